Context: an optimization exercise on an open-source flow, tuned for small area. The choices shown serve that exercise and are no tape-out recipe.
At most, simulation tests tie the RTL to the original design; equivalence was not proved.
The runs stand in the order in which they began. Some may have run side by side, so a run need not build on the results above it, and the first need not be the original design.
Not every run is shown, and edits may drop behaviour that the tests do not exercise.
No functional check of the RTL was part of runs 4 and 8.
The clock port is modelled as an ideal driver; clocking choices that lean on that would not hold on a real chip.
Power and IR drop assume default switching activity.

File: flow/design.v
`timescale 1ns/1ns
module lock_by_sequence_detector_pro(clk, rst, BTN, code_8bit, digit_seg, digit_cath, R_N5_T5, G_R3_T6);
parameter code2=8'b11111111;
parameter code1=8'b00000000;
parameter code0=8'b11111111;
input clk;
input rst;
input BTN;
input [7:0] code_8bit;
output [7:0] digit_seg;
output [1:0] digit_cath;
output[1:0] R_N5_T5;
output[1:0] G_R3_T6;
wire BTN_pulse;
reg [1:0] choose;
reg [1:0] cnt;
reg [23:0] code_temp;
reg self_lock;
reg correct;
reg false;
reg [1:0] R_N5_T5_temp;
reg [1:0] G_R3_T6_temp;
reg [27:0] flag_G;
reg [27:0] flag_R;
wire digit_seg_temp;
assign R_N5_T5[0] = self_lock==1?0:R_N5_T5_temp[0];
assign R_N5_T5[1] = self_lock==1?0:R_N5_T5_temp[1];
assign G_R3_T6[0] = self_lock==1?1:G_R3_T6_temp[0];
assign G_R3_T6[1] = self_lock==1?1:G_R3_T6_temp[1];
always @(posedge clk or posedge rst) begin
	if (rst) begin
		G_R3_T6_temp<=2'b11;
	end
	else if(flag_G==25000000) begin
		G_R3_T6_temp<=2'b11;
	end
	else if (correct) begin
		G_R3_T6_temp<=0;
	end
	else begin
		G_R3_T6_temp<=G_R3_T6_temp;
	end
end
always @(posedge clk or posedge rst) begin
	if (rst) begin
		flag_G<=0;
	end
	else if (G_R3_T6_temp==0) begin
		flag_G<=flag_G+1;
	end
	else begin
		flag_G<=0;
	end
end
always @(posedge clk or posedge rst) begin
	if (rst) begin
		R_N5_T5_temp<=2'b11;
	end
	else if (flag_R==25000000) begin
		R_N5_T5_temp<=2'b11;
	end
	else if (false) begin
		R_N5_T5_temp<=0;
	end
	else begin
		R_N5_T5_temp<=R_N5_T5_temp;
	end
end
always @(posedge clk or posedge rst) begin
	if (rst) begin
		flag_R<=0;
	end
	else if (R_N5_T5_temp==0) begin
		flag_R<=flag_R+1;
	end
	else begin
		flag_R<=0;
	end
end
always @(posedge clk or posedge rst) begin
	if (rst) begin
		cnt<=0;
	end
	else if (cnt==3) begin
		cnt<=0;
	end
	else if (BTN_pulse)begin
		cnt<=cnt+1;
	end
end
always @(posedge clk or posedge rst) begin
	if (rst) begin
		code_temp<=0;
	end
	else if(BTN_pulse) begin
		if (cnt==0) begin
			code_temp[7:0]<=code_8bit;
		end
		else if (cnt==1) begin
			code_temp[15:8]<=code_8bit;
		end
		else begin
			code_temp[23:16]<=code_8bit;
		end
	end
	else begin
		code_temp<=code_temp;
	end
end
always @(posedge clk or posedge rst) begin
	if (rst) begin
		choose<=0;
		self_lock<=0;
		correct<=0;
		false<=0;
	end
	else if (correct==1) begin
		correct<=0;
	end
	else if (false==1) begin
		false<=0;
	end
	else if (choose==3) begin
		self_lock<=1;
	end
	else if (cnt == 3) begin
		if (code_temp!={code2, code1, code0}) begin
			choose<=choose+1;
			false<=1;
		end
		else begin
			choose<=0;
			correct<=1;
		end
	end
end
debounce u_debounce(.clk(clk),.rst(rst),.key(~BTN),.key_pulse(BTN_pulse));
seg_scan u_decode(.clk_50M(clk),.rst_button(rst), .switch(code_8bit), .digit_seg(digit_seg), .digit_cath(digit_cath));
endmodule
 module debounce (clk,rst,key,key_pulse);
        parameter       N  =  1;                       
	input             clk;
        input             rst;
        input 	[N-1:0]   key;                         
	output  [N-1:0]   key_pulse;                   
        reg     [N-1:0]   key_rst_pre;                 
        reg     [N-1:0]   key_rst;                     
        wire    [N-1:0]   key_edge;                    
        always @(posedge clk  or  posedge rst)
          begin
             if (rst) begin
                 key_rst <= {N{1'b1}};                 
                 key_rst_pre <= {N{1'b1}};
             end
             else begin
                 key_rst <= key;                      
                 key_rst_pre <= key_rst;              
             end    
           end
        assign  key_edge = key_rst_pre & (~key_rst); 
        reg	[17:0]	  cnt;                        
        always @(posedge clk or posedge rst)
           begin
             if(rst)
                cnt <= 18'h0;
             else if(key_edge)
                cnt <= 18'h0;
             else
                cnt <= cnt + 1'h1;
             end  
        reg     [N-1:0]   key_sec_pre;                 
        reg     [N-1:0]   key_sec;                    
        always @(posedge clk  or  posedge rst)
          begin
             if (rst) 
                 key_sec <= {N{1'b1}};                
             else if (cnt==18'h3ffff)
                 key_sec <= key;  
          end
       always @(posedge clk  or  posedge rst)
          begin
             if (rst)
                 key_sec_pre <= {N{1'b1}};
             else                   
                 key_sec_pre <= key_sec;             
         end      
       assign  key_pulse = key_sec_pre & (~key_sec);     
endmodule
module seg_scan(clk_50M,rst_button, switch, digit_seg, digit_cath);
input clk_50M;  
input rst_button;
input [7:0] switch;
output reg [7:0] digit_seg;  
output [1:0] digit_cath;  
wire reset;  
assign reset = rst_button;
reg [31:0] div_count;
always @(posedge clk_50M,posedge reset)
begin
    if(reset)
        div_count <= 0;    
    else
        div_count <= div_count + 1;
end
wire [7:0] digit_display;
assign digit_display = switch;
wire [3:0] digit;
always @(*)       
begin
    case (digit)
        4'h0:  digit_seg <= 8'b11111100;  
        4'h1:  digit_seg <= 8'b01100000;   
        4'h2:  digit_seg <= 8'b11011010;
        4'h3:  digit_seg <= 8'b11110010;
        4'h4:  digit_seg <= 8'b01100110;
        4'h5:  digit_seg <= 8'b10110110;
        4'h6:  digit_seg <= 8'b10111110;
        4'h7:  digit_seg <= 8'b11100000;
        4'h8:  digit_seg <= 8'b11111110;
        4'h9:  digit_seg <= 8'b11110110;
        4'hA:  digit_seg <= 8'b11101110;
        4'hB:  digit_seg <= 8'b00111110;
        4'hC:  digit_seg <= 8'b10011100;
        4'hD:  digit_seg <= 8'b01111010;
        4'hE:  digit_seg <= 8'b10011110;
        4'hF:  digit_seg <= 8'b10001110;
    endcase
end
reg segcath_holdtime;
always @(posedge clk_50M, posedge reset)
begin
if(reset)
     segcath_holdtime <= 0;
else if (div_count[10:0] == 11'h3ff)
     segcath_holdtime <= ~segcath_holdtime;
end
assign digit_cath ={segcath_holdtime, ~segcath_holdtime};
assign digit =segcath_holdtime ? digit_display[7:4] : digit_display[3:0];
endmodule
File: flow/run.sh
#!/bin/bash
# synth_recipe.tcl (not shown) runs the flow's synth.tcl, then flattens the netlist and writes it again
# the make line also repeats each setting of config.mk as NAME=value (left out here)
make -C /OpenROAD-flow-scripts/flow DESIGN_CONFIG=/design/flow/config.mk WORK_HOME=/design/flow/orfs CLKGATE_MAP_FILE= SYNTH_SCRIPT=/design/flow/synth_recipe.tcl finish
File: flow/config.mk
export PLATFORM = sky130hd
export DESIGN_NAME = lock_by_sequence_detector_pro
export DESIGN_NICKNAME = lock_by_sequence_detector_pro
export VERILOG_FILES = /design/flow/design.v
export SDC_FILE = /design/flow/constraint.sdc
export NUM_CORES = 4
export LEC_CHECK = 0
export CAP_MARGIN = 20
export CORE_MARGIN = 2
export CORE_UTILIZATION = 40
export SLEW_MARGIN = 20
File: flow/constraint.sdc
create_clock -name core_clock -period 10.0 [get_ports {clk}]
set_input_delay 2.0000 -clock core_clock [delete_from_list [all_inputs] [get_ports {clk}]]
set_output_delay 2.0000 -clock core_clock [all_outputs]
set_load 0.01 [all_outputs]
==> results.json, run 1 <==
{
  "status": "timing/DRC/antenna clean",
  "gp_congestion": 0.7903,
  "cp.arrival_ns": 4.31,
  "cts_hold_buf": 0,
  "cts.path.max_buffers": 2,
  "synth_nets": 625,
  "period_needed_ns": 6.310,
  "cap_viol_max_count": 0,
  "die_area_um2": 16330,
  "yosys_warnings": 3,
  "worstSetupPathType": "in -> out",
  "rsz0062_at_grt": "false",
  "pre_cts_slack_ns": 3.691,
  "synth_cells": 596,
  "cts_setup_buffers": 0,
  "critPathMaxFanout": 6,
  "synth_flop_cell": "dfrtp_1",
  "finalClockSkew_ns": 0.007943,
  "vdd_drop_max_v": 0.0001146,
  "finalSetupViolCount": 0,
  "required_ns": 8.00,
  "cts_tree": "yes",
  "drc_errors": 0,
  "hpwlAfterDp_mm": 7.813,
  "drt-vias-per-instance": 5.412,
  "area_growth_pct": 15.61,
  "cts_sinks": 123,
  "crit_chain": "clkdlybuf4s50_1 -> mux2i_1 -> inv_1 -> ha_1 -> nand2b_1 -> a21oi_1 -> a21oi_1 -> clkdlybuf4s50_1",
  "seq_area_frac_synth": 0.5033,
  "max_freq_mhz": 158.5,
  "antenna_found_initial": 0,
  "cts_htree_levels": 4,
  "drt-initial-drc-count": 198,
  "nNetsFinal": 643,
  "p_leak_nw": 2.890,
  "maxSlewViolCount": 0,
  "n_antenna_cell": 0,
  "grt_first_pass_wirelength_mm": 20.09,
  "grt_max_degree": 70,
  "netlist_area_um2": 6131,
  "clk_pin_slew_ns": 0.06,
  "async_flop_share": 1.000,
  "postRouteAntennaNets": 0,
  "grt_use_total": 0.1536,
  "port_buffers": 23,
  "slew_headroom": 0.4287,
  "synth_cell_types": 46,
  "grt_pass1_vias": 4289,
  "hp-class": "reg -> reg",
  "dr_total_vias": 4411,
  "syn_area_per_cell_um2": 10.29,
  "powerDensity_nw_per_um2": 192.0,
  "timing.hold.ws_ns": 0.3704,
  "numCtsBuffers": 17,
  "finalSetupTns_ns": 0,
  "drt-wirelength-per-cell_um": 14.11,
  "drt_wl_total_mm": 11.50,
  "start_kind": "input pin",
  "critPathMaxStageDelay_ns": 0.55,
  "setup_ws_ns": 3.690,
  "drt-pass1-iter-count": 4,
  "crit_path_end_kind": "primary output",
  "drive_above_1_share": 0.1228,
  "hold_violations": 0,
  "ioPinCount": 25,
  "cts_root_buffer": "clkbuf_16",
  "tightest_slew_ns": 0.8569,
  "crit_path_top_delay_cell": "clkdlybuf4s50_1",
  "fp-row-count": 45,
  "die_h_um": 127.8,
  "synth-seq-cells": 123,
  "clk_latency_ns": 0.41,
  "coreArea_um2": 15090,
  "initial_utilization": 0.4063,
  "fp.dieW_um": 127.8,
  "finalCritPeriodShare": 0.6310,
  "synth_edf_count": 0,
  "cts.repair.resized": 0,
  "grt-ovfl-total": 0,
  "finalPower_mw": 1.361
}
[registers in the layout (all words and copies together) (netlist names)]
register and cells:
G_R3_T6_temp 1, R_N5_T5_temp 1, choose 2, cnt 2, code_temp 24, correct 1, false 1, flag_G 28
flag_R 28, self_lock 1, u_debounce.cnt 18, u_debounce.key_rst 1, u_debounce.key_rst_pre 1, u_debounce.key_sec 1, u_debounce.key_sec_pre 1, u_decode.div_count 11
u_decode.segcath_holdtime 1
[Yosys cell counts, drive strengths merged (16+ instances only)]
cell,n,area [um^2]
nand4,25,156.4
or3,16,100.1
nand3,30,167.7
xnor2,20,175.2
or4,18,138.9
inv,17,63.81
o31ai,16,120.1
xor2,29,254.0
nor2,51,191.4
ha,18,225.2
o21ai,19,95.09
dfrtp,117,2928
mux2,27,304.0
nand2,47,176.4
clkbuf,17,63.81
a21oi,33,165.2
[critical path: cells and delay by family]
kind,cells,cell delay (ns)
buf+inv,3,1.19
mux,1,0.49
fa+ha+maj,1,0.26
compound gates,2,0.22
simple gates,1,0.15
[where the power goes]
part	internal (mW)	switching [mW]	total [mW]
Clock	0.371	0.233	0.604
Combinational	0.0838	0.0661	0.150
Sequential	0.566	0.0415	0.607
Total	1.02	0.340	1.36
[per-layer routing]
| metal | vias up | part of all wire | track usage | wire length (um) |
|---|---|---|---|---|
| met3 | 13 | 0.037 | 0.04424 | 429 |
| met2 | 65 | 0.46 | 0.2413 | 5336 |
| li1 | 2182 | - | - | - |
| met5 | - | 0 | 0 | 0 |
| met4 | 0 | 0.012 | 0.05882 | 143 |
| met1 | 2151 | 0.49 | 0.2020 | 5592 |
[cell families (layout without fill, tap and decap cells)]
family | after synthesis | in the layout | share of synthesized area
adders and majority gates | 18 | 18 | 0.03674
other | 1 | 1 | 0.0006117
AOI/OAI and AO/OA | 76 | 76 | 0.07102
xor gates and xnor gates | 49 | 49 | 0.07000
muxes | 31 | 31 | 0.05612
DFF | 123 | 123 | 0.5033
buffers and inverters | 42 | 73 | 0.02898
and+or+nand+nor | 256 | 256 | 0.2333
[final timing paths]
path | start | end | slack [ns] | cells after the start
setup / recovery | code_8bit[5] | digit_seg[1] | 3.69 | 8
hold / removal | u_debounce.key_rst | u_debounce.key_rst_pre | 0.37 | 0
setup reg to reg | flag_G[3] | flag_G[27] | 7.58 | 4
hold reg to reg | u_debounce.key_rst | u_debounce.key_rst_pre | 0.37 | 0
max in group asynchronous | rst | flag_R[17] | 6.65 | 3
min in group asynchronous | rst | u_decode.div_count[3] | 2.04 | 2
[stage by stage]
step / cell area (um^2) / std cells / utilization
after floorplan: 6131 / 596 / -
after global placement: 6492 / 783 / 0.4303
after detailed placement: 6495 / 783 / 0.4304
after CTS: 7084 / 815 / 0.4695
after global routing: 7088 / 815 / 0.4697
final: 7088 / 815 / 0.4697
[cell type report]
class	count	area (um^2)
clock buffers	17	425.4
inverters	17	66.31
clock inverters	15	163.9
well taps	188	235.2
flip-flops and latches	123	3085
repair buffers	24	237.7
fillers	1417	8001
multi-input cells	431	2874
[placed cells by master (no fill, tap or decap), drive strengths merged, types with 20 or more instances in the layout]
cell type,Yosys,layout
nand2,47,47
nand4,25,25
xor2,29,29
xnor2,20,20
nand3,30,30
dfrtp,117,117
nor2,51,51
a21oi,33,33
mux2,27,27
inv,17,23
clkdlybuf4s50,0,23
==> inputs of run 2 (changes only) <==
==> flow/design.v (replaced) <==
`timescale 1ns/1ns
module lock_by_sequence_detector_pro(clk, rst, BTN, code_8bit, digit_seg, digit_cath, R_N5_T5, G_R3_T6);
input clk;
input rst;
input BTN;
input [7:0] code_8bit;
output [7:0] digit_seg;
output [1:0] digit_cath;
output [1:0] R_N5_T5;
output [1:0] G_R3_T6;
reg b1, b2;
always @(posedge clk or posedge rst)
	if (rst) begin b1 <= 1'b0; b2 <= 1'b0; end
	else begin b1 <= BTN; b2 <= b1; end
wire key_edge = b1 & ~b2;
localparam [17:0] DP = 18'h2aaaa;
reg [17:0] d;
wire dclr = rst | key_edge;
wire dm = (d[16:0] == DP[16:0]);
wire dev = dm & ~d[17];
always @(posedge clk)
	if (dclr) d <= DP;
	else d <= {~d[16:0], ~(d[17] ^ d[10]) ^ dm};
reg ks, pls;
always @(posedge clk or posedge rst)
	if (rst) begin ks <= 1'b0; pls <= 1'b0; end
	else begin
		if (dev) ks <= BTN;
		pls <= dev & BTN & ~ks;
	end
reg [1:0] cnt;
wire cnt3 = cnt[1] & ~cnt[0];
always @(posedge clk or posedge rst)
	if (rst) cnt <= 2'b00;
	else if (cnt3 | pls) cnt <= {cnt[0], ~cnt[1]};
wire cnt0 = ~cnt[1] & ~cnt[0];
wire cnt1 = ~cnt[1] & cnt[0];
wire byte_ok = cnt1 ? (code_8bit == 8'h00) : (code_8bit == 8'hff);
reg ok;
always @(posedge clk)
	if (pls) ok <= (ok | cnt0) & byte_ok;
reg pend;
always @(posedge clk)
	pend <= cnt3;
wire correct = pend & ok;
wire wrong = pend & ~ok;
reg [1:0] choose;
reg self_lock;
always @(posedge clk or posedge rst)
	if (rst) begin choose <= 2'b00; self_lock <= 1'b0; end
	else begin
		if (pend) choose <= ok ? 2'b00 : {choose[0], ~choose[1]};
		if (choose[1] & ~choose[0]) self_lock <= 1'b1;
	end
localparam [24:0] TT = 25'h14fd512;
reg goff, roff;
reg [24:0] tg, tr;
wire g_end = (tg == TT);
wire r_end = (tr == TT);
always @(posedge clk or posedge rst)
	if (rst) begin goff <= 1'b1; roff <= 1'b1; end
	else begin
		goff <= goff ? ~correct : g_end;
		roff <= roff ? ~wrong : r_end;
	end
always @(posedge clk) begin
	tg <= goff ? 25'd0 : {~tg[23:0], ~(tg[24] ^ tg[21])};
	tr <= roff ? 25'd0 : {~tr[23:0], ~(tr[24] ^ tr[21])};
end
assign R_N5_T5 = {2{~(self_lock | ~roff)}};
assign G_R3_T6 = {2{self_lock | goff}};
localparam [10:0] QP = 11'h2aa;
localparam [10:0] QR = 11'h54a;
reg [10:0] q;
wire qm = (q[9:0] == QP[9:0]);
always @(posedge clk)
	if (rst) q <= QR;
	else q <= {~q[9:0], q[10] ^ q[8] ^ qm};
reg sel;
always @(posedge clk or posedge rst)
	if (rst) sel <= 1'b0;
	else if (q[10] & qm) sel <= ~sel;
assign digit_cath = {sel, ~sel};
wire [3:0] digit = sel ? code_8bit[7:4] : code_8bit[3:0];
wire [3:0] dn = ~digit;
wire [15:0] mt;
assign mt[0] = dn[3] & dn[2] & dn[1] & dn[0];
assign mt[1] = dn[3] & dn[2] & dn[1] & digit[0];
assign mt[2] = dn[3] & dn[2] & digit[1] & dn[0];
assign mt[3] = dn[3] & dn[2] & digit[1] & digit[0];
assign mt[4] = dn[3] & digit[2] & dn[1] & dn[0];
assign mt[5] = dn[3] & digit[2] & dn[1] & digit[0];
assign mt[6] = dn[3] & digit[2] & digit[1] & dn[0];
assign mt[7] = dn[3] & digit[2] & digit[1] & digit[0];
assign mt[8] = digit[3] & dn[2] & dn[1] & dn[0];
assign mt[9] = digit[3] & dn[2] & dn[1] & digit[0];
assign mt[10] = digit[3] & dn[2] & digit[1] & dn[0];
assign mt[11] = digit[3] & dn[2] & digit[1] & digit[0];
assign mt[12] = digit[3] & digit[2] & dn[1] & dn[0];
assign mt[13] = digit[3] & digit[2] & dn[1] & digit[0];
assign mt[14] = digit[3] & digit[2] & digit[1] & dn[0];
assign mt[15] = digit[3] & digit[2] & digit[1] & digit[0];
wire seg_a = mt[0] | mt[2] | mt[3] | mt[5] | mt[6] | mt[7] | mt[8] | mt[9] | mt[10] | mt[12] | mt[14] | mt[15];
wire seg_b = mt[0] | mt[1] | mt[2] | mt[3] | mt[4] | mt[7] | mt[8] | mt[9] | mt[10] | mt[13];
wire seg_c = mt[0] | mt[1] | mt[3] | mt[4] | mt[5] | mt[6] | mt[7] | mt[8] | mt[9] | mt[10] | mt[11] | mt[13];
wire seg_d = mt[0] | mt[2] | mt[3] | mt[5] | mt[6] | mt[8] | mt[9] | mt[11] | mt[12] | mt[13] | mt[14];
wire seg_e = mt[0] | mt[2] | mt[6] | mt[8] | mt[10] | mt[11] | mt[12] | mt[13] | mt[14] | mt[15];
wire seg_f = mt[0] | mt[4] | mt[5] | mt[6] | mt[8] | mt[9] | mt[10] | mt[11] | mt[12] | mt[14] | mt[15];
wire seg_g = mt[2] | mt[3] | mt[4] | mt[5] | mt[6] | mt[8] | mt[9] | mt[10] | mt[11] | mt[13] | mt[14] | mt[15];
assign digit_seg = {seg_a, seg_b, seg_c, seg_d, seg_e, seg_f, seg_g, 1'b0};
endmodule
--- a/flow/config.mk
+++ b/flow/config.mk
@@ -8,4 +8,5 @@
 export CAP_MARGIN = 20
 export CORE_MARGIN = 2
-export CORE_UTILIZATION = 40
+export CORE_UTILIZATION = 70
+export CTS_BUF_LIST = sky130_fd_sc_hd__clkbuf_8
 export SLEW_MARGIN = 20
==> run 2 against run 1 <==
Against the previous run:
- still clean
- combinational power decreased by 82%
- via count decreased by 54%
- sequential power decreased by 38%
- critical endpoint is now digit_seg[6]
- critical path depth decreased by 2
- setup slack improved by 0.33 ns
- clock skew about the same
==> results.json, run 2 <==
{
  "drt_wl_total_mm": 4.753,
  "fp-row-count": 24,
  "die_h_um": 70.26,
  "yosysTopAreaCellShare": 0.5212,
  "synth_cells": 301,
  "cts.repair.resized": 0,
  "finalSetupTns_ns": 0,
  "fp.dieW_um": 70.26,
  "drt-pass1-iter-count": 4,
  "synth_edf_count": 1,
  "postRouteAntennaNets": 0,
  "yosys.area_share.adder": 0,
  "synth-simple-area-share": 0.2227,
  "grt_first_pass_wirelength_mm": 8.694,
  "cap_viol_max_count": 0,
  "finalCritPeriodShare": 0.5979,
  "hold_violations": 0,
  "powerDensity_nw_per_um2": 189.0,
  "n_antenna_cell": 0,
  "drt-vias-per-instance": 5.443,
  "vdd_drop_max_v": 0.0001507,
  "die_area_um2": 4936,
  "yosysMostFrequentCell": "dfxtp_1",
  "finalClockSkew_ns": 0.008033,
  "power.clock.fraction": 0.384,
  "p_leak_nw": 1.361,
  "synth-seq-cells": 93,
  "final_cell_mix": "dfxtp_1, nor2_1, nand2_1",
  "antenna_found_initial": 0,
  "tightest_slew_ns": 0.5827,
  "critPathMaxFanout": 6,
  "synth_cell_types": 44,
  "met2_usage": 0.3574,
  "netlist_area_um2": 3073,
  "grt_max_degree": 28,
  "cp.arrival_ns": 3.98,
  "port_buffers": 23,
  "maxSlewViolCount": 0,
  "synth_nets": 312,
  "comb_power_share": 0.041,
  "synth_flop_cell": "dfxtp_1",
  "cts.path.max_buffers": 2,
  "cts_root_buffer": "clkbuf_8",
  "syn_area_per_cell_um2": 10.21,
  "drive_above_1_share": 0.07862,
  "ioPinCount": 25,
  "async_flop_share": 0.1290,
  "worstSetupPathType": "in -> out",
  "drt-wirelength-per-cell_um": 12.85,
  "grt.busiest_layer": "met2",
  "hp-class": "reg -> reg",
  "synthTopCellsByCount": "dfxtp_1, nor2_1, nand2_1",
  "drt-initial-drc-count": 88,
  "layout_commonest_cell": "dfxtp_1",
  "synth_mux_area_frac": 0.03257,
  "crit_path_end_kind": "primary output",
  "drc_errors": 0,
  "start_kind": "input pin",
  "status": "timing/DRC/antenna clean",
  "cts_setup_buffers": 0,
  "seqPwrFrac": 0.576,
  "synth_top_family_by_area": "simple AND/OR/NAND/NOR gates",
  "gr-usage-met3": 0.06782,
  "initial_utilization": 0.7156,
  "grt.met1_usage": 0.2762,
  "required_ns": 8.00,
  "hpwlAfterDp_mm": 3.233,
  "yosys-top-cells-area": "dfxtp_1, nor2_1, dfrtp_1, nand2_1, buf_4",
  "synthXorXnorAreaFrac": 0.01710,
  "finalPower_mw": 0.6526,
  "top_regs": "tg (25), tr (25), d (18)",
  "area_growth_pct": 12.38,
  "cts_hold_buf": 0,
  "p_int_mw": 0.5221,
  "power.switching_mw": 0.1305,
  "nNetsFinal": 324,
  "cts_sinks": 93,
  "yosys_warnings": 1,
  "seq_area_frac_synth": 0.6295,
  "slew_headroom": 0.6101,
  "yosysTopAreaCell": "dfxtp_1",
  "period_needed_ns": 5.979,
  "grt_pass1_vias": 2059,
  "cts_tree": "yes",
  "finalSetupViolCount": 0,
  "cts_htree_levels": 3,
  "rsz0062_at_grt": "false",
  "gp_congestion": 0.7556,
  "netSwitchingFraction": 0.2000,
  "grt-ovfl-total": 0,
  "clk_pin_slew_ns": 0.08,
  "dr_total_vias": 2014,
  "grt_use_total": 0.2232,
  "coreArea_um2": 4294,
  "max_freq_mhz": 167.3,
  "synth_compound_gate_area_share": 0.04886,
  "clk_latency_ns": 0.34,
  "numCtsBuffers": 9
}
-- run 2: changes by cell type in the layout (fill, tap and decap cells not counted), moves of 19 or more --
cell     change
nand3_1     -25
nand2_1     -22
nor2_1      +20
nand4_1     -19
dfxtp_1     +80
xor2_1      -25
dfrtp_1    -107
a21oi_1     -28
mux2_2      -23
-- run 2: path summary, 6_finish.rpt --
path	start	end	slack (ns)	depth (start not counted)
max in group asynchronous	rst	cnt[0]	7.38	2
max reg2reg	d[12]	ks	8.27	4
min reg2reg	d[8]	d[9]	0.37	1
max	code_8bit[5]	digit_seg[6]	4.02	6
min	d[8]	d[9]	0.37	1
min in group asynchronous	rst	choose[1]	2.24	2
-- run 2: cell type report --
type | count | area (um^2)
fillers | 273 | 840.8
well taps | 52 | 65.06
repair buffers | 23 | 230.2
clock inverters | 4 | 45.04
flip-flops and latches | 93 | 1934
inverters | 6 | 22.52
clock buffers | 12 | 165.2
multi-input cells | 180 | 991.0
-- run 2: routing by layer --
layer | vias up | wire, um
met5 | - | 0
met4 | 0 | 103
li1 | 1020 | -
met3 | 11 | 136
met1 | 958 | 2273
met2 | 25 | 2240
-- run 2: stage by stage --
| stage | cell area, um^2 | worst slack [ns] | util | instances | hold slack [ns] |
|---|---|---|---|---|---|
| after global routing | 3453 | 3.861 | 0.8042 | 370 | 0.3935 |
| after global placement | 3243 | 4.124 | 0.7552 | 354 | 0.3583 |
| after floorplan | 3073 | 5.094 | - | 301 | 0.3465 |
| after CTS | 3453 | 4.043 | 0.8042 | 370 | 0.3716 |
| after detailed placement | 3243 | 4.049 | 0.7552 | 354 | 0.3623 |
| final | 3453 | 4.021 | 0.8042 | 370 | 0.3709 |
-- run 2: logic make-up after synthesis --
kind of cell / after synthesis
AO/OA/AOI/OAI: 24
AND/OR/NAND/NOR: 140
other: 1
XOR/XNOR: 6
flip-flops: 93
buffers and inverters: 28
multiplexers: 9
-- run 2: critical path, cell delays in order --
cell and delay, ns:
clkdlybuf4s50_1 0.46, mux2i_1 0.41, nand2_1 0.20, xor2_1 0.18
a21oi_1 0.16, clkdlybuf4s50_1 0.55
-- run 2: power by group through the flow --
stage	Clock (mW)	Combinational, mW	Sequential (mW)
6_report	0.250	0.0265	0.376
2_1_floorplan	0	0.0182	0.384
3_3_place_gp	0	0.0262	0.384
4_1_cts	0.257	0.0266	0.376
3_5_place_dp	0	0.0264	0.384
5_1_grt	0.272	0.0294	0.376
==> inputs of run 3 (changes only) <==
==> flow/flow/run.sh (new file) <==
#!/bin/bash
# The standard ORFS layout (standard.sh), changed in two places:
# the port buffers use the smallest buffer, and clock tree synthesis
# inserts no dummy loads and uses smaller sink clusters.
set -o pipefail
export BUFFER_PORTS_ARGS="-buffer_cell sky130_fd_sc_hd__buf_1"
export CTS_ARGS="-sink_clustering_enable -repair_clock_nets -buf_list {sky130_fd_sc_hd__clkbuf_4 sky130_fd_sc_hd__clkbuf_8} -sink_clustering_size 10 -dont_use_dummy_load"
bash standard.sh > standard.log 2>&1
==> flow/standard.sh (new file) <==
#!/bin/bash
# synth_recipe.tcl (not shown) runs the flow's synth.tcl, then flattens the netlist and writes it again
# the make line also repeats each setting of config.mk as NAME=value (left out here)
make -C /OpenROAD-flow-scripts/flow DESIGN_CONFIG=/design/flow/config.mk WORK_HOME=/design/flow/orfs CLKGATE_MAP_FILE= SYNTH_SCRIPT=/design/flow/synth_recipe.tcl "${@:-finish}"
--- a/flow/config.mk
+++ b/flow/config.mk
@@ -9,4 +9,4 @@
 export CORE_MARGIN = 2
 export CORE_UTILIZATION = 70
-export CTS_BUF_LIST = sky130_fd_sc_hd__clkbuf_8
+export CTS_BUF_LIST = sky130_fd_sc_hd__clkbuf_4
 export SLEW_MARGIN = 20
removed: flow/run.sh
==> run 3 against run 2 <==
Against the previous run:
- sequential power barely moved
- flip-flop and latch count unchanged
- synthesized area did not move
- setup slack gained 0.81 ns
- first-iteration DRC count down 3.4%
- cell area is 6.7% lower
- critical path depth unchanged
==> results.json, run 3 <==
{
  "initial_utilization": 0.7156,
  "worstHoldPathCells": 0,
  "gp_congestion": 0.8085,
  "antenna_found_initial": 0,
  "layout_commonest_cell": "dfxtp_1",
  "synth_compound_gate_area_share": 0.04886,
  "area_growth_pct": 4.886,
  "maxUsedRoutingLayer": "met4",
  "cts_setup_buffers": 0,
  "yosys-top-cells-area": "dfxtp_1, nor2_1, dfrtp_1, nand2_1, buf_4",
  "synth_edf_count": 1,
  "drt_wl_total_mm": 4.453,
  "seq_area_frac_synth": 0.6295,
  "cts_hold_buf": 0,
  "drt-vias-per-instance": 5.474,
  "ioPinCount": 25,
  "fp.dieW_um": 70.26,
  "synthTopCellsByCount": "dfxtp_1, nor2_1, nand2_1",
  "async_flop_share": 0.1290,
  "grt_max_degree": 28,
  "vdd_drop_max_v": 0.0001474,
  "p_leak_nw": 1.250,
  "yosysTopAreaCell": "dfxtp_1",
  "synth-simple-area-share": 0.2227,
  "drive_above_1_share": 0.06109,
  "final_util": 0.7506,
  "cts.path.max_buffers": 2,
  "period_needed_ns": 5.171,
  "wl_met1_mm": 2.141,
  "grt_use_total": 0.2038,
  "synth_top_family_by_area": "simple AND/OR/NAND/NOR gates",
  "grt_first_pass_wirelength_mm": 7.838,
  "place_area_um2": 3099,
  "r2r_start": "d[8]",
  "clk_latency_ns": 0.34,
  "grt-ovfl-total": 0,
  "max_freq_mhz": 193.4,
  "hold_violations": 0,
  "maxSlewViolCount": 0,
  "fp-row-count": 24,
  "regToRegSetupSlack_ns": 8.25,
  "synthXorXnorAreaFrac": 0.01710,
  "die_area_um2": 4936,
  "top_regs": "tg (25), tr (25), d (18)",
  "finalCritPeriodShare": 0.5171,
  "timing.hold.ws_ns": 0.3696,
  "fin_cells": 363,
  "stdcell_area_um2": 3223,
  "synth_nets": 312,
  "cts_tree": "yes",
  "setup_ws_ns": 4.829,
  "synth-seq-cells": 93,
  "grt_pass1_vias": 1851,
  "cap_viol_max_count": 0,
  "worstSetupPathType": "in -> out",
  "cts.repair.resized": 0,
  "hold_start": "b1",
  "final_cell_mix": "dfxtp_1, nor2_1, nand2_1",
  "netlist_area_um2": 3073,
  "drc_errors": 0,
  "status": "timing/DRC/antenna clean",
  "syn_area_per_cell_um2": 10.21,
  "whs_endpoint": "b2",
  "finalClockSkew_ns": 0.02172,
  "die_h_um": 70.26,
  "start_kind": "input pin",
  "r2r_cells": 4,
  "yosysTopAreaCellShare": 0.5212,
  "yosys.area_share.adder": 0,
  "powerDensity_nw_per_um2": 179.3,
  "synth_cells": 301,
  "crit_path_end_kind": "primary output",
  "met3_length_um": 163,
  "yosysMostFrequentCell": "dfxtp_1",
  "hpwlAfterDp_mm": 3.161,
  "drt-pass1-iter-count": 4,
  "hp-class": "reg -> reg",
  "yosys_warnings": 1,
  "nNetsFinal": 324,
  "port_buffers": 23,
  "rsz0062_at_grt": "false",
  "critPathMaxFanout": 6,
  "cts_root_buffer": "clkbuf_8",
  "clk_pin_slew_ns": 0.06,
  "placed_cells": 354,
  "synth_cell_types": 44,
  "drt-wirelength-per-cell_um": 12.27,
  "numCtsBuffers": 9,
  "cts_htree_levels": 3,
  "cts_sinks": 93,
  "wl_met2_mm": 2.089,
  "finalSetupTns_ns": 0,
  "drt-initial-drc-count": 85,
  "synth_mux_area_frac": 0.03257,
  "finalPower_mw": 0.5779,
  "slew_headroom": 0.6069,
  "tightest_slew_ns": 0.5890,
  "finalSetupViolCount": 0,
  "cp.arrival_ns": 3.17,
  "synth_flop_cell": "dfxtp_1",
  "postRouteAntennaNets": 0,
  "reg2reg_to": "ks",
  "dr_total_vias": 1987,
  "n_antenna_cell": 0,
  "coreArea_um2": 4294,
  "pre_cts_slack_ns": 4.844,
  "required_ns": 8.00
}
[run 3: changes by cell type in the layout (fill, tap and decap cells not counted)]
cell             previous run  this run
buf_1                       0        23
clkbuf_8                   12         9
clkdlybuf4s50_1            23         0
bufinv_16                   1         0
clkinv_2                    1         0
inv_1                       7         6
inv_4                       1         0
[run 3: worst max path at each step]
stage	start	end	slack [ns]	cells after the start
final	code_8bit[5]	digit_seg[6]	4.83	6
after global routing	code_8bit[5]	digit_seg[4]	4.69	6
after CTS	code_8bit[5]	digit_seg[6]	4.83	6
after detailed placement	code_8bit[5]	digit_seg[6]	4.84	6
after global placement	code_8bit[5]	digit_seg[6]	4.87	6
after floorplan	code_8bit[6]	digit_seg[5]	5.09	5
[run 3: cell families after synthesis]
family,count (synthesis)
multiplexers,9
other,1
flip-flops,93
AND/OR/NAND/NOR,140
AO/OA/AOI/OAI,24
XOR/XNOR,6
buffers and inverters,28
[run 3: where the power goes]
| part | internal [mW] | leakage, nW | total [mW] | switching, mW |
|---|---|---|---|---|
| clock network | 0.0805 | 0.0647 | 0.181 | 0.101 |
| logic | 0.00751 | 0.364 | 0.0208 | 0.0133 |
| registers | 0.374 | 0.821 | 0.376 | 0.00152 |
| total | 0.462 | 1.25 | 0.578 | 0.115 |
[run 3: area by class of cell]
class / instances / area, um^2
Timing Repair Buffer: 23 / 86.33
Tap cell: 52 / 65.06
Fill cell: 322 / 1071
Inverter: 6 / 22.52
Multi-Input combinational cell: 180 / 991.0
Sequential cell: 93 / 1934
Clock buffer: 9 / 123.9
[run 3: metal layers]
layer | global-route usage | vias to the layer above
met4 | 0.1026 | 0
met1 | 0.2634 | 931
met5 | 0 | -
met3 | 0.05195 | 6
met2 | 0.3187 | 32
li1 | - | 1018
[run 3: critical path, stage by stage]
cell,delay [ns]
buf_1,0.11
mux2i_1,0.38
nand2_1,0.20
xor2_1,0.18
a21oi_1,0.14
buf_1,0.17
==> inputs of run 4 (changes only) <==
--- a/flow/design.v
+++ b/flow/design.v
@@ -53,5 +53,8 @@
 		if (choose[1] & ~choose[0]) self_lock <= 1'b1;
 	end
-localparam [24:0] TT = 25'h14fd512;
+localparam [24:0] TGATE = 25'h0242205;
+localparam [24:0] TOFF  = 25'h0202205;
+localparam [24:0] TINV  = TGATE & ~25'd1;
+localparam [24:0] TT    = 25'h06ae67d;
 reg goff, roff;
 reg [24:0] tg, tr;
@@ -64,7 +67,9 @@
 		roff <= roff ? ~wrong : r_end;
 	end
+wire [24:0] tg_on = {tg[23:0], tg[24] ^ tg[21]} ^ TINV;
+wire [24:0] tr_on = {tr[23:0], tr[24] ^ tr[21]} ^ TINV;
 always @(posedge clk) begin
-	tg <= goff ? 25'd0 : {~tg[23:0], ~(tg[24] ^ tg[21])};
-	tr <= roff ? 25'd0 : {~tr[23:0], ~(tr[24] ^ tr[21])};
+	tg <= goff ? ((tg_on & ~TGATE) | TOFF) : tg_on;
+	tr <= roff ? ((tr_on & ~TGATE) | TOFF) : tr_on;
 end
 assign R_N5_T5 = {2{~(self_lock | ~roff)}};
==> flow/flow/run.sh (replaced) <==
#!/bin/bash
# The standard ORFS layout (standard.sh), changed in two places:
# the port buffers use the smallest buffer, and clock tree synthesis
# inserts no dummy loads and uses smaller sink clusters.
set -o pipefail
export BUFFER_PORTS_ARGS="-buffer_cell sky130_fd_sc_hd__buf_1"
export CTS_ARGS="-sink_clustering_enable -repair_clock_nets -root_buf sky130_fd_sc_hd__clkbuf_8 -buf_list sky130_fd_sc_hd__clkbuf_4 -sink_clustering_size 8 -dont_use_dummy_load"
bash standard.sh > standard.log 2>&1
==> run 4 against run 3 <==
Against the previous run:
- die area fell by 3.9%
- largest cell class unchanged
- still clean on timing, DRC and antenna
- cell area fell by 3.4%
- clock skew fell by 0.0062 ns
- maximum frequency fell by 5.8%
- flip-flop and latch count did not move
- critical endpoint is now digit_seg[7]
- register-to-register slack got worse by 0.02 ns
==> results.json, run 4 <==
{
  "syn_area_per_cell_um2": 11.28,
  "antenna_found_initial": 0,
  "seq_area_frac_synth": 0.6568,
  "grt.busiest_layer": "met2",
  "grt_first_pass_wirelength_mm": 7.003,
  "port_buffers": 23,
  "die_area_um2": 4742,
  "gp_congestion": 0.7584,
  "fp-row-count": 23,
  "crit_path_end_kind": "primary output",
  "initial_utilization": 0.7311,
  "cp.arrival_ns": 3.49,
  "area_growth_pct": 5.735,
  "gr-usage-met3": 0.09253,
  "crit_path_top_delay_cell": "mux2i_1",
  "top_regs": "tg (25), tr (25), d (18)",
  "finalSetupTns_ns": 0,
  "async_flop_share": 0.1290,
  "period_needed_ns": 5.488,
  "postRouteAntennaNets": 0,
  "fp.dieW_um": 68.87,
  "placed_cells": 318,
  "cts_sinks": 93,
  "cts_hold_buf": 0,
  "hold_violations": 0,
  "synth_edf_count": 1,
  "start_kind": "input pin",
  "finalPower_mw": 0.5814,
  "final_util": 0.7730,
  "cap_viol_max_count": 0,
  "cts_tree": "yes",
  "coreArea_um2": 4029,
  "drt-initial-drc-count": 52,
  "drc_errors": 0,
  "slew_headroom": 0.3702,
  "rsz0062_at_grt": "false",
  "grt_pass1_vias": 1649,
  "synth_nets": 272,
  "cts_root_buffer": "clkbuf_8",
  "tightest_slew_ns": 0.9184,
  "yosysMostFrequentCell": "dfxtp_1",
  "yosysTopAreaCell": "dfxtp_1",
  "grt_use_total": 0.2086,
  "yosys_warnings": 1,
  "p_leak_nw": 1.219,
  "multiInputGateArea_um2": 869.6,
  "numCtsBuffers": 9,
  "final_cell_mix": "dfxtp_1, nor2_1, nand2_1, buf_1, nand2b_1",
  "synthTopCellsByCount": "dfxtp_1, nor2_1, nand2_1",
  "cts.path.max_buffers": 2,
  "power.clock.fraction": 0.317,
  "cts_setup_buffers": 0,
  "drt-wirelength-per-cell_um": 13.24,
  "yosysTopAreaCellShare": 0.5438,
  "grt-ovfl-total": 0,
  "finalClockSkew_ns": 0.01550,
  "cts_htree_levels": 3,
  "drt-vias-per-instance": 5.413,
  "clk_pin_slew_ns": 0.08,
  "comb_power_share": 0.036,
  "synth_cells": 261,
  "critPathMaxStageDelay_ns": 0.73,
  "dr_total_vias": 1770,
  "yosys-top-cells-area": "dfxtp_1, dfrtp_1, nor2_1, nand2_1, buf_4",
  "finalCritPeriodShare": 0.5488,
  "num-fill-cells": 268,
  "power.switching_mw": 0.1190,
  "worstSetupPathType": "in -> out",
  "layout_commonest_cell": "dfxtp_1",
  "crit_chain": "buf_1 -> mux2i_1 -> nor4_1 -> a311oi_1 -> buf_1",
  "netlist_area_um2": 2945,
  "clk_latency_ns": 0.34,
  "powerDensity_nw_per_um2": 186.7,
  "status": "timing/DRC/antenna clean",
  "hp-class": "reg -> reg",
  "timing.hold.ws_ns": 0.3411,
  "finalSetupViolCount": 0,
  "seqPwrFrac": 0.647,
  "synth_cell_types": 46,
  "synth_flop_cell": "dfxtp_1",
  "critPathMaxFanout": 13,
  "grt.met1_usage": 0.2706,
  "max_freq_mhz": 182.2,
  "regArea_um2": 1934,
  "vdd_drop_max_v": 0.0001397,
  "drive_above_1_share": 0.07942,
  "die_h_um": 68.87,
  "drt_wl_total_mm": 4.331,
  "synth-seq-cells": 93,
  "fin_cells": 327,
  "cpMostUsedCell": "buf_1",
  "drt-pass1-iter-count": 5,
  "n_antenna_cell": 0,
  "required_ns": 8.00,
  "hpwlAfterDp_mm": 2.896,
  "ioPinCount": 25,
  "met2_usage": 0.3065,
  "grt_max_degree": 18,
  "maxSlewViolCount": 0,
  "p_int_mw": 0.4624,
  "nNetsFinal": 290,
  "cts.repair.resized": 0,
  "netSwitchingFraction": 0.2047
}
## run 4: cell count changes after synthesis, moves of 4 or more
cell,delta
xnor2_1,+4
inv_1,+4
nor2_1,-47
xor2_1,-4
nand2b_1,+10
clkbuf_1,-7
## run 4: cell type report
| cell class | count | share of cell area |
|---|---|---|
| Clock buffer | 9 | 0.03978 |
| Inverter | 10 | 0.01205 |
| Multi-Input combinational cell | 142 | 0.2792 |
| Sequential cell | 93 | 0.6211 |
| Tap cell | 50 | 0.02009 |
| Timing Repair Buffer | 23 | 0.02772 |
## run 4: metrics by stage
stage / area (um^2) / setup WS, ns
after detailed placement: 2990 / 4.526
after global routing: 3114 / 4.336
after CTS: 3114 / 4.539
final: 3114 / 4.512
after floorplan: 2945 / 5.019
after global placement: 2990 / 4.602
## run 4: power groups by stage
stage                     Clock, mW  Sequential, mW  Combinational (mW)
after global placement            0           0.384              0.0208
after CTS                     0.191           0.376              0.0212
final                         0.184           0.376              0.0211
after detailed placement          0           0.384              0.0211
after floorplan                   0           0.384              0.0184
after global routing          0.202           0.376              0.0240
## run 4: routing by layer
metal  share of wire  vias to the layer above  wire (um)
li1                -                      916          -
met5               0                        -          0
met3           0.041                        6        176
met2            0.46                       23       1987
met4           0.014                        0         62
met1            0.49                      825       2105
## run 4: cells by family after synthesis
group | share of synthesized area
other cells | 0.001273
compound gates | 0.05523
xor+xnor | 0.01784
flops | 0.6568
buf+inv | 0.04800
mux | 0.02974
simple gates | 0.1912
## run 4: worst max-delay path, delay by kind of cell
kind / cells / cell delay, ns
muxes: 1 / 0.73
AOI/OAI and AO/OA: 1 / 0.30
buffers and inverters: 2 / 0.29
and+or+nand+nor: 1 / 0.18
## run 4: final timing paths
kind / from / to / slack, ns / depth (start not counted)
worst min-delay path: tr[23] / tr[24] / 0.34 / 0
worst min register to register: tr[23] / tr[24] / 0.34 / 0
min in group asynchronous: rst / b1 / 1.86 / 2
worst max-delay path: code_8bit[7] / digit_seg[7] / 4.51 / 5
max in group asynchronous: rst / ks / 7.74 / 2
worst max register to register: d[10] / ks / 8.23 / 4
==> inputs of run 5 (changes only) <==
--- a/flow/design.v
+++ b/flow/design.v
@@ -57,8 +57,9 @@
 localparam [24:0] TINV  = TGATE & ~25'd1;
 localparam [24:0] TT    = 25'h06ae67d;
+localparam [24:0] TB    = 25'h1ffffd7;
 reg goff, roff;
 reg [24:0] tg, tr;
-wire g_end = (tg == TT);
-wire r_end = (tr == TT);
+wire g_end = ((tg & TB) == (TT & TB));
+wire r_end = ((tr & TB) == (TT & TB));
 always @(posedge clk or posedge rst)
 	if (rst) begin goff <= 1'b1; roff <= 1'b1; end
==> flow/flow/run.sh (replaced) <==
#!/bin/bash
# The standard ORFS layout (standard.sh), changed in three places:
# the port buffers use the smallest buffer, clock tree synthesis uses
# clkbuf_4 and inserts no dummy loads, and after it the clock buffers with
# a large fanout are upsized (flow/post_cts.tcl).
set -o pipefail
export BUFFER_PORTS_ARGS="-buffer_cell sky130_fd_sc_hd__buf_1"
export CTS_ARGS="-sink_clustering_enable -repair_clock_nets -buf_list sky130_fd_sc_hd__clkbuf_4 -dont_use_dummy_load"
export POST_CTS_TCL="$PWD/flow/post_cts.tcl"
bash standard.sh > standard.log 2>&1
==> flow/flow/post_cts.tcl (new file) <==
# After clock tree synthesis: a clkbuf_4 that drives many flip-flops gives
# them a slow clock edge, so each clock buffer driving 12 or more pins is
# upsized to clkbuf_8, and the placement is legalised again.
set upsized 0
foreach inst [get_cells *] {
  if { [get_property $inst ref_name] ne "sky130_fd_sc_hd__clkbuf_4" } { continue }
  set name [get_full_name $inst]
  set net [get_nets -of_objects [get_pins $name/X]]
  set fanout [llength [get_pins -of_objects $net -filter "direction==input"]]
  if { $fanout >= 12 } {
    replace_cell $name sky130_fd_sc_hd__clkbuf_8
    incr upsized
    puts "post_cts: upsized $name (fanout $fanout)"
  }
}
puts "post_cts: upsized $upsized clock buffers"
if { $upsized > 0 } {
  detailed_placement
  check_placement -verbose
}
--- a/flow/config.mk
+++ b/flow/config.mk
@@ -8,5 +8,6 @@
 export CAP_MARGIN = 20
 export CORE_MARGIN = 2
-export CORE_UTILIZATION = 70
+export CORE_UTILIZATION = 85
 export CTS_BUF_LIST = sky130_fd_sc_hd__clkbuf_4
+export PLACE_DENSITY = 0.9
 export SLEW_MARGIN = 20
==> run 5 against run 4 <==
Against the previous run:
- still clean on timing, DRC and antenna
- total power shrank 3.0%
- setup slack got worse by 0.036 ns
- critical path depth did not move
- sequential power is essentially flat
- wire length increased by 33%
- cell count down 1.5%
- non-clock buffer count unchanged
- sequential share of layout area up 0.94 points
- clock skew rose by 0.0065 ns
- critical endpoint is now digit_seg[3]
==> results.json, run 5 <==
{
  "regToRegSetupSlack_ns": 8.24,
  "cts_tree": "yes",
  "cts_sinks": 93,
  "layout_commonest_cell": "dfxtp_1",
  "grt_pass1_vias": 2010,
  "area_growth_pct": 4.741,
  "yosysMostFrequentCell": "dfxtp_1",
  "r2r_cells": 4,
  "vdd_drop_max_v": 0.0001510,
  "synthTopCellsByCount": "dfxtp_1, nand2_1, nor2_1",
  "final_cell_mix": "dfxtp_1, nand2_1, nor2_1",
  "max_freq_mhz": 181.0,
  "async_flop_share": 0.1290,
  "synth-seq-cells": 93,
  "synth_cells": 260,
  "grt_first_pass_wirelength_mm": 9.729,
  "reg2reg_to": "ks",
  "antenna_found_initial": 0,
  "drt-pass1-iter-count": 4,
  "drt-wirelength-per-cell_um": 17.89,
  "grt-ovfl-total": 0,
  "yosys_warnings": 1,
  "finalCritPeriodShare": 0.5524,
  "cap_viol_max_count": 0,
  "top_regs": "tg (25), tr (25), d (18)",
  "netlist_area_um2": 2929,
  "initial_utilization": 0.8847,
  "status": "timing/DRC/antenna clean",
  "grt_use_total": 0.3341,
  "synth_edf_count": 1,
  "period_needed_ns": 5.524,
  "slew_headroom": 0.3429,
  "dr_total_vias": 1952,
  "required_ns": 8.00,
  "fp.dieW_um": 62.70,
  "synth_nets": 271,
  "clk_pin_slew_ns": 0.10,
  "drc_errors": 0,
  "ioPinCount": 25,
  "drive_above_1_share": 0.07246,
  "port_buffers": 23,
  "postRouteAntennaNets": 0,
  "crit_path_end_kind": "primary output",
  "fp-row-count": 21,
  "n_antenna_cell": 0,
  "grt_max_degree": 18,
  "drt_wl_total_mm": 5.760,
  "stdcell_area_um2": 3068,
  "worstSetupPathType": "in -> out",
  "hold_violations": 0,
  "rsz0062_at_grt": "false",
  "r2r_start": "d[14]",
  "finalClockSkew_ns": 0.02199,
  "worstHoldPathCells": 0,
  "finalSetupViolCount": 0,
  "yosysTopAreaCell": "dfxtp_1",
  "cp-startpoint": "code_8bit[6]",
  "drt-initial-drc-count": 150,
  "hp-class": "reg -> reg",
  "seq_area_frac_synth": 0.6604,
  "yosysTopAreaCellShare": 0.5468,
  "nNetsFinal": 289,
  "yosys-top-cells-area": "dfxtp_1, dfrtp_1, nand2_1, nor2_1, buf_4",
  "synth_flop_cell": "dfxtp_1",
  "whs_endpoint": "tr[8]",
  "tightest_slew_ns": 0.9582,
  "drt-vias-per-instance": 6.062,
  "gp_congestion": 0.7969,
  "syn_area_per_cell_um2": 11.27,
  "start_kind": "input pin",
  "synth_cell_types": 44,
  "finalSetupTns_ns": 0,
  "hpwlAfterDp_mm": 3.603,
  "place_area_um2": 2969,
  "die_area_um2": 3931,
  "p_leak_nw": 1.201,
  "hold_start": "tr[7]",
  "powerDensity_nw_per_um2": 183.9,
  "maxSlewViolCount": 0,
  "critPathMaxFanout": 14,
  "clk_latency_ns": 0.41,
  "die_h_um": 62.70,
  "setup_ws_ns": 4.476,
  "coreArea_um2": 3311,
  "cp.arrival_ns": 3.52,
  "timing.hold.ws_ns": 0.3360,
  "pre_cts_slack_ns": 4.522
}
run 5: critical path, cell delays in order:
cell and delay [ns]:
buf_1 0.11, mux2i_1 0.74, o21ai_0 0.24, a22oi_1 0.24
buf_1 0.19
run 5: logic make-up after synthesis:
family,Yosys count,share of synthesized area
and+or+nand+nor,102,0.1922
DFF,93,0.6604
AOI/OAI and AO/OA,26,0.05254
buffers and inverters,24,0.04571
muxes,8,0.02990
xor gates and xnor gates,6,0.01794
other,1,0.001280
run 5: layout make-up:
type,instances,area (um^2)
Multi-Input combinational cell,143,860.8
Sequential cell,93,1934
Clock buffer,9,98.84
Fill cell,107,242.7
Tap cell,46,57.56
Inverter,8,30.03
Timing Repair Buffer,23,86.33
run 5: routing by layer:
layer  vias to the layer above  wire length [um]  track usage
li1                        904                 -            -
met1                       951              2276       0.3872
met2                        76              2992       0.5726
met3                        21               318       0.1135
met4                         0               174       0.1306
met5                         -                 0            0
run 5: through the flow:
stage                       util  instances  total power, mW
after floorplan                -        260           0.4020
after global placement    0.8968        313           0.4043
after detailed placement  0.8968        313           0.4053
after global routing      0.9267        322           0.5837
final                     0.9267        322           0.5641
run 5: worst max path at each step:
stage	endpoint	slack, ns
final	digit_seg[3]	4.48
after global routing	digit_seg[1]	4.28
after detailed placement	digit_seg[7]	4.52
after global placement	digit_seg[7]	4.62
after floorplan	digit_seg[1]	5.02
run 5: power by group:
group          total, mW  internal [mW]  switching [mW]
clock network      0.166         0.0631           0.103
logic             0.0218        0.00741          0.0144
registers          0.376          0.374         0.00196
==> inputs of run 6 (changes only) <==
--- a/flow/config.mk
+++ b/flow/config.mk
@@ -8,6 +8,5 @@
 export CAP_MARGIN = 20
 export CORE_MARGIN = 2
-export CORE_UTILIZATION = 85
+export CORE_UTILIZATION = 70
 export CTS_BUF_LIST = sky130_fd_sc_hd__clkbuf_4
-export PLACE_DENSITY = 0.9
 export SLEW_MARGIN = 20
==> run 6 against run 5 <==
Against the previous run:
- still clean on timing, DRC and antenna
- total power is 2.7% lower
- critical path depth is 1 higher
- critical path type unchanged
- synthesized cell count stayed put
- hold slack worse by 0.0043 ns
- synthesized area stayed put
- combinational power is 2% lower
- global-route usage is 13 points lower
- cell area is 0.24% lower
==> results.json, run 6 <==
{
  "status": "timing/DRC/antenna clean",
  "drc_errors": 0,
  "yosysMostFrequentCell": "dfxtp_1",
  "die_area_um2": 4718,
  "synthTopCellsByCount": "dfxtp_1, nand2_1, nor2_1",
  "synth_edf_count": 1,
  "initial_utilization": 0.7322,
  "async_flop_share": 0.1290,
  "postRouteAntennaNets": 0,
  "clk_latency_ns": 0.41,
  "finalSetupViolCount": 0,
  "vdd_drop_max_v": 0.0001206,
  "fin_cells": 326,
  "synth-seq-cells": 93,
  "synth_cell_types": 44,
  "netlist_area_um2": 2929,
  "cp-endpoint": "digit_seg[1]",
  "drt-wirelength-per-cell_um": 13.46,
  "antenna_found_initial": 0,
  "reg2reg_to": "ks",
  "hp-class": "reg -> reg",
  "place_area_um2": 2974,
  "r2r_cells": 4,
  "tightest_slew_ns": 0.9215,
  "yosysTopAreaCell": "dfxtp_1",
  "synth_cells": 260,
  "yosys_warnings": 1,
  "cp-startpoint": "code_8bit[7]",
  "gp_congestion": 0.7786,
  "grt.busiest_layer": "met2",
  "grt-ovfl-total": 0,
  "die_h_um": 68.69,
  "cap_viol_max_count": 0,
  "finalSetupTns_ns": 0,
  "cp.arrival_ns": 3.49,
  "finalClockSkew_ns": 0.02717,
  "crit_path_end_kind": "primary output",
  "yosysTopAreaCellShare": 0.5468,
  "timing.hold.ws_ns": 0.3317,
  "area_growth_pct": 4.485,
  "num-fill-cells": 283,
  "regToRegSetupSlack_ns": 8.28,
  "r2r_start": "d[13]",
  "grt_pass1_vias": 1686,
  "period_needed_ns": 5.488,
  "fp.dieW_um": 68.69,
  "synth_flop_cell": "dfxtp_1",
  "finalCritPeriodShare": 0.5488,
  "n_antenna_cell": 0,
  "grt_max_degree": 18,
  "cts_tree": "yes",
  "critPathMaxFanout": 13,
  "drt-initial-drc-count": 65,
  "drive_above_1_share": 0.07246,
  "fp-row-count": 23,
  "maxSlewViolCount": 0,
  "slew_headroom": 0.3681,
  "dr_total_vias": 1805,
  "hold_violations": 0,
  "hpwlAfterDp_mm": 3.076,
  "nNetsFinal": 289,
  "final_cell_mix": "dfxtp_1, nand2_1, nor2_1",
  "port_buffers": 23,
  "final_util": 0.7651,
  "start_kind": "input pin",
  "stdcell_area_um2": 3060,
  "clk_pin_slew_ns": 0.08,
  "coreArea_um2": 4000,
  "worstSetupPathType": "in -> out",
  "layout_commonest_cell": "dfxtp_1",
  "ioPinCount": 25,
  "drt-pass1-iter-count": 5,
  "required_ns": 8.00,
  "drt-vias-per-instance": 5.537,
  "gr-usage-met3": 0.05844,
  "rsz0062_at_grt": "false",
  "grt.met1_usage": 0.2495,
  "placed_cells": 317,
  "grt_use_total": 0.2084,
  "cts_sinks": 93,
  "setup_ws_ns": 4.512,
  "powerDensity_nw_per_um2": 179.3,
  "synth_nets": 271,
  "seq_area_frac_synth": 0.6604,
  "max_freq_mhz": 182.2,
  "finalPower_mw": 0.5487,
  "met2_usage": 0.3389,
  "grt_first_pass_wirelength_mm": 7.079,
  "pre_cts_slack_ns": 4.525,
  "drt_wl_total_mm": 4.387,
  "top_regs": "tg (25), tr (25), d (18)",
  "syn_area_per_cell_um2": 11.27,
  "yosys-top-cells-area": "dfxtp_1, dfrtp_1, nand2_1, nor2_1, buf_4",
  "p_leak_nw": 1.196
}
## run 6: cell counts after synthesis
Identical to the previous run, type by type.
## run 6: cells by family (layout without fill, tap and decap cells)
family,Yosys count,in the layout,share of synthesized area
DFF,93,93,0.6604
buffers and inverters,24,40,0.04571
other,1,1,0.001280
xor gates and xnor gates,6,6,0.01794
and+or+nand+nor,102,102,0.1922
AOI/OAI and AO/OA,26,26,0.05254
muxes,8,8,0.02990
## run 6: power breakdown
| part | switching [mW] | internal, mW |
|---|---|---|
| clock network | 0.0970 | 0.0546 |
| logic | 0.0139 | 0.00741 |
| registers | 0.00159 | 0.374 |
## run 6: critical path: stages
cell     delay, ns
buf_1         0.10
mux2i_1       0.73
or3_1         0.23
a21oi_1       0.07
a31oi_1       0.19
buf_1         0.17
## run 6: worst min-delay path by stage
stage                from    end  cells past startpoint
floorplan           tg[3]  tg[4]                      0
global placement    tr[3]  tr[4]                      0
detailed placement  tg[3]  tg[4]                      0
global route        tr[2]  tr[3]                      0
finish              tr[5]  tr[6]                      0
## run 6: metal layers
| layer | wire, um | share of wire |
|---|---|---|
| met1 | 1982 | 0.45 |
| met2 | 2195 | 0.50 |
| met3 | 150 | 0.034 |
| met4 | 59 | 0.013 |
| met5 | 0 | 0 |
## run 6: cell type report
cell class	count	area, um^2	share of cell area
Tap cell	50	62.56	0.02044
Sequential cell	93	1934	0.6321
Clock buffer	9	86.33	0.02821
Multi-Input combinational cell	143	860.8	0.2813
Timing Repair Buffer	23	86.33	0.02821
Inverter	8	30.03	0.009812
==> inputs of run 7 (changes only) <==
==> flow/flow/post_cts.tcl (replaced) <==
# After clock tree synthesis:
# 1. Logic cells that synthesis upsized for speed are set back to their
#    smallest drive strength (the design has several ns of slack); then
#    repair_design fixes any slew or capacitance limit this breaks.
# 2. A clkbuf_4 that drives many flip-flops gives them a slow clock edge, so
#    each clock buffer driving 12 or more pins is upsized to clkbuf_8.
# The placement is legalised again afterwards.
set db [ord::get_db]
set block [ord::get_db_block]
set downsized 0
foreach inst [$block getInsts] {
  set master [$inst getMaster]
  set mname [$master getName]
  if { [$master getType] ne "CORE" } { continue }
  if { ![regexp {^(sky130_fd_sc_hd__[a-z0-9]+)_([0-9]+)$} $mname -> base size] } { continue }
  if { [string match "*__df*" $base] || [string match "*__sdf*" $base] || [string match "*__edf*" $base] } { continue }
  if { [string match "*clkbuf*" $base] || [string match "*tap*" $base] || [string match "*conb*" $base] } { continue }
  set best ""
  set best_area [expr {[$master getWidth] * [$master getHeight]}]
  foreach s {0 1 2} {
    if { $s >= $size } { break }
    set cand [$db findMaster "${base}_$s"]
    if { $cand eq "NULL" || $cand eq "" } { continue }
    set a [expr {[$cand getWidth] * [$cand getHeight]}]
    if { $a < $best_area } { set best $cand; set best_area $a }
  }
  if { $best ne "" } {
    puts "post_cts: [$inst getName] $mname -> [$best getName]"
    $inst swapMaster $best
    incr downsized
  }
}
puts "post_cts: downsized $downsized logic cells"

set upsized 0
foreach inst [get_cells *] {
  if { [get_property $inst ref_name] ne "sky130_fd_sc_hd__clkbuf_4" } { continue }
  set name [get_full_name $inst]
  set net [get_nets -of_objects [get_pins $name/X]]
  set fanout [llength [get_pins -of_objects $net -filter "direction==input"]]
  if { $fanout >= 12 } {
    replace_cell $name sky130_fd_sc_hd__clkbuf_8
    incr upsized
    puts "post_cts: upsized $name (fanout $fanout)"
  }
}
puts "post_cts: upsized $upsized clock buffers"
estimate_parasitics -placement
repair_design -cap_margin 20 -slew_margin 20
detailed_placement
check_placement -verbose
==> run 7 against run 6 <==
Against the previous run:
- still clean on timing, DRC and antenna
- non-clock buffer count stayed put
- via count decreased by 0.39%
- sequential power hardly changed
- clock skew about the same
- maximum frequency hardly changed
- synthesized cell count did not move
- first-iteration DRC count down 1.5%
- critical path type unchanged
==> results.json, run 7 <==
{
  "yosysTopAreaCellShare": 0.5468,
  "max_freq_mhz": 182.3,
  "multiInputGateArea_um2": 845.8,
  "final_cell_mix": "dfxtp_1, nand2_1, nor2_1",
  "clk_latency_ns": 0.40,
  "coreArea_um2": 4000,
  "start_kind": "input pin",
  "fin_cells": 326,
  "fp-row-count": 23,
  "nNetsFinal": 289,
  "rsz0062_at_grt": "false",
  "setup_ws_ns": 4.515,
  "finalClockSkew_ns": 0.02692,
  "cap_viol_max_count": 0,
  "hold_violations": 0,
  "maxSlewViolCount": 0,
  "synth_nets": 271,
  "powerDensity_nw_per_um2": 180.1,
  "finalCritPeriodShare": 0.5485,
  "drc_errors": 0,
  "synth_cells": 260,
  "period_needed_ns": 5.485,
  "grt_use_total": 0.2088,
  "hold_start": "tr[5]",
  "cp-startpoint": "code_8bit[7]",
  "drt-initial-drc-count": 64,
  "yosys-top-cells-area": "dfxtp_1, dfrtp_1, nand2_1, nor2_1, buf_4",
  "cts_tree": "yes",
  "initial_utilization": 0.7322,
  "async_flop_share": 0.1290,
  "placed_cells": 317,
  "antenna_found_initial": 0,
  "tightest_slew_ns": 0.9196,
  "pre_cts_slack_ns": 4.525,
  "yosysTopAreaCell": "dfxtp_1",
  "area_growth_pct": 3.973,
  "drt-wirelength-per-cell_um": 13.48,
  "slew_headroom": 0.3694,
  "critPathMaxFanout": 13,
  "dr_total_vias": 1798,
  "hpwlAfterDp_mm": 3.076,
  "crit_path_end_kind": "primary output",
  "drt-pass1-iter-count": 4,
  "clk_pin_slew_ns": 0.08,
  "synthTopCellsByCount": "dfxtp_1, nand2_1, nor2_1",
  "ioPinCount": 25,
  "drive_above_1_share": 0.05797,
  "p_leak_nw": 1.186,
  "syn_area_per_cell_um2": 11.27,
  "grt_pass1_vias": 1691,
  "vdd_drop_max_v": 0.0001225,
  "grt_first_pass_wirelength_mm": 7.100,
  "grt-ovfl-total": 0,
  "finalSetupViolCount": 0,
  "netlist_area_um2": 2929,
  "drt_wl_total_mm": 4.395,
  "die_h_um": 68.69,
  "synth_cell_types": 44,
  "cts_sinks": 93,
  "port_buffers": 23,
  "seq_area_frac_synth": 0.6604,
  "synth_edf_count": 1,
  "postRouteAntennaNets": 0,
  "finalSetupTns_ns": 0,
  "top_regs": "tg (25), tr (25), d (18)",
  "yosysMostFrequentCell": "dfxtp_1",
  "cp.arrival_ns": 3.49,
  "die_area_um2": 4718,
  "regArea_um2": 1934,
  "drt-vias-per-instance": 5.515,
  "worstSetupPathType": "in -> out",
  "grt_max_degree": 18,
  "n_antenna_cell": 0,
  "synth-seq-cells": 93,
  "layout_commonest_cell": "dfxtp_1",
  "synth_flop_cell": "dfxtp_1",
  "gp_congestion": 0.7786,
  "num-fill-cells": 287,
  "status": "timing/DRC/antenna clean",
  "hp-class": "reg -> reg",
  "required_ns": 8.00,
  "yosys_warnings": 1,
  "r2r_start": "d[10]",
  "fp.dieW_um": 68.69
}
## run 7: cell counts after synthesis
No cell type changed its count.
## run 7: final cells by class
cell class,instances,share of cell area
flip-flops and latches,93,0.6352
well taps,50,0.02054
repair buffers,23,0.02835
inverters,8,0.009860
clock buffers,9,0.02835
multi-input cells,143,0.2777
## run 7: layer usage
layer | up-vias | GRT usage | part of all wire
met1 | 867 | 0.2505 | 0.45
li1 | 902 | - | -
met3 | 6 | 0.05844 | 0.028
met2 | 23 | 0.3389 | 0.50
met5 | - | 0 | 0
met4 | 0 | 0.1125 | 0.014
## run 7: kinds of logic (layout without fill, tap and decap cells)
kind of cell	Yosys count	after routing	share of synthesized area
compound gates	26	26	0.05254
xor+xnor	6	6	0.01794
buf+inv	24	40	0.04571
flops	93	93	0.6604
mux	8	8	0.02990
other cells	1	1	0.001280
simple gates	102	102	0.1922
## run 7: critical path, stage by stage
cell	delay, ns
buf_1	0.10
mux2i_1	0.73
or3_1	0.23
a21oi_1	0.07
a31oi_1	0.19
buf_1	0.17
## run 7: path summary, 6_finish.rpt
kind	slack (ns)	endpoint	cells after the start
max in group asynchronous	7.79	ks	2
max reg2reg	8.21	ks	4
min reg2reg	0.33	tr[6]	0
min in group asynchronous	1.80	choose[0]	2
max	4.51	digit_seg[1]	6
min	0.33	tr[6]	0
## run 7: report_power, final
part / leakage (nW) / switching, mW / internal [mW]
Clock: 0.0492 / 0.0970 / 0.0547
Combinational: 0.310 / 0.0139 / 0.00706
Sequential: 0.827 / 0.00157 / 0.374
Total: 1.19 / 0.112 / 0.436
## run 7: metrics by stage
step | util | hold WS (ns) | power, mW | instance area (um^2)
floorplan | - | 0.3096 | 0.4020 | 2929
global placement | 0.7435 | 0.3124 | 0.4048 | 2974
detailed placement | 0.7435 | 0.3161 | 0.4055 | 2974
global route | 0.7613 | 0.3357 | 0.5692 | 3045
finish | 0.7613 | 0.3317 | 0.5484 | 3045
==> inputs of run 8 (changes only) <==
--- a/flow/design.v
+++ b/flow/design.v
@@ -58,22 +58,22 @@
 localparam [24:0] TT    = 25'h06ae67d;
 localparam [24:0] TB    = 25'h1ffffd7;
-reg goff, roff;
+reg gon, ron;
 reg [24:0] tg, tr;
 wire g_end = ((tg & TB) == (TT & TB));
 wire r_end = ((tr & TB) == (TT & TB));
 always @(posedge clk or posedge rst)
-	if (rst) begin goff <= 1'b1; roff <= 1'b1; end
+	if (rst) begin gon <= 1'b0; ron <= 1'b0; end
 	else begin
-		goff <= goff ? ~correct : g_end;
-		roff <= roff ? ~wrong : r_end;
+		gon <= gon ? ~g_end : correct;
+		ron <= ron ? ~r_end : wrong;
 	end
 wire [24:0] tg_on = {tg[23:0], tg[24] ^ tg[21]} ^ TINV;
 wire [24:0] tr_on = {tr[23:0], tr[24] ^ tr[21]} ^ TINV;
 always @(posedge clk) begin
-	tg <= goff ? ((tg_on & ~TGATE) | TOFF) : tg_on;
-	tr <= roff ? ((tr_on & ~TGATE) | TOFF) : tr_on;
+	tg <= gon ? tg_on : ((tg_on & ~TGATE) | TOFF);
+	tr <= ron ? tr_on : ((tr_on & ~TGATE) | TOFF);
 end
-assign R_N5_T5 = {2{~(self_lock | ~roff)}};
-assign G_R3_T6 = {2{self_lock | goff}};
+assign R_N5_T5 = {2{ron & ~self_lock}};
+assign G_R3_T6 = {2{self_lock | ~gon}};
 localparam [10:0] QP = 11'h2aa;
 localparam [10:0] QR = 11'h54a;
==> run 8 against run 7 <==
Against the previous run:
- still clean
- total power rose by 1.9%
- clock skew increased by 0.0019 ns
- cell area is 0.33% lower
- wire length down 3.4%
- maximum frequency rose by 5.1%
- sequential power about the same
- cell count shrank 1.5%
- synthesized cell count decreased by 1.2%
- via count is 1.4% lower
- global-route usage down 0.76 points
- clock power rose by 6%
- synthesized area decreased by 0.68%
- critical path type unchanged
- largest cell class unchanged
==> results.json, run 8 <==
{
  "synth_flop_cell": "dfxtp_1",
  "rsz0062_at_grt": "false",
  "fp-row-count": 23,
  "antenna_found_initial": 0,
  "regToRegSetupSlack_ns": 8.16,
  "drt_wl_total_mm": 4.247,
  "worstHoldPathCells": 0,
  "powerDensity_nw_per_um2": 184.2,
  "vdd_drop_max_v": 0.0001413,
  "drt-initial-drc-count": 58,
  "r2r_cells": 4,
  "status": "timing/DRC/antenna clean",
  "hp-class": "reg -> reg",
  "clk_latency_ns": 0.42,
  "slew_headroom": 0.6076,
  "required_ns": 8.00,
  "final_util": 0.7588,
  "hold_start": "tg[3]",
  "layout_commonest_cell": "dfxtp_1",
  "cp.arrival_ns": 3.22,
  "grt-ovfl-total": 0,
  "whs_endpoint": "tg[4]",
  "finalSetupTns_ns": 0,
  "yosysTopAreaCellShare": 0.5505,
  "reg2reg_to": "ks",
  "nNetsFinal": 284,
  "top_regs": "tg (25), tr (25), d (18)",
  "port_buffers": 23,
  "grt_pass1_vias": 1609,
  "async_flop_share": 0.1290,
  "finalSetupViolCount": 0,
  "start_kind": "input pin",
  "synth_cells": 257,
  "initial_utilization": 0.7272,
  "netlist_area_um2": 2909,
  "gp_congestion": 0.7577,
  "num-fill-cells": 274,
  "maxSlewViolCount": 0,
  "dr_total_vias": 1773,
  "max_freq_mhz": 191.5,
  "die_h_um": 68.47,
  "critPathMaxFanout": 6,
  "worstSetupPathType": "in -> out",
  "finalCritPeriodShare": 0.5221,
  "n_antenna_cell": 0,
  "drt-wirelength-per-cell_um": 13.23,
  "crit_path_end_kind": "primary output",
  "tightest_slew_ns": 0.5864,
  "r2r_start": "d[12]",
  "synthTopCellsByCount": "dfxtp_1, nand2_1, nor2_1",
  "seq_area_frac_synth": 0.6641,
  "yosysMostFrequentCell": "dfxtp_1",
  "cap_viol_max_count": 0,
  "ioPinCount": 25,
  "hold_violations": 0,
  "period_needed_ns": 5.221,
  "cts_sinks": 93,
  "cts_tree": "yes",
  "drt-pass1-iter-count": 4,
  "grt_use_total": 0.2012,
  "drc_errors": 0,
  "syn_area_per_cell_um2": 11.32,
  "coreArea_um2": 4000,
  "area_growth_pct": 4.344,
  "grt_first_pass_wirelength_mm": 6.865,
  "stdcell_area_um2": 3035,
  "synth-seq-cells": 93,
  "synth_nets": 268,
  "yosys_warnings": 1,
  "synth_cell_types": 44,
  "drt-vias-per-instance": 5.523,
  "postRouteAntennaNets": 0,
  "clk_pin_slew_ns": 0.08,
  "grt_max_degree": 18,
  "hpwlAfterDp_mm": 3.064,
  "place_area_um2": 2948,
  "yosys-top-cells-area": "dfxtp_1, dfrtp_1, nand2_1, nor2_1, buf_4",
  "finalClockSkew_ns": 0.02886,
  "fp.dieW_um": 68.47,
  "synth_edf_count": 1,
  "die_area_um2": 4687,
  "final_cell_mix": "dfxtp_1, nand2_1, nor2_1, buf_1, dfrtp_1",
  "p_leak_nw": 1.161,
  "yosysTopAreaCell": "dfxtp_1",
  "drive_above_1_share": 0.05166
}
==> run 8: worst max-delay path by stage <==
stage                               to  slack (ns)          from
after floorplan           digit_seg[5]        5.09  code_8bit[6]
after global placement    digit_seg[6]        4.85  code_8bit[5]
after detailed placement  digit_seg[6]        4.80  code_8bit[5]
after global routing      digit_seg[6]        4.58  code_8bit[5]
final                     digit_seg[6]        4.78  code_8bit[5]
==> run 8: layer usage <==
metal / global-route usage / share of wire
met5: 0 / 0
met4: 0.05250 / 0.012
met3: 0.07895 / 0.041
met2: 0.3101 / 0.46
met1: 0.2647 / 0.48
==> run 8: cells by family (layout without fill, tap and decap cells) <==
logic type,Yosys count,count (layout),share of synthesized area
and+or+nand+nor,99,99,0.1819
DFF,93,93,0.6641
muxes,9,9,0.03441
AOI/OAI and AO/OA,25,25,0.05463
xor gates and xnor gates,6,6,0.01806
other,1,1,0.001289
buffers and inverters,24,38,0.04559
==> run 8: area by class of cell <==
class / instances / area [um^2] / share of cell area
clock buffer: 9 / 98.84 / 0.03256
inverter: 6 / 22.52 / 0.007420
multi-input combinational: 140 / 833.3 / 0.2745
sequential: 93 / 1932 / 0.6364
tap: 50 / 62.56 / 0.02061
timing repair buffer: 23 / 86.33 / 0.02844
==> run 8: metrics by stage <==
| stage | instances | hold WS, ns | power (mW) | setup slack, ns |
|---|---|---|---|---|
| finish | 321 | 0.3267 | 0.5590 | 4.779 |
| floorplan | 257 | 0.3096 | 0.4033 | 5.086 |
| global placement | 312 | 0.3107 | 0.4062 | 4.849 |
| detailed placement | 312 | 0.3132 | 0.4068 | 4.801 |
| global route | 321 | 0.3331 | 0.5803 | 4.577 |
==> run 8: critical path, stage by stage <==
cell and delay (ns):
buf_1 0.11, mux2i_1 0.40, nand2_1 0.21, xor2_1 0.18
a21oi_1 0.15, buf_1 0.16
==> run 8: power by group <==
group          switching [mW]  internal [mW]
clock network          0.0981         0.0630
registers             0.00187          0.375
logic                  0.0138        0.00744
==> inputs of run 9 (changes only) <==
--- a/flow/design.v
+++ b/flow/design.v
@@ -74,5 +74,5 @@
 	tr <= ron ? tr_on : ((tr_on & ~TGATE) | TOFF);
 end
-assign R_N5_T5 = {2{ron & ~self_lock}};
+assign R_N5_T5 = {2{~(ron | self_lock)}};
 assign G_R3_T6 = {2{self_lock | ~gon}};
 localparam [10:0] QP = 11'h2aa;
@@ -88,5 +88,6 @@
 	else if (q[10] & qm) sel <= ~sel;
 assign digit_cath = {sel, ~sel};
-wire [3:0] digit = sel ? code_8bit[7:4] : code_8bit[3:0];
+wire [3:0] digit;
+nibble_mux u_nibble_mux(.sel(sel), .code(code_8bit), .digit(digit));
 wire [3:0] dn = ~digit;
 wire [15:0] mt;
@@ -116,2 +117,8 @@
 assign digit_seg = {seg_a, seg_b, seg_c, seg_d, seg_e, seg_f, seg_g, 1'b0};
 endmodule
+module nibble_mux(sel, code, digit);
+input sel;
+input [7:0] code;
+output [3:0] digit;
+assign digit = sel ? code[7:4] : code[3:0];
+endmodule
--- a/flow/config.mk
+++ b/flow/config.mk
@@ -11,2 +11,3 @@
 export CTS_BUF_LIST = sky130_fd_sc_hd__clkbuf_4
 export SLEW_MARGIN = 20
+export SYNTH_HIERARCHICAL = 1
==> run 9 against run 8 <==
Against the previous run:
- still clean
- die area decreased by 0.77%
- sequential power about the same
- flip-flop and latch count unchanged
- cell count decreased by 0.31%
- clock power decreased by 3%
- synthesized area decreased by 0.82%
- critical path depth increased by 1
- clock skew increased by 0.0051 ns
- count of clock-buffer cells in the layout unchanged
- highest routed layer unchanged
==> results.json, run 9 <==
{
  "status": "timing/DRC/antenna clean",
  "final_cell_mix": "dfxtp_1, nand2_1, nor2_1",
  "finalClockSkew_ns": 0.03395,
  "hpwlAfterDp_mm": 2.914,
  "yosysTopAreaCell": "dfxtp_1",
  "hold_start": "tg[15]",
  "yosysMostFrequentCell": "dfxtp_1",
  "top_regs": "tg (25), tr (25), d (18)",
  "synth_flop_cell": "dfxtp_1",
  "vdd_drop_max_v": 0.0001294,
  "slew_headroom": 0.5839,
  "grt_pass1_vias": 1467,
  "yosys-top-cells-area": "dfxtp_1, dfrtp_1, nand2_1, nor2_1, buf_4",
  "synthTopCellsByCount": "dfxtp_1, nand2_1, nor2_1",
  "synth-seq-cells": 93,
  "finalSetupViolCount": 0,
  "grt_use_total": 0.1937,
  "powerDensity_nw_per_um2": 184.3,
  "regArea_um2": 1932,
  "tightest_slew_ns": 0.6234,
  "syn_area_per_cell_um2": 11.23,
  "drt-wirelength-per-cell_um": 13.04,
  "initial_utilization": 0.7265,
  "nNetsFinal": 283,
  "period_needed_ns": 5.280,
  "grt-ovfl-total": 0,
  "required_ns": 8.00,
  "synth_edf_count": 1,
  "synth_nets": 268,
  "maxSlewViolCount": 0,
  "fin_cells": 320,
  "gp_congestion": 0.6952,
  "n_antenna_cell": 0,
  "grt_first_pass_wirelength_mm": 6.444,
  "grt_max_degree": 18,
  "num-fill-cells": 271,
  "antenna_found_initial": 0,
  "yosys_warnings": 7,
  "seq_area_frac_synth": 0.6696,
  "die_h_um": 68.20,
  "r2r_start": "d[10]",
  "cts_tree": "yes",
  "start_kind": "input pin",
  "synthXorXnorAreaFrac": 0.01518,
  "coreArea_um2": 3971,
  "cp.arrival_ns": 3.28,
  "cts_sinks": 93,
  "hp-class": "reg -> reg",
  "fp-row-count": 23,
  "synth_compound_gate_area_share": 0.05507,
  "synth_cell_types": 37,
  "drt_wl_total_mm": 4.174,
  "finalPower_mw": 0.5535,
  "drc_errors": 0,
  "hold_violations": 0,
  "p_int_mw": 0.4414,
  "postRouteAntennaNets": 0,
  "synth_mux_area_frac": 0.03166,
  "rsz0062_at_grt": "false",
  "p_leak_nw": 1.166,
  "setup_ws_ns": 4.720,
  "final_util": 0.7561,
  "comb_power_share": 0.038,
  "fp.dieW_um": 68.20,
  "drt-initial-drc-count": 20,
  "finalCritPeriodShare": 0.5280,
  "cap_viol_max_count": 0,
  "seqPwrFrac": 0.681,
  "drive_above_1_share": 0.06296,
  "area_growth_pct": 4.076,
  "synth_top_family_by_area": "simple AND/OR/NAND/NOR gates",
  "synth_cells": 257,
  "power.switching_mw": 0.1121,
  "clk_pin_slew_ns": 0.11,
  "multiInputGateArea_um2": 803.3,
  "drt-vias-per-instance": 5.422,
  "netlist_area_um2": 2885,
  "yosysTopAreaCellShare": 0.5551,
  "worstSetupPathType": "in -> out",
  "layout_commonest_cell": "dfxtp_1",
  "dr_total_vias": 1735,
  "async_flop_share": 0.1290,
  "clk_latency_ns": 0.40,
  "power.clock.fraction": 0.281,
  "synth-simple-area-share": 0.1791,
  "critPathMaxFanout": 11,
  "die_area_um2": 4651,
  "port_buffers": 23,
  "drt-pass1-iter-count": 4,
  "placed_cells": 311,
  "ioPinCount": 25,
  "crit_path_end_kind": "primary output",
  "max_freq_mhz": 189.4,
  "yosys.area_share.adder": 0,
  "cp-startpoint": "code_8bit[1]",
  "finalSetupTns_ns": 0,
  "pre_cts_slack_ns": 4.728,
  "netSwitchingFraction": 0.2025
}
[run 9: logic make-up (layout without fill, tap and decap cells)]
family	count (synthesis)	after routing
and+or+nand+nor	98	98
other	1	1
muxes	8	8
AOI/OAI and AO/OA	26	26
xor gates and xnor gates	5	5
DFF	93	93
buffers and inverters	26	39
[run 9: per-stage QoR]
stage          instance area, um^2  hold slack (ns)
2_1_floorplan                 2885           0.3096
3_5_place_dp                  2922           0.3146
6_report                      3003           0.3098
5_1_grt                       3003           0.3298
3_3_place_gp                  2922           0.3101
[run 9: cell type report]
cell class / count / area share
repair buffers: 23 / 0.02875
flip-flops and latches: 93 / 0.6433
inverters: 7 / 0.008750
well taps: 50 / 0.02083
clock buffers: 9 / 0.03083
multi-input cells: 138 / 0.2675
[run 9: worst paths after layout]
kind                           endpoint  slack, ns  depth (start not counted)
max                        digit_seg[6]       4.72                          7
min                              tg[16]       0.31                          0
max reg2reg                          ks       8.09                          3
min reg2reg                      tg[16]       0.31                          0
max in group asynchronous           ron       7.75                          2
min in group asynchronous        cnt[0]       1.81                          2
[run 9: power by group through the flow]
| stage | sequential, mW | clock, mW | combinational (mW) |
|---|---|---|---|
| finish | 0.377 | 0.156 | 0.0210 |
| global route | 0.377 | 0.176 | 0.0237 |
| detailed placement | 0.385 | 0 | 0.0217 |
| global placement | 0.385 | 0 | 0.0210 |
| floorplan | 0.385 | 0 | 0.0193 |
[run 9: layer usage]
| layer | wire, um | track usage |
|---|---|---|
| met1 | 2078 | 0.2524 |
| met2 | 1927 | 0.2816 |
| met3 | 138 | 0.08388 |
| met5 | 0 | 0 |
| met4 | 29 | 0.08250 |
[run 9: per-module statistics from Yosys (local to each module, per instance)]
module,cells,cell area (um^2)
lock_by_sequence_detector_pro,253,2840
nibble_mux,4,45.04
[run 9: critical path, stage by stage]
cell and delay [ns]:
buf_1 0.10, mux2_2 0.35, nand2b_1 0.21, nor2_1 0.18
a21oi_1 0.06, mux2_2 0.26, buf_1 0.13
==> inputs of run 10 (changes only) <==
--- a/flow/design.v
+++ b/flow/design.v
@@ -88,6 +88,5 @@
 	else if (q[10] & qm) sel <= ~sel;
 assign digit_cath = {sel, ~sel};
-wire [3:0] digit;
-nibble_mux u_nibble_mux(.sel(sel), .code(code_8bit), .digit(digit));
+wire [3:0] digit = sel ? code_8bit[7:4] : code_8bit[3:0];
 wire [3:0] dn = ~digit;
 wire [15:0] mt;
@@ -117,8 +116,2 @@
 assign digit_seg = {seg_a, seg_b, seg_c, seg_d, seg_e, seg_f, seg_g, 1'b0};
 endmodule
-module nibble_mux(sel, code, digit);
-input sel;
-input [7:0] code;
-output [3:0] digit;
-assign digit = sel ? code[7:4] : code[3:0];
-endmodule
--- a/flow/config.mk
+++ b/flow/config.mk
@@ -11,3 +11,2 @@
 export CTS_BUF_LIST = sky130_fd_sc_hd__clkbuf_4
 export SLEW_MARGIN = 20
-export SYNTH_HIERARCHICAL = 1
==> run 10 against run 9 <==
Against the previous run:
- critical path type unchanged
- core utilization increased by 0.14 points
- non-clock buffer count unchanged
- count of clock-buffer cells in the layout unchanged
- largest power group unchanged
- largest cell class unchanged
- critical endpoint is now digit_seg[7]
- wire length decreased by 0.72%
- synthesized cell count increased by 0.39%
- first-iteration DRC count increased to 2.7 times the previous value
- flip-flop and latch count unchanged
==> results.json, run 10 <==
{
  "status": "timing/DRC/antenna clean",
  "start_kind": "input pin",
  "synth_cell_types": 45,
  "grt_pass1_vias": 1536,
  "seqPwrFrac": 0.680,
  "rsz0062_at_grt": "false",
  "synth_edf_count": 1,
  "regToRegSetupSlack_ns": 8.26,
  "seq_area_frac_synth": 0.6647,
  "cpLargestDelayFamily": "multiplexers",
  "die_h_um": 68.44,
  "drt-initial-drc-count": 53,
  "n_antenna_cell": 0,
  "fp-row-count": 23,
  "drc_errors": 0,
  "finalPower_mw": 0.5538,
  "setup_ws_ns": 4.734,
  "drt-pass1-iter-count": 4,
  "yosys.area_share.adder": 0,
  "cp-startpoint": "code_8bit[5]",
  "finalCritPeriodShare": 0.5266,
  "synthTopCellsByCount": "dfxtp_1, nand2_1, nor2_1",
  "hp-class": "reg -> reg",
  "placed_cells": 313,
  "syn_area_per_cell_um2": 11.27,
  "stdcell_area_um2": 3030,
  "comb_power_share": 0.038,
  "synth-seq-cells": 93,
  "powerDensity_nw_per_um2": 182.7,
  "synth_compound_gate_area_share": 0.05381,
  "r2r_start": "d[10]",
  "layout_commonest_cell": "dfxtp_1",
  "grt-ovfl-total": 0,
  "grt_use_total": 0.1961,
  "yosysTopAreaCell": "dfxtp_1",
  "clk_latency_ns": 0.41,
  "dr_total_vias": 1756,
  "yosys-top-cells-area": "dfxtp_1, dfrtp_1, nand2_1, nor2_1, buf_4",
  "drive_above_1_share": 0.04779,
  "drt-wirelength-per-cell_um": 12.87,
  "yosysMostFrequentCell": "dfxtp_1",
  "final_cell_mix": "dfxtp_1, nand2_1, nor2_1",
  "synth_nets": 269,
  "gp_congestion": 0.7913,
  "synthXorXnorAreaFrac": 0.01808,
  "slew_headroom": 0.5984,
  "netSwitchingFraction": 0.2035,
  "tightest_slew_ns": 0.6017,
  "top_regs": "tg (25), tr (25), d (18)",
  "synth_top_family_by_area": "simple AND/OR/NAND/NOR gates",
  "worstSetupPathType": "in -> out",
  "reg2reg_to": "ks",
  "power.switching_mw": 0.1127,
  "p_leak_nw": 1.169,
  "finalSetupViolCount": 0,
  "final_util": 0.7576,
  "finalSetupTns_ns": 0,
  "hold_violations": 0,
  "netlist_area_um2": 2907,
  "initial_utilization": 0.7266,
  "crit_chain": "buf_1 -> mux2i_1 -> nand2_1 -> and3_1 -> o22ai_1 -> buf_1",
  "yosys_warnings": 1,
  "synth_flop_cell": "dfxtp_1",
  "critPathMaxFanout": 6,
  "synth_cells": 258,
  "die_area_um2": 4683,
  "period_needed_ns": 5.266,
  "required_ns": 8.00,
  "grt_max_degree": 18,
  "ioPinCount": 25,
  "max_freq_mhz": 189.9,
  "cp.depth": 6,
  "area_growth_pct": 4.262,
  "cp-endpoint": "digit_seg[7]",
  "pre_cts_slack_ns": 4.768,
  "synth_mux_area_frac": 0.03444,
  "port_buffers": 23,
  "place_area_um2": 2945,
  "fin_cells": 322,
  "clk_pin_slew_ns": 0.09,
  "cp.arrival_ns": 3.27,
  "antenna_found_initial": 0,
  "cap_viol_max_count": 0,
  "vdd_drop_max_v": 0.0001281,
  "timing.hold.ws_ns": 0.3347,
  "drt-vias-per-instance": 5.453,
  "crit_path_end_kind": "primary output",
  "power.clock.fraction": 0.282,
  "crit_path_top_delay_cell": "mux2i_1",
  "r2r_cells": 4,
  "maxSlewViolCount": 0,
  "drt_wl_total_mm": 4.144,
  "synth-simple-area-share": 0.1821,
  "cts_tree": "yes",
  "fp.dieW_um": 68.44,
  "p_int_mw": 0.4411,
  "async_flop_share": 0.1290,
  "path_buf_inv": 2,
  "nNetsFinal": 285,
  "cpMostUsedCell": "buf_1",
  "postRouteAntennaNets": 0,
  "grt_first_pass_wirelength_mm": 6.589,
  "hpwlAfterDp_mm": 2.884,
  "finalClockSkew_ns": 0.02788,
  "coreArea_um2": 4000,
  "cts_sinks": 93,
  "yosysTopAreaCellShare": 0.5510,
  "critPathMaxStageDelay_ns": 0.44
}
## run 10: cells by family (layout without fill, tap and decap cells)
group	Yosys count	count (layout)
AO/OA/AOI/OAI	25	25
AND/OR/NAND/NOR	100	100
XOR/XNOR	6	6
multiplexers	9	9
other	1	1
buffers and inverters	24	38
flip-flops	93	93
## run 10: worst min path at each step
stage,start,end,slack (ns),cells past startpoint
after floorplan,tg[3],tg[4],0.31,0
after global placement,tr[5],tr[6],0.31,0
after detailed placement,tg[3],tg[4],0.32,0
after global routing,tg[15],tg[16],0.33,0
final,tg[18],tg[19],0.33,0
## run 10: cell type report
| type | instances | area, um^2 |
|---|---|---|
| Clock buffer | 9 | 92.59 |
| Fill cell | 280 | 969.7 |
| Inverter | 6 | 22.52 |
| Multi-Input combinational cell | 141 | 834.6 |
| Sequential cell | 93 | 1932 |
| Tap cell | 50 | 62.56 |
| Timing Repair Buffer | 23 | 86.33 |
## run 10: per-layer routing
layer / vias up / wire [um] / part of all wire / track usage
met5: - / 0 / 0 / 0
met4: 0 / 68 / 0.016 / 0.09000
met3: 8 / 126 / 0.030 / 0.07895
met2: 23 / 1951 / 0.47 / 0.2897
met1: 831 / 1997 / 0.48 / 0.2516
li1: 894 / - / - / -
## run 10: power groups by stage
stage	combinational [mW]	sequential, mW	clock, mW
global placement	0.0210	0.385	0
finish	0.0211	0.377	0.156
detailed placement	0.0214	0.385	0
global route	0.0242	0.377	0.175
floorplan	0.0187	0.384	0

afterwards: timing with drivers on the ports:
How much do the figures lean on ideal ports? The routed layouts below were timed once more, with nothing changed but the port constraints. Step 1 assumes that a clkbuf_16 drives the clock port and a buf_2 every other input. Step 2 moves the port delays by t, midway between the first and last clock arrival at a register: inputs arrive t later, outputs are due t later. That takes back most of the time a late clock gives input paths. Three values: no drivers, after step 1, after step 2; two values: the first two.
run	t, ns	setup WS [ns]	clock arrival spread, ns
run 1	0.450	3.690 / 3.669 / 3.669	0.008 / 0.008
run 2	0.364	4.021 / 3.996 / 3.996	0.009 / 0.009
run 3	0.359	4.829 / 4.810 / 4.810	0.022 / 0.022
run 4	0.369	4.512 / 4.483 / 4.483	0.022 / 0.022
run 5	0.429	4.476 / 4.444 / 4.444	0.023 / 0.022
run 6	0.423	4.512 / 4.492 / 4.492	0.027 / 0.027
run 7	0.417	4.515 / 4.495 / 4.495	0.027 / 0.027
run 8	0.428	4.779 / 4.757 / 4.757	0.030 / 0.030
run 9	0.411	4.720 / 4.699 / 4.699	0.034 / 0.034
run 10	0.421	4.734 / 4.711 / 4.711	0.028 / 0.028
After both steps every run listed still meets setup and hold. For run 5, which loses most, drivers alone change the setup slack by -0.032 ns; drivers and shift together by -0.032 ns.
